Context: an optimization exercise on an open-source flow, tuned for small area. The choices shown serve that exercise and are no tape-out recipe.
Where RTL was checked, it was by simulation tests only, not by an equivalence proof against the original.
The runs stand in the order in which they began. Some may have run side by side, so a run need not build on the results above it, and the first need not be the original design.
Not every run is shown, and edits may drop behaviour that the tests do not exercise.
Function not checked in runs 2 to 4: the RTL went through the layout flow alone.
In runs 12 and 13 the design's own scripts or RTL, not TritonCTS, make the clock network.
No driver is modelled on the clock port, so clock power and skew are understated where the tree is cut down; a real chip needs a root buffer or a tree.

**flow/design.v**
```verilog
module debouncer(
  input clk,  
  input PB,   
  output reg PB_state,   
  output PB_state_nx,    
  output PB_fall         
);
  reg PB_sync_0;
  always @(posedge clk) PB_sync_0 <= PB;
  reg PB_sync_1;
  always @(posedge clk) PB_sync_1 <= PB_sync_0;
  reg [15:0] PB_cnt;
  always @(posedge clk)
  if(PB_state==PB_sync_1)
    PB_cnt <= 0;
  else
  begin
    PB_cnt <= PB_cnt + 1'b1; 
    if(PB_cnt == 16'hffff) PB_state <= ~PB_state; 
  end
  wire PB_toggle = (PB_state != PB_sync_1) && (PB_cnt == 16'hffff);
  assign PB_state_nx = PB_state ^ PB_toggle;
  assign PB_fall = PB_state & PB_toggle;
endmodule
module counter4_up(
  input clk,
  input rst,
  input en,
  output reg [3:0] cnt
);
  wire [3:0] q_next;
  always@(posedge clk)
  if(rst)
    cnt <= 0;
  else if(en)
    cnt <= q_next;
  assign q_next = cnt + 1;
endmodule
module hex_to_sseg_case(
  input [3:0] hex,
  output reg [7:0] sseg );
  always @*
  begin
    case(hex)
      4'b0000: sseg = 8'b1100_0000;  
      4'b0001: sseg = 8'b1111_1001;  
      4'b0010: sseg = 8'b1010_0100;  
      4'b0011: sseg = 8'b1011_0000;  
      4'b0100: sseg = 8'b1001_1001;  
      4'b0101: sseg = 8'b1001_0010;  
      4'b0110: sseg = 8'b1000_0010;  
      4'b0111: sseg = 8'b1111_1000;  
      4'b1000: sseg = 8'b1000_0000;  
      4'b1001: sseg = 8'b1001_0000;  
      4'b1010: sseg = 8'b1000_1000;  
      4'b1011: sseg = 8'b1000_0011;  
      4'b1100: sseg = 8'b1100_0110;  
      4'b1101: sseg = 8'b1010_0001;  
      4'b1110: sseg = 8'b1000_0110;  
      4'b1111: sseg = 8'b1000_1110;  
    endcase
  end
endmodule
module mux_sseg_4dig(
  input wire clk, reset,
  input [7:0] dig3, dig2, dig1, dig0,
  output reg [3:0] en_dig,
  output reg [7:0] sseg
  );
  localparam N = 18;
  reg [N-1:0] q_reg;
  wire [N-1:0] q_next;
  always@(posedge clk)
  if(reset)
    q_reg <= 0;
  else
    q_reg <= q_next;
  assign q_next = q_reg + 1'b1;
  always @*
  case(q_reg[N-1:N-2])
    2'b00:
      begin
        en_dig = 4'b1110;
        sseg = dig0;
      end
    2'b01:
      begin
        en_dig = 4'b1101;
        sseg = dig1;
      end
    2'b10:
      begin
        en_dig = 4'b1011;
        sseg = dig2;
      end
    2'b11:    
      begin
        en_dig = 4'b0111;
        sseg = dig3;
      end
  endcase
endmodule
module tes_mux_sseg_counter4_up(
  input clk,
  input [3:0] btn,
  input reset,
  output [3:0] led,
  output [7:0] sseg,
  output [3:0] en_dig  
);
  wire [3:0] cnt0, cnt1, cnt2, cnt3;
  wire [7:0] dig0, dig1, dig2, dig3;
  wire [3:0] dbtn;
  wire [3:0] dbtn_nx;
  wire [3:0] dbtn_fall;
  wire dreset;
  wire dreset_nx;
  wire dreset_fall;
  debouncer DB0( clk, btn[0], dbtn[0], dbtn_nx[0], dbtn_fall[0] );
  debouncer DB1( clk, btn[1], dbtn[1], dbtn_nx[1], dbtn_fall[1] );
  debouncer DB2( clk, btn[2], dbtn[2], dbtn_nx[2], dbtn_fall[2] );
  debouncer DB3( clk, btn[3], dbtn[3], dbtn_nx[3], dbtn_fall[3] );
  debouncer DBr( clk, reset, dreset, dreset_nx, dreset_fall ); 
  wire clr = ~dreset | ~dreset_nx;
  counter4_up CNT0( clk, clr, dbtn_fall[0], cnt0 );
  counter4_up CNT1( clk, clr, dbtn_fall[1], cnt1 );
  counter4_up CNT2( clk, clr, dbtn_fall[2], cnt2 );
  counter4_up CNT3( clk, clr, dbtn_fall[3], cnt3 );  
  assign led = ~cnt0;  
  hex_to_sseg_case BCD4SSEG0( cnt0, dig0);
  hex_to_sseg_case BCD4SSEG1( cnt1, dig1);
  hex_to_sseg_case BCD4SSEG2( cnt2, dig2);
  hex_to_sseg_case BCD4SSEG3( cnt3, dig3);  
  mux_sseg_4dig MUXSSEG( clk, clr, dig3, dig2, dig1, dig0, en_dig, sseg); 
endmodule
```
**flow/run.sh**
```bash
#!/bin/bash
# synth_recipe.tcl (not shown) runs the flow's synth.tcl, then flattens the netlist and writes it again
# the make line also repeats each setting of config.mk as NAME=value (left out here)
make -C /OpenROAD-flow-scripts/flow DESIGN_CONFIG=/design/flow/config.mk WORK_HOME=/design/flow/orfs CLKGATE_MAP_FILE= SYNTH_SCRIPT=/design/flow/synth_recipe.tcl finish
```
**flow/constraint.sdc**
```tcl
create_clock -name core_clock -period 10.0 [get_ports {clk}]
set_input_delay 2.0000 -clock core_clock [delete_from_list [all_inputs] [get_ports {clk}]]
set_output_delay 2.0000 -clock core_clock [all_outputs]
set_load 0.01 [all_outputs]
```
**flow/config.mk**
```make
export PLATFORM = sky130hd
export DESIGN_NAME = tes_mux_sseg_counter4_up
export DESIGN_NICKNAME = tes_mux_sseg_counter4_up
export VERILOG_FILES = /design/flow/design.v
export SDC_FILE = /design/flow/constraint.sdc
export NUM_CORES = 4
export LEC_CHECK = 0
export CAP_MARGIN = 20
export CORE_MARGIN = 2
export CORE_UTILIZATION = 40
export SLEW_MARGIN = 20
```
==> results of run 1 <==
==> path summary, 6_finish.rpt <==
check	startpoint	to	slack [ns]	depth (start not counted)
worst max register to register	DBr.PB_cnt[0]	MUXSSEG.dig3[4]	6.73	13
worst min register to register	DB1.PB_sync_0	DB1.PB_sync_1	0.33	0
worst max-delay path	MUXSSEG.q_reg[16]	sseg[5]	5.75	2
worst min-delay path	DB1.PB_sync_0	DB1.PB_sync_1	0.33	0
==> cells by family after synthesis <==
group	Yosys count
AND/OR/NAND/NOR	297
XOR/XNOR	87
other	1
AO/OA/AOI/OAI	91
buffers and inverters	52
adder cells (fa/ha/maj)	34
flip-flops	157
multiplexers	32
==> per-stage QoR <==
step | std cells | utilization, % | cell area (um2) | hold WS (ns) | setup WS, ns
3_3_place_gp | 982 | 43.6 | 7600 | 0.316 | 6.19
3_5_place_dp | 982 | 43.6 | 7600 | 0.312 | 6.17
6_report | 1014 | 46.9 | 8170 | 0.327 | 5.75
5_1_grt | 1014 | 46.9 | 8170 | 0.338 | 5.62
2_1_floorplan | 751 | - | 7180 | 0.310 | 6.62
4_1_cts | 1014 | 46.9 | 8170 | 0.327 | 5.70
==> worst max-delay path, cell delays in order, from the launching register on <==
cell             delay, ns
dfxtp_1               0.74
mux4_2                0.59
clkdlybuf4s50_1       0.49
==> Yosys cell counts (all sizes together), types with 12 or more instances <==
master,n
mux2i,21
and4,15
xnor2,37
nand3,49
ha,34
dfxtp,152
nor2,96
xor2,50
nand2,32
inv,32
and3,22
nand4,18
o21ai,22
a21oi,28
o22ai,12
==> cell usage in the layout (no fill, tap or decap), types with 3 or more instances in the layout <==
cell type          n
and2_1             9
xor2_1            50
nand4_1           18
clkinv_2           3
nor4_1             3
nand3_1           48
inv_1             31
or4_1              4
or2_2              4
buf_4              6
nor3b_1            4
nand2b_1           6
ha_1              34
nor2b_1           10
xnor2_1           37
o22ai_1           12
nor2_1            96
dfxtp_1          152
clkdlybuf4s50_1   20
nor3_1             8
edfxtp_1           5
mux2_2             4
mux2i_1           21
o2bb2ai_1          6
o21ai_0           21
a221oi_1           3
a21oi_1           26
and4_1            15
mux4_2             7
or3_1              9
and3_1            22
o31ai_1            5
nand2_1           32
clkbuf_16         18
inv_6              6
==> area by class of cell <==
type                       count  share of cell area [%]
multi-input combinational    542                    46.1
sequential                   157                    39.1
clock buffer                  19                    5.68
tap                          225                    3.45
timing repair buffer          26                    3.00
inverter                      32                    1.47
clock inverter                13                    1.26
==> per-layer routing <==
metal	track usage, %	wire length [um]	vias to the layer above
met4	6.41	221	0
li1	-	-	2675
met2	24.9	6340	70
met3	3.29	414	18
met1	18.6	6450	2488
met5	0	0	-
==> results list, run 1 <==
* Register area: 3190 um2
- In the routed layout, each cell is associated on average with a via count of 5.18.
- Among all flip-flop cells after synthesis, the most frequent one is dfxtp_1.
- From left edge to right edge, the die measures 138 um.
- Post-synth EDFFs: 5
* Die span in y: 138 um
* Htree depth: 4
* CTS Hold Bufs: 0
- The floorplan step defined a core boundary enclosing 17400 um2.
- Entering global routing, the biggest net connects 45 pins.
- Die ar.: 19000 um2
* Largest register FFs: 18
* Cells after synthesis: 751
- Fin. max-slew vios: 0
- The worst setup path is captured at an output port.
- Number of antenna repair diodes: 0
* Standard-cell rows: 48
- After detailed routing, the total wire length is 13.4 mm.
- Simple-gate share of the synthesized area: 21.8%
* Fraction of final layout cells sized beyond drive strength 1: 8.11%
- Number of design-rule violations left by the first detailed-router iteration: 284
- Clock tree from TritonCTS: done
- The synthesized netlist occupies a cell area of 7180 um2.
- Setup repair after global routing left no endpoint under its margin.
- The synthesized netlist devotes 5.93% of its cell area to adder and majority cells.
- Wire length of the first global-routing pass: 22.7 mm
- Kind of start point of the critical path: flip-flop
- The number of hold violations in the final report was 0.
- Average wire per cell in the routed design: 13.2 um
- Across the run, the number of max-cap violations was 0.
- Across every metal layer, demand over resource in global routing totals 15.0%.
* Number of top-level pins: 22
- Multiplexer area fraction after synthesis: 5.75%
* Synthesized flop and latch total: 157
- The number of gates resized after CTS was 0.
- The multi-input combinational cells in the finished layout cover a total of 3760 um2.
- After synthesis, the netlist uses 58 different library cells.
- Setup violations remaining at the end of the flow were counted as 0.
- The synthesized netlist devotes 10.6% of its cell area to XOR and XNOR gates.
- After legalization and detailed placement, the total HPWL measured 9.46 mm.
- Data on the critical path is required at its endpoint by 8.00 ns.
- Proportion of register bits with asynchronous set or reset after synthesis: 0%
* Maximum clock path buffer count: 2
- Area added between synthesis and finish: 13.8%
- Routability Congestion: 0.766
* Dominant combinational cell family by area after synthesis: simple AND/OR/NAND/NOR gates
- Initial Util: 41.2%
- The synthesized design devotes to its leading area cell type 42.4% of total area.
- The flow ran to the end and the layout has no timing, DRC or antenna violations.
- The filler cells instantiated in the layout total 1671.
- CP max FO: 13
- The total overflow left after global routing is 0.
- After detailed routing, the number of remaining DRC violations is 0.
* Post-synthesis sequential area ratio: 44.5%
- Arrival time of data at the critical path endpoint: 2.25 ns
- Clock tree synthesis found a total of 157 sinks.
* Yosys Warn Count: 4
- Summing the areas of all compound-gate instances in the mapped netlist gives 8.28% of the synthesized area.
- Clock-pin slew was measured on the worst setup and hold paths at 0.06 ns.
* Number of antenna violations at the first check in global routing: 0
* Net total in the final layout: 816
* TritonCTS Buffers: 17
- The root buffer cell chosen for the clock tree is clkbuf_16.
* Clock period minus final worst setup slack: 4.25 ns
- Synthesized area per cell: 9.56 um2
- Headroom to the max-slew limit: 37.1%
- In this run the worst hold path is classified as flip-flop to flip-flop.
* Clock latency reported for the late side of the worst-skew pair: 0.43 ns
* DRT antenna net count: 0
- Peak clock frequency supported by timing: 236 MHz
- Counting every net in the synthesized netlist gives 791.
- Final period utilization: 42.5%
- Worst slew pin tran: 0.943 ns
* Largest area contributor in the synthesized netlist: dfxtp_1
- Across the routed clock network, the largest skew measured is 0.00847 ns.
* First-pass DRT Iterations: 5
* Postcts setup bufs: 0
- Ranked by total cell area, the synthesized netlist is headed by dfxtp_1 (42%), xor2_1 (6.1%), ha_1 (5.9%).
* Setup CP Type: flip-flop to output port
- Sum of negative setup slack: 0 ns
- The detailed router placed 5251 vias in this run.
- Port-buffer cells: 20
* Number of global-route vias before repair: 4994
Power of run 1 is not shown: the default activity estimate is doubtful for this run.
==> inputs of run 2 (changes only) <==
==> flow/design.v (replaced) <==
module debouncer(
  input clk,
  input PB,              
  output reg PB_state,   
  output PB_state_nx,    
  output PB_fall         
);
  reg PB_sync_0;
  always @(posedge clk) PB_sync_0 <= PB;
  reg PB_sync_1;
  always @(posedge clk) PB_sync_1 <= PB_sync_0;
  wire run = PB_state ^ PB_sync_1;    
  wire term;
  lfsr_cnt16 CNT(clk, run, term);
  assign PB_state_nx = term ? PB_sync_1 : PB_state;
  assign PB_fall = PB_state & ~PB_sync_1 & term;
  always @(posedge clk) PB_state <= PB_state_nx;
endmodule
module lfsr_cnt16(
  input clk,
  input en,
  output term
);
  localparam [15:0] P = 16'haaaa;         
  localparam [15:0] S0 = 16'haaaa;        
  localparam [15:0] T = 16'h5555;         
  reg  [15:0] r;
  wire [15:0] t = r ^ P;
  wire z15 = ~|t[14:0];
  wire fb = t[15] ^ t[14] ^ t[12] ^ t[3] ^ z15;
  wire [15:0] tn = {t[14:0], fb};
  always @(posedge clk) r <= en ? (tn ^ P) : 16'h0000;
  assign term = (t == T);
endmodule
module counter4_up(
  input clk,
  input rst,
  input en,
  output reg [3:0] cnt_n
);
  always @(posedge clk)
  if (rst)
    cnt_n <= 4'hf;
  else if (en)
    cnt_n <= cnt_n - 1'b1;
endmodule
module hex_to_sseg_case(
  input [3:0] hex_n,
  output reg [7:0] sseg );
  always @*
  begin
    case(~hex_n)
      4'b0000: sseg = 8'b1100_0000;  
      4'b0001: sseg = 8'b1111_1001;  
      4'b0010: sseg = 8'b1010_0100;  
      4'b0011: sseg = 8'b1011_0000;  
      4'b0100: sseg = 8'b1001_1001;  
      4'b0101: sseg = 8'b1001_0010;  
      4'b0110: sseg = 8'b1000_0010;  
      4'b0111: sseg = 8'b1111_1000;  
      4'b1000: sseg = 8'b1000_0000;  
      4'b1001: sseg = 8'b1001_0000;  
      4'b1010: sseg = 8'b1000_1000;  
      4'b1011: sseg = 8'b1000_0011;  
      4'b1100: sseg = 8'b1100_0110;  
      4'b1101: sseg = 8'b1010_0001;  
      4'b1110: sseg = 8'b1000_0110;  
      default: sseg = 8'b1000_1110;  
    endcase
  end
endmodule
module mux_sseg_4dig(
  input wire clk, reset,
  input [3:0] dig3, dig2, dig1, dig0,    
  output reg [3:0] en_dig,
  output [7:0] sseg
  );
  wire wrap;
  lfsr_cnt16 LOW(clk, ~reset, wrap);
  reg [1:0] k;
  always @(posedge clk)
  if (reset)
    k <= 2'd0;
  else if (wrap)
    k <= k + 1'b1;
  reg [3:0] dsel;
  always @*
  case (k)
    2'b00: begin en_dig = 4'b1110; dsel = dig0; end
    2'b01: begin en_dig = 4'b1101; dsel = dig1; end
    2'b10: begin en_dig = 4'b1011; dsel = dig2; end
    default: begin en_dig = 4'b0111; dsel = dig3; end
  endcase
  hex_to_sseg_case DEC(dsel, sseg);
endmodule
module tes_mux_sseg_counter4_up(
  input clk,
  input [3:0] btn,
  input reset,
  output [3:0] led,
  output [7:0] sseg,
  output [3:0] en_dig
);
  wire [3:0] cnt0_n, cnt1_n, cnt2_n, cnt3_n;
  wire [3:0] dbtn;
  wire [3:0] dbtn_nx;
  wire [3:0] dbtn_fall;
  wire dreset;
  wire dreset_nx;
  wire dreset_fall;
  debouncer DB0( clk, btn[0], dbtn[0], dbtn_nx[0], dbtn_fall[0] );
  debouncer DB1( clk, btn[1], dbtn[1], dbtn_nx[1], dbtn_fall[1] );
  debouncer DB2( clk, btn[2], dbtn[2], dbtn_nx[2], dbtn_fall[2] );
  debouncer DB3( clk, btn[3], dbtn[3], dbtn_nx[3], dbtn_fall[3] );
  debouncer DBr( clk, reset, dreset, dreset_nx, dreset_fall );
  wire clr = ~dreset | ~dreset_nx;
  counter4_up CNT0( clk, clr, dbtn_fall[0], cnt0_n );
  counter4_up CNT1( clk, clr, dbtn_fall[1], cnt1_n );
  counter4_up CNT2( clk, clr, dbtn_fall[2], cnt2_n );
  counter4_up CNT3( clk, clr, dbtn_fall[3], cnt3_n );
  assign led = cnt0_n;  
  mux_sseg_4dig MUXSSEG( clk, clr, cnt3_n, cnt2_n, cnt1_n, cnt0_n, en_dig, sseg);
endmodule
--- a/flow/config.mk
+++ b/flow/config.mk
@@ -10,2 +10,5 @@
 export CORE_UTILIZATION = 40
+export CTS_BUF_LIST = sky130_fd_sc_hd__clkbuf_4
+export CTS_CLUSTER_DIAMETER = 100
+export CTS_CLUSTER_SIZE = 40
 export SLEW_MARGIN = 20
==> run 2 against run 1 <==
Still clean on timing, DRC and antenna. Core utilization shrank 0.84 points. Sequential share of layout area rose by 11 points. Global-route usage fell by 0.83 points. First-iteration DRC count fell by 17%. Register-to-register slack better by 1.4 ns. Non-clock buffer count down 6. Setup slack lost 1.1 ns. Die area fell by 35%. Synthesized cell count shrank 41%. Critical path depth is 8 higher. Highest routed layer unchanged.
==> results list, run 2 <==
- The number of nets in the final layout is 497 (-39%).
* GRT Resource Usage Total: 14.1% (-0.83 points)
- The share of layout cells above drive strength 1 was 9.58% (+1.5 points).
* Vias: 3104 (-41%)
- The worst setup path is launched from a flip-flop.
* Synthesized area per cell: 10.4 um2 (+9.2%)
* Area added between synthesis and finish: 13.0%
- Fin. max-slew vios: 0 (unchanged)
* Number of max-capacitance violations reported: 0 (unchanged)
* Initial Util: 40.8% (-0.46 points)
* Number of clock sinks seen by CTS: 129 (-18%)
- TritonCTS built the clock tree.
- Final period utilization: 53.9% (+11 points)
* CP max FO: 7 (-6)
- The count of cells resized by post-cts repair came to 0 (unchanged).
- The post-synthesis cell type count was 37 (-36%).
- For this run, the leading register cell type out of synthesis is dfxtp_1.
- Vias per cell: 4.97 (-3.9%)
* Die ar.: 12400 um2 (-35%)
* Worst slew pin tran: 0.969 ns (+0.0260 ns)
- Routability Congestion: 0.769 (+0.42%)
* Placed inst area: 4920 um2 (-35%)
- Arrival time of data at the critical path endpoint: 3.39 ns (+1.14 ns)
- The maximum number of pins on one net before global-route repair is 19 (-58%).
* Port-buffer cells: 20 (unchanged)
* First-pass DRT Iterations: 4 (-1)
* Clock latency reported for the late side of the worst-skew pair: 0.53 ns (+0.10 ns)
- Reg-to-reg slack, setup: 8.18 ns (+1.45 ns)
- Cells after synthesis: 442 (-41%)
- Die X: 111 um (-19%)
- Cell types with the largest area share after synthesis: dfxtp_1 (54%), nor2_1 (8.1%), ha_1 (6.5%)
- Setup violation total in the final timing report: 0 (unchanged)
* Core ar.: 11300 um2 (-35%)
- The post-CTS setup buffer count is 0 (unchanged).
- CTS Hold Bufs: 0 (unchanged)
- The sequential element share of the synthesized area came to 56.8% (+12 points).
- DRT antenna net count: 0 (unchanged)
- The data required time of the worst path was 8.00 ns (about the same).
* Post-route DRC violation count: 0 (unchanged)
- Setup repair after global routing left no endpoint under its margin.
- Yosys Warn Count: 5 (+1)
- The async set-or-reset flop fraction in the synthesized netlist is 0% (unchanged).
- The total congestion overflow is 0 (unchanged).
- Synth top cells by count: dfxtp_1 (125), nor2_1 (99), ha_1 (24), inv_1 (22), nand4_1 (18)
- Global-route track usage on met1: 16.5% (-2.1 points)
* Clk root buf: clkbuf_4
* Sum of negative setup slack: 0 ns (unchanged)
- Standard-cell rows: 39 (-19%)
- Wire length of the first global-routing pass: 13.9 mm (-39%)
* Register clock-pin slew on the reported worst setup and hold paths: 0.10 ns (+0.04 ns)
- The library cell used most frequently in the layout, excluding fill and tap cells, is dfxtp_1.
- The flow ran to the end and the layout has no timing, DRC or antenna violations.
- The area share of the largest cell type after synthesis came to 54.2% (+12 points).
- Synthesized flop and latch total: 129 (-18%)
- Htree depth: 4 (unchanged)
- Die span in y: 111 um (-19%)
* Most Used Layer, Global Route: met2
- Half-perimeter wire length after detailed placement: 5.62 mm (-41%)
* Nets in the synthesized netlist: 472 (-40%)
- The global-route track usage on met2 is 22.9% (-2.0 points).
- The count of flip-flops with a built-in enable after synthesis came to 4 (-1).
- The worst setup path is of the flip-flop to output port kind.
- The clock skew was 0.0124 ns (+0.00394 ns).
- The number of buffers inserted during clock tree synthesis came to 17 (unchanged).
- Peak clock frequency supported by timing: 185 MHz (-21%)
* Post-route cell area: 5220 um2 (-36%)
- Top library cells by usage in the layout, fill and taps aside: dfxtp_1 (125), nor2_1 (99), ha_1 (24)
- Combined area of all synthesized cells: 4610 um2 (-36%)
- Number of top-level pins: 22 (unchanged)
* Met3 routing resource usage after global routing: 5.39% (+2.1 points)
- The detailed router's first-iteration violation count was 237 (-17%).
* Largest area contributor in the synthesized netlist: dfxtp_1
* Average wire per cell in the routed design: 12.8 um (-3.3%)
- The total length of routed wires was 7.99 mm (-40%).
- Type of the most critical hold path: flip-flop to flip-flop
* Most repeated cell in the gate-level netlist after synthesis: dfxtp_1
- The max-slew headroom at the worst pin came to 35.4% (-1.7 points).
* Critical path endpoint category: output port
- Number of global-route vias before repair: 3085 (-38%)
- The number of antenna violations at the first check in global routing was 1 (+1).
- The number of hold violations in the final report came to 0 (unchanged).
* Clock period minus final worst setup slack: 5.39 ns (+1.15 ns)
- Maximum clock path buffer count: 2 (unchanged)
[run 2: cells by family (layout without fill, tap and decap cells)]
kind of cell	after synthesis	count (layout)	synth area share [%]
xor+xnor	21	21	3.99
compound gates	45	45	6.35
flops	129	129	56.8
simple gates	174	174	20.1
mux	12	12	2.74
other cells	1	2	0.0813
fa+ha+maj	24	24	6.51
buf+inv	36	74	3.39
[run 2: critical path, cell delays in order, from the launching register on]
cell and delay (ns):
dfxtp_1 0.41, inv_1 0.09, ha_1 0.26, a222oi_1 0.39, mux2i_1 0.30, inv_1 0.15, ha_1 0.23, inv_1 0.08
mux2_2 0.27, mux2i_1 0.14, clkdlybuf4s50_1 0.55
[run 2: final cells by class]
type	count	area, um2
well taps	143	179
multi-input cells	277	1840
diodes	1	2.50
inverters	22	82.6
clock inverters	15	158
flip-flops and latches	129	2620
fillers	1100	6110
repair buffers	20	200
clock buffers	17	128
[run 2: through the flow]
step	std cells	setup WS (ns)	hold WS, ns	util [%]
after detailed placement	591	5.18	0.312	43.5
final	624	4.61	0.337	46.1
after global routing	624	4.37	0.334	46.1
after global placement	591	5.37	0.315	43.5
after floorplan	442	5.94	0.310	-
after CTS	623	4.56	0.339	46.0
[run 2: worst paths after layout]
kind	cells after the start	startpoint	endpoint
max	10	MUXSSEG.k[0]	sseg[3]
min	0	DB3.PB_sync_0	DB3.PB_sync_1
max reg2reg	5	DBr.CNT.r[14]	MUXSSEG.k[0]
min reg2reg	0	DB3.PB_sync_0	DB3.PB_sync_1
[run 2: per-layer routing]
layer  share of wire (%)  vias up
li1                    -     1592
met1                  46     1448
met2                  48       49
met3                 4.3       15
met4                 1.8        0
met5                   0        -
Power of run 2 is not shown: the default activity estimate is doubtful for this run.
==> inputs of run 3 (changes only) <==
==> flow/flow/run.sh (new file) <==
#!/bin/bash
# Standard ORFS layout (standard.sh, standard synthesis), with two
# changes: clock tree synthesis without dummy loads, and minimum-size
# buffers on the ports.  Tool output goes to the logs under orfs/logs and
# to standard.log here.
set -euo pipefail
CTS="-sink_clustering_enable -repair_clock_nets -dont_use_dummy_load -buf_list sky130_fd_sc_hd__clkbuf_4"
bash standard.sh "CTS_ARGS=$CTS" "BUFFER_PORTS_ARGS=-buffer_cell sky130_fd_sc_hd__buf_1" finish > standard.log 2>&1
==> flow/standard.sh (new file) <==
#!/bin/bash
# synth_recipe.tcl (not shown) runs the flow's synth.tcl, then flattens the netlist and writes it again
# the make line also repeats each setting of config.mk as NAME=value (left out here)
make -C /OpenROAD-flow-scripts/flow DESIGN_CONFIG=/design/flow/config.mk WORK_HOME=/design/flow/orfs CLKGATE_MAP_FILE= SYNTH_SCRIPT=/design/flow/synth_recipe.tcl "${@:-finish}"
--- a/flow/config.mk
+++ b/flow/config.mk
@@ -10,5 +10,2 @@
 export CORE_UTILIZATION = 40
-export CTS_BUF_LIST = sky130_fd_sc_hd__clkbuf_4
-export CTS_CLUSTER_DIAMETER = 100
-export CTS_CLUSTER_SIZE = 40
 export SLEW_MARGIN = 20
removed: flow/run.sh
==> run 3 against run 2 <==
Hold slack lost 0.021 ns. Non-clock buffer count is the same. Setup slack gained 0.49 ns. Flip-flop and latch count is the same. Clock skew grew 0.031 ns.
==> results list, run 3 <==
* Synthesized area per cell: 10.4 um2 (unchanged)
- The global-route total usage across every layer is 13.4% (-0.69 points).
- The post-route DRC violation count came to 0 (unchanged).
* Peak clock frequency supported by timing: 204 MHz (+9.9%)
- Standard-cell rows: 39 (unchanged)
- Register area: 2620 um2 (unchanged)
- CTS Hold Bufs: 0 (unchanged)
- The critical-path maximum fanout came to 7 (unchanged).
- The sequential element share of the synthesized area came to 56.8% (unchanged).
- Category of cells accounting for the largest share of critical-path delay: multiplexers
* Worst clock skew on the final layout: 0.0432 ns (+0.0308 ns)
* Post-cts sizing count: 0 (unchanged)
* Post-route cell area: 4930 um2 (-5.5%)
* Port-buffer cells: 20 (unchanged)
- By area the synthesized netlist is led by dfxtp_1 (54%), nor2_1 (8.1%), ha_1 (6.5%).
* Pin count of the biggest net entering global routing: 19 (unchanged)
- The count of yosys warnings during synthesis came to 5 (unchanged).
- CP peak stage delay: 0.41 ns (-0.14 ns)
- The total I/O pin count was 22 (unchanged).
- Aggregate routed wire length: 7.83 mm (-1.9%)
- By area, the combinational part of the netlist is dominated by simple AND/OR/NAND/NOR gates.
- The fraction of the mapped netlist area in simple logic gates came to 20.1% (unchanged).
* Postcts setup bufs: 0 (unchanged)
- The ratio of routed vias to standard cells was 5.00 (+0.61%).
- The post-synthesis xor/xnor area fraction is 3.99% (unchanged).
- Synthesized flop and latch total: 129 (unchanged)
- The maximum buffer depth of the clock tree is 2 (unchanged).
* Number of max-capacitance violations reported: 0 (unchanged)
- Largest area contributor in the synthesized netlist: dfxtp_1
* Crit path buf inv count: 4 (unchanged)
* Post-synth EDFFs: 4 (unchanged)
- The number of hold violations in the final report is 0 (unchanged).
* Number of clock sinks seen by CTS: 129 (unchanged)
* Setup CP Type: flip-flop to output port
- The antenna cell count was 0 (-1).
- The number of inserted filler cells in the final layout was 1101 (+0.091%).
* Proportion of register bits with asynchronous set or reset after synthesis: 0% (unchanged)
- Clock latency reported for the late side of the worst-skew pair: 0.53 ns (about the same)
* Most common cell after layout, fill and taps aside: dfxtp_1
- The worst setup path is captured at an output port.
- Die span in y: 111 um (unchanged)
- The detailed router's first-iteration violation count is 202 (-15%).
- Number of antenna violations at the first check in global routing: 0 (-1)
- Synth top cells by count: dfxtp_1 (125), nor2_1 (99), ha_1 (24), inv_1 (22), nand4_1 (18)
- The final estimated routing congestion in global placement was 0.786 (+2.2%).
- The total number of H-tree levels came to 4 (unchanged).
* Die ar.: 12400 um2 (unchanged)
- The top cell types in the final layout, fill and taps aside, are dfxtp_1 (125), nor2_1 (99), ha_1 (24).
- The total nets after synthesis was 472 (unchanged).
- Kind of start point of the critical path: flip-flop
* First-pass DRT Iterations: 4 (unchanged)
- Average wire per cell in the routed design: 12.9 um (+0.67%)
* Cell at the slowest stage of the critical path: dfxtp_1
* Data required time at the worst endpoint: 8.00 ns (about the same)
- The area share of the largest cell type after synthesis was 54.2% (unchanged).
* Setup violation total in the final timing report: 0 (unchanged)
* DRT antenna net count: 0 (unchanged)
- The share of layout cells above drive strength 1 was 6.67% (-2.9 points).
- The clock transition time at the flip-flop clock pins of the worst setup and hold paths came to 0.12 ns (+0.02 ns).
- Vias: 3043 (-2.0%)
- Area added between synthesis and finish: 6.83%
- The synthesized area is 4610 um2 (unchanged).
- The share of the synthesized area in compound gates (AO/OA/AOI/OAI) was 6.34% (unchanged).
- The measured slew at the worst slew-check pin is 0.978 ns (+0.00839 ns).
- Overflow left after global routing: 0 (unchanged)
- Clock period minus final worst setup slack: 4.90 ns (-0.487 ns)
- Placed inst area: 4790 um2 (-2.5%)
* Fin. max-slew vios: 0 (unchanged)
- Cells after synthesis: 442 (unchanged)
- The adder and majority cell fraction of the synthesized area came to 6.51% (unchanged).
- Most repeated cell in the gate-level netlist after synthesis: dfxtp_1
* Net total in the final layout: 497 (unchanged)
- The area inside the core boundary was 11300 um2 (unchanged).
* Initial Util: 40.8% (unchanged)
* Type of the most critical hold path: flip-flop to flip-flop
* Most common cell type on the critical path: inv_1
- The arrival time of the worst setup path came to 2.90 ns (-0.49 ns).
* Leading register cell type out of synthesis: dfxtp_1
* Cells along the critical path: inv_1 -> ha_1 -> a222oi_1 -> mux2i_1 -> inv_1 -> ha_1 -> inv_1 -> mux2_2 -> mux2i_1 -> buf_1
- The setup TNS is 0 ns (unchanged).
* Unique cell type count in the Yosys netlist: 37 (unchanged)
- The number of buffers inserted during clock tree synthesis is 17 (unchanged).
- Final period utilization: 49.0% (-4.9 points)
- The global-route wire length before repair came to 13.4 mm (-4.1%).
* Result of the run: no timing/DRC/antenna violations
- Clock tree from TritonCTS: done
* Number of global-route vias before repair: 2984 (-3.3%)
- Setup repair after global routing missed its margin: no
- The detailed placer's ending HPWL came to 5.58 mm (-0.77%).
- Multiplexer area fraction after synthesis: 2.74% (unchanged)
- The max-slew headroom at the worst pin came to 34.8% (-0.56 points).
- The root buffer cell chosen for the clock tree is clkbuf_4.
* Multi-input combinational cell area: 1840 um2 (unchanged)
- The die width came to 111 um (unchanged).
-- run 3: worst paths after layout --
kind | endpoint | startpoint | depth (start not counted) | slack (ns)
min reg2reg | DB2.PB_sync_1 | DB2.PB_sync_0 | 0 | 0.32
max reg2reg | MUXSSEG.LOW.r[5] | DBr.CNT.r[14] | 5 | 8.20
min | DB2.PB_sync_1 | DB2.PB_sync_0 | 0 | 0.32
max | sseg[3] | MUXSSEG.k[0] | 10 | 5.10
-- run 3: cell families after synthesis --
group / count (synthesis)
mux: 12
fa+ha+maj: 24
flops: 129
simple gates: 174
other cells: 1
buf+inv: 36
compound gates: 45
xor+xnor: 21
-- run 3: final cells by class --
type | count | area share, %
clock buffers | 17 | 2.59
inverters | 22 | 1.68
multi-input cells | 277 | 37.4
flip-flops and latches | 129 | 53.2
well taps | 143 | 3.63
repair buffers | 20 | 1.52
-- run 3: metal layers --
metal | vias to the layer above | part of all wire (%) | track usage, %
met1 | 1403 | 49 | 16.1
met4 | 0 | 1.5 | 5.68
met5 | - | 0 | 0
met3 | 13 | 4.4 | 5.44
li1 | 1583 | - | -
met2 | 44 | 45 | 21.5
-- run 3: metrics by stage --
stage	utilization [%]	cells	hold slack, ns	setup WS [ns]
final	43.5	608	0.316	5.10
after global routing	43.5	608	0.327	4.84
after CTS	43.5	608	0.322	5.07
after detailed placement	42.4	591	0.313	5.67
after global placement	42.4	591	0.310	5.75
after floorplan	-	442	0.310	5.94
Power of run 3 is not shown: the default activity estimate is doubtful for this run.
==> inputs of run 4 (changes only) <==
--- a/flow/config.mk
+++ b/flow/config.mk
@@ -9,3 +9,4 @@
 export CORE_MARGIN = 2
-export CORE_UTILIZATION = 40
+export CORE_UTILIZATION = 70
+export PLACE_DENSITY = 0.8
 export SLEW_MARGIN = 20
==> run 4 against run 3 <==
Critical endpoint unchanged. Sequential share of layout area is 0.91 points higher. Core utilization is 33 points higher. Global-route usage is 9.5 points higher.
==> results list, run 4 <==
- Combined area of all synthesized cells: 4610 um2 (unchanged)
- The antenna cell count was 0 (unchanged).
- The logic depth of the worst register-to-register path was 5 (unchanged).
- Setup repair after global routing missed its margin: no
* Nets in the synthesized netlist: 472 (unchanged)
- Headroom to the max-slew limit: 32.7% (-2.1 points)
- Cell types with the largest area share after synthesis: dfxtp_1 (54%), nor2_1 (8.1%), ha_1 (6.5%)
* Yosys Warn Count: 5 (unchanged)
- The number of nets in the final layout was 497 (unchanged).
* Number of max-capacitance violations reported: 0 (unchanged)
* Aggregate routed wire length: 7.68 mm (-2.0%)
* Post-cts sizing count: 0 (unchanged)
* Clock latency reported for the late side of the worst-skew pair: 0.49 ns (-0.04 ns)
- Htree depth: 4 (unchanged)
* Timing startpoint of the critical path: MUXSSEG.k[0]
- The average wire per cell in the routed design is 14.2 um (+9.9%).
* Port-buffer cells: 20 (unchanged)
* CTS Hold Bufs: 0 (unchanged)
- The tightest min-delay check is of the flip-flop to flip-flop type.
* Kind of start point of the critical path: flip-flop
- From synthesis to final layout, the design area changed by 5.04%.
- Final period utilization: 49.3% (+0.25 points)
- The final estimated routing congestion in global placement was 0.914 (+16%).
* First-pass DRT Iterations: 5 (+1)
- The async set-or-reset flop fraction in the synthesized netlist came to 0% (unchanged).
* Half-perimeter wire length after detailed placement: 5.59 mm (+0.23%)
* Overflow left after global routing: 0 (unchanged)
* Hold violation count in the final report: 0 (unchanged)
- The mean area per synthesized cell came to 10.4 um2 (unchanged).
- Clock tree from TritonCTS: done
- DRT antenna net count: 0 (unchanged)
* Clk root buf: clkbuf_4
* Register clock-pin slew on the reported worst setup and hold paths: 0.08 ns (-0.04 ns)
- Fin. max-slew vios: 0 (unchanged)
* Fillcell total: 463 (-58%)
- The share of layout cells above drive strength 1 was 6.67% (unchanged).
- Core ar.: 6350 um2 (-44%)
- Die X: 85.2 um (-24%)
- Result of the run: no timing/DRC/antenna violations
* Number of top-level pins: 22 (unchanged)
- Post-route DRC violation count: 0 (unchanged)
- The worst register-to-register path ends at MUXSSEG.k[1].
- The starting density of the core came to 72.7% (+32 points).
- The number of antenna violations at the first check in global routing was 0 (unchanged).
- Setup violation total in the final timing report: 0 (unchanged)
- The die outline area was 7260 um2 (-42%).
* CP max FO: 7 (unchanged)
- The count of flip-flops with a built-in enable after synthesis came to 4 (unchanged).
* Vias per cell: 5.65 (+13%)
- The path with the worst hold slack has its endpoint at DB1.PB_sync_1.
- The clock skew came to 0.0317 ns (-0.0115 ns).
- Largest area contributor in the synthesized netlist: dfxtp_1
- Startpoint of the worst register-to-register path: DBr.CNT.r[14]
- The total vias in the final route is 3064 (+0.69%).
- The post-route minimum period is 4.93 ns (+0.0253 ns).
* GRT Resource Usage Total: 22.9% (+9.5 points)
- The maximum buffer depth of the clock tree was 2 (unchanged).
- Number of clock sinks seen by CTS: 129 (unchanged)
* Unique cell type count in the Yosys netlist: 37 (unchanged)
* Number of design-rule violations left by the first detailed-router iteration: 145 (-28%)
- Most repeated cell in the gate-level netlist after synthesis: dfxtp_1
- The global-route wire length before repair was 13.1 mm (-2.2%).
- The gate count after technology mapping was 442 (unchanged).
- Arrival time of data at the critical path endpoint: 2.93 ns (+0.03 ns)
- The height of the die was 85.2 um (-24%).
- Standard-cell rows: 29 (-26%)
- The number of buffers inserted during clock tree synthesis came to 17 (unchanged).
- The sequential element share of the synthesized area was 56.8% (unchanged).
- Most common cell after layout, fill and taps aside: dfxtp_1
- For this run, the leading register cell type out of synthesis is dfxtp_1.
* Synthesized flop and latch total: 129 (unchanged)
- The achievable frequency came to 203 MHz (-0.51%).
* Sum of negative setup slack: 0 ns (unchanged)
- Top library cells by usage in the layout, fill and taps aside: dfxtp_1 (125), nor2_1 (99), ha_1 (24)
* Hold Path Depth: 0 (unchanged)
* Postcts setup bufs: 0 (unchanged)
* Reg-to-reg slack, setup: 8.22 ns (+0.02 ns)
- Fraction of synthesized cell area taken by the top area cell type: 54.2% (unchanged)
* Setup CP Type: flip-flop to output port
- Hold Startpoint: DB1.PB_sync_0
- Critical path endpoint category: output port
- Pin count of the biggest net entering global routing: 19 (unchanged)
* Data required time at the worst endpoint: 8.00 ns (about the same)
* Synth top cells by count: dfxtp_1 (125), nor2_1 (99), ha_1 (24), inv_1 (22), nand4_1 (18)
- Worst slew pin tran: 1.01 ns (+0.0314 ns)
- Util after Layout: 76.3% (+33 points)
- The via count of the first global-routing pass is 2917 (-2.2%).
==> run 4: cell families after synthesis <==
logic type               synth area share [%]
AND/OR/NAND/NOR                          20.1
flip-flops                               56.8
AO/OA/AOI/OAI                            6.35
buffers and inverters                    3.39
adder cells (fa/ha/maj)                  6.51
XOR/XNOR                                 3.99
multiplexers                             2.74
other                                  0.0813
==> run 4: worst max-delay path by stage <==
stage	slack, ns	to	cells after the start
after CTS	5.08	sseg[3]	10
final	5.07	sseg[3]	10
after detailed placement	5.57	sseg[3]	10
after global placement	5.77	sseg[3]	10
after global routing	4.88	sseg[3]	10
after floorplan	5.94	sseg[3]	9
==> run 4: per-layer routing <==
layer | vias up | track usage [%] | part of all wire [%]
met3 | 7 | 7.10 | 4.3
met4 | 0 | 8.23 | 1.1
met5 | - | 0 | 0
li1 | 1586 | - | -
met1 | 1413 | 28.8 | 46
met2 | 58 | 37.4 | 48
==> run 4: per-stage QoR <==
step	area [um2]	hold WS (ns)	instances	worst slack, ns
2_1_floorplan	4610	0.310	442	5.94
5_1_grt	4850	0.314	542	4.88
6_report	4850	0.315	542	5.07
3_3_place_gp	4710	0.312	525	5.77
3_5_place_dp	4710	0.312	525	5.57
4_1_cts	4840	0.313	542	5.08
==> run 4: final cells by class <==
type | count | area, um2 | share of cell area (%)
Inverter | 22 | 82.6 | 1.70
Multi-Input combinational cell | 277 | 1840 | 38.0
Sequential cell | 129 | 2620 | 54.1
Clock buffer | 17 | 128 | 2.63
Timing Repair Buffer | 20 | 75.1 | 1.55
Tap cell | 77 | 96.3 | 1.99
==> run 4: worst max-delay path, cell delays in order, from the launching register on <==
cell and delay [ns]:
dfxtp_1 0.41, inv_1 0.09, ha_1 0.26, a222oi_1 0.40, mux2i_1 0.31, inv_1 0.15
ha_1 0.22, inv_1 0.07, mux2_2 0.26, mux2i_1 0.13, buf_1 0.17
Power of run 4 is not shown: the default activity estimate is doubtful for this run.
==> inputs of run 5 (changes only) <==
--- a/flow/design.v
+++ b/flow/design.v
@@ -15,3 +15,3 @@
   assign PB_state_nx = term ? PB_sync_1 : PB_state;
-  assign PB_fall = PB_state & ~PB_sync_1 & term;
+  assign PB_fall = (term & ~PB_sync_1) & PB_state;
   always @(posedge clk) PB_state <= PB_state_nx;
@@ -23,12 +23,11 @@
 );
-  localparam [15:0] P = 16'haaaa;         
-  localparam [15:0] S0 = 16'haaaa;        
-  localparam [15:0] T = 16'h5555;         
-  reg  [15:0] r;
-  wire [15:0] t = r ^ P;
-  wire z15 = ~|t[14:0];
-  wire fb = t[15] ^ t[14] ^ t[12] ^ t[3] ^ z15;
-  wire [15:0] tn = {t[14:0], fb};
-  always @(posedge clk) r <= en ? (tn ^ P) : 16'h0000;
-  assign term = (t == T);
+  reg [15:0] r;
+  wire ev = ((r[0] & r[2]) & (r[4] & r[6])) & ((r[8] & r[10]) & (r[12] & r[14]));
+  wire z15 = ev & ~(((r[1] | r[3]) | (r[5] | r[7])) | ((r[9] | r[11]) | r[13]));
+  assign term = ev & (((r[1] & r[3]) & (r[5] & r[7])) & ((r[9] & r[11]) & r[13])) & ~r[15];
+  wire fb = ((r[15] ^ r[12]) ^ (r[14] ^ r[3])) ^ z15;
+  always @(posedge clk) begin
+    r[0] <= en & ~fb;
+    r[15:1] <= en ? ~r[14:0] : 15'd0;
+  end
 endmodule
@@ -40,10 +39,11 @@
 );
+  wire c1 = en & ~cnt_n[0];
+  wire c2 = c1 & ~cnt_n[1];
+  wire c3 = c2 & ~cnt_n[2];
   always @(posedge clk)
-  if (rst)
-    cnt_n <= 4'hf;
-  else if (en)
-    cnt_n <= cnt_n - 1'b1;
+    cnt_n <= {rst | (cnt_n[3] ^ c3), rst | (cnt_n[2] ^ c2),
+              rst | (cnt_n[1] ^ c1), rst | (cnt_n[0] ^ en)};
 endmodule
 module hex_to_sseg_case(
-  input [3:0] hex_n,
+  input [3:0] hex,
   output reg [7:0] sseg );
@@ -51,3 +51,3 @@
   begin
-    case(~hex_n)
+    case(hex)
       4'b0000: sseg = 8'b1100_0000;  
@@ -73,4 +73,4 @@
   input wire clk, reset,
-  input [3:0] dig3, dig2, dig1, dig0,    
-  output reg [3:0] en_dig,
+  input [3:0] dig3_n, dig2_n, dig1_n, dig0_n,
+  output [3:0] en_dig,
   output [7:0] sseg
@@ -81,15 +81,6 @@
   always @(posedge clk)
-  if (reset)
-    k <= 2'd0;
-  else if (wrap)
-    k <= k + 1'b1;
-  reg [3:0] dsel;
-  always @*
-  case (k)
-    2'b00: begin en_dig = 4'b1110; dsel = dig0; end
-    2'b01: begin en_dig = 4'b1101; dsel = dig1; end
-    2'b10: begin en_dig = 4'b1011; dsel = dig2; end
-    default: begin en_dig = 4'b0111; dsel = dig3; end
-  endcase
-  hex_to_sseg_case DEC(dsel, sseg);
+    k <= {~reset & (k[1] ^ (wrap & k[0])), ~reset & (k[0] ^ wrap)};
+  assign en_dig = {~(k[1] & k[0]), ~(k[1] & ~k[0]), ~(~k[1] & k[0]), ~(~k[1] & ~k[0])};
+  wire [3:0] dsel_n = k[1] ? (k[0] ? dig3_n : dig2_n) : (k[0] ? dig1_n : dig0_n);
+  hex_to_sseg_case DEC(~dsel_n, sseg);
 endmodule
==> run 5 against run 4 <==
Still clean on timing, DRC and antenna. Clock skew rose by 0.012 ns. Synthesized area fell by 4.4%. Final cell count fell by 6.1%. Routed wire length fell by 11%. Flip-flop and latch count did not move. Sequential share of layout area rose by 2.1 points. Maximum frequency rose by 2.2%. Count of clock-buffer cells in the layout did not move.
==> results list, run 5 <==
- Hold violation count in the final report: 0 (unchanged)
- Multi-input combinational cell area: 1680 um2 (-8.9%)
* Largest area contributor in the synthesized netlist: dfxtp_1
- Synth top cells by count: dfxtp_1 (125), nor2_1 (97), xnor2_1 (22), nand2_1 (20), ha_1 (19)
* Setup repair after global routing missed its margin: no
- The count of cells resized by post-cts repair is 0 (unchanged).
- Cell types with the largest area share after synthesis: dfxtp_1 (57%), nor2_1 (8.3%), ha_1 (5.4%)
- DRT antenna net count: 0 (unchanged)
- Worst clock skew on the final layout: 0.0436 ns (+0.0119 ns)
* Cells after synthesis: 409 (-7.5%)
- The measured slew at the worst slew-check pin came to 0.705 ns (-0.304 ns).
* Top library cells by usage in the layout, fill and taps aside: dfxtp_1 (125), nor2_1 (97), nand2_1 (20), buf_1 (20), ha_1 (19)
- Fraction of synthesized cell area taken by the top area cell type: 56.8% (+2.5 points)
- Final period utilization: 48.2% (-1.1 points)
- The number of antenna violations at the first check in global routing is 0 (unchanged).
* Number of antenna repair diodes: 0 (unchanged)
- The post-synthesis sequential element count came to 129 (unchanged).
* Combined area of all synthesized cells: 4410 um2 (-4.4%)
- Type of the most critical hold path: flip-flop to flip-flop
- Standard-cell rows: 28 (-3.4%)
- The area inside the core boundary came to 5990 um2 (-5.7%).
- The worst setup slack for register-to-register paths came to 7.99 ns (-0.23 ns).
* Overflow left after global routing: 0 (unchanged)
* Aggregate routed wire length: 6.83 mm (-11%)
- The post-CTS setup buffer count is 0 (unchanged).
- The post-route DRC violation count is 0 (unchanged).
* Number of design-rule violations left by the first detailed-router iteration: 107 (-26%)
- The share of layout cells above drive strength 1 is 7.14% (+0.48 points).
- The worst-skew pair later-pin latency was 0.50 ns (about the same).
- The area of all sequential standard cells is 2620 um2 (unchanged).
- GRT Resource Usage Total: 21.7% (-1.2 points)
- The area growth from synthesis to layout is 5.73%.
- Arrival time of data at the critical path endpoint: 2.82 ns (-0.11 ns)
* Critical path endpoint category: output port
* Die span in y: 83.4 um (-2.1%)
- STA classifies the critical path startpoint as a flip-flop.
- dfxtp_1 is the most common cell in the netlist.
- The reported max-cap violation count was 0 (unchanged).
- Wire length of the first global-routing pass: 12.0 mm (-8.4%)
- Net total in the final layout: 461 (-7.2%)
* Synthesized area per cell: 10.8 um2 (+3.3%)
- The total vias in the final route came to 2783 (-9.2%).
- The number of clock sinks seen by CTS was 129 (unchanged).
- The post-synthesis cell type count is 40 (+8.1%).
- The count of yosys warnings during synthesis was 5 (unchanged).
* Post-synthesis sequential area ratio: 59.5% (+2.6 points)
* TritonCTS Buffers: 17 (unchanged)
* Die X: 83.4 um (-2.1%)
- Number of top-level pins: 22 (unchanged)
- The maximum number of pins on one net before global-route repair was 18 (-1).
* Die ar.: 6950 um2 (-4.2%)
- The flow ran to the end and the layout has no timing, DRC or antenna violations.
- Leading register cell type out of synthesis: dfxtp_1
- The count of flip-flops with a built-in enable after synthesis came to 4 (unchanged).
- Maximum clock path buffer count: 2 (unchanged)
* Setup violation total in the final timing report: 0 (unchanged)
* Half-perimeter wire length after detailed placement: 4.97 mm (-11%)
- The ratio of routed vias to standard cells is 5.47 (-3.3%).
- The tree is rooted in a clkbuf_4.
* Register clock-pin slew on the reported worst setup and hold paths: 0.08 ns (about the same)
* Sum of negative setup slack: 0 ns (unchanged)
* Met1 wire length: 3.17 mm (-11%)
* Routed wire length on met3: 238 um (-27%)
* Htree depth: 4 (unchanged)
- The final estimated routing congestion in global placement came to 0.829 (-9.3%).
- Top Layer Used: met4
* Total length of routed met2 wires: 3.33 mm (-11%)
- The post-route minimum period came to 4.82 ns (-0.108 ns).
- Port-buffer cells: 20 (unchanged)
* Setup CP Type: flip-flop to output port
- Nets in the synthesized netlist: 434 (-8.1%)
* Clock tree from TritonCTS: done
* Fillcell total: 405 (-13%)
- First-pass DRT Iterations: 4 (-1)
- The critical-path maximum fanout is 10 (+3).
* Data required time at the worst endpoint: 8.00 ns (about the same)
- The total of hold buffers inserted after clock tree synthesis was 0 (unchanged).
- The average wire per cell in the routed design is 13.4 um (-5.2%).
- Headroom to the max-slew limit: 52.8% (+20 points)
* Fin. max-slew vios: 0 (unchanged)
* Peak clock frequency supported by timing: 207 MHz (+2.2%)
- Most common cell after layout, fill and taps aside: dfxtp_1
* Number of global-route vias before repair: 2792 (-4.3%)
* Proportion of register bits with asynchronous set or reset after synthesis: 0% (unchanged)
- Initial Util: 73.6% (+0.93 points)
==> run 5: changes by cell type in the layout (fill, tap and decap cells not counted), moves of 8 or more <==
cell / delta
a21oi_1: -8
and4_1: -8
and3_1: -8
o21ai_0: -16
a31oi_1: -8
nand2_1: +19
xnor2_1: +9
==> run 5: final timing paths <==
check	endpoint	depth (start not counted)	start
setup / recovery	sseg[3]	5	MUXSSEG.k[0]
hold / removal	DB2.PB_sync_1	0	DB2.PB_sync_0
setup reg to reg	CNT0.cnt_n[3]	8	DB0.CNT.r[14]
hold reg to reg	DB2.PB_sync_1	0	DB2.PB_sync_0
==> run 5: cell type report <==
type / count / share of cell area, %
clock buffer: 17 / 2.74
tap: 75 / 2.01
timing repair buffer: 20 / 1.61
multi-input combinational: 251 / 36.0
inverter: 17 / 1.37
sequential: 129 / 56.3
==> run 5: kinds of logic (layout without fill, tap and decap cells) <==
| kind of cell | count (synthesis) | in the layout | share of synthesized area [%] |
|---|---|---|---|
| mux | 8 | 8 | 3.26 |
| simple gates | 177 | 177 | 19.3 |
| buf+inv | 29 | 54 | 3.29 |
| flops | 129 | 129 | 59.5 |
| xor+xnor | 34 | 34 | 6.75 |
| other cells | 1 | 1 | 0.0850 |
| fa+ha+maj | 19 | 19 | 5.39 |
| compound gates | 12 | 12 | 2.44 |
==> run 5: layer usage <==
metal	GRT usage [%]	up-vias
met3	6.86	9
li1	-	1423
met4	8.94	0
met5	0	-
met1	26.1	1305
met2	35.9	46
==> run 5: per-stage QoR <==
stage	instance area, um2	util (%)	hold WS [ns]	worst slack, ns	std cells
after global placement	4500	75.1	0.310	5.75	492
after CTS	4620	77.2	0.334	5.11	509
after global routing	4660	77.8	0.344	4.98	509
after floorplan	4410	-	0.310	5.97	409
final	4660	77.8	0.335	5.18	509
after detailed placement	4500	75.1	0.314	5.65	492
==> run 5: critical path, stage by stage (launching register included) <==
cell,delay (ns)
dfxtp_1,0.54
mux4_1,0.76
inv_1,0.17
ha_1,0.26
mux4_1,0.50
buf_1,0.14
Power of run 5 is not shown: the default activity estimate is doubtful for this run.
==> inputs of run 6 (changes only) <==
--- a/flow/design.v
+++ b/flow/design.v
@@ -24,5 +24,4 @@
   reg [15:0] r;
-  wire ev = ((r[0] & r[2]) & (r[4] & r[6])) & ((r[8] & r[10]) & (r[12] & r[14]));
-  wire z15 = ev & ~(((r[1] | r[3]) | (r[5] | r[7])) | ((r[9] | r[11]) | r[13]));
-  assign term = ev & (((r[1] & r[3]) & (r[5] & r[7])) & ((r[9] & r[11]) & r[13])) & ~r[15];
+  wire z15 = (r[14:0] == 15'h5555);
+  assign term = z15 & ~r[15];
   wire fb = ((r[15] ^ r[12]) ^ (r[14] ^ r[3])) ^ z15;
@@ -30,3 +29,3 @@
     r[0] <= en & ~fb;
-    r[15:1] <= en ? ~r[14:0] : 15'd0;
+    r[15:1] <= en ? ~r[14:0] : 15'h2aaa;
   end
==> flow/flow/run.sh (replaced) <==
#!/bin/bash
# Layout flow: the standard flow (standard.sh, standard synthesis) with
#  - the synthesized netlist's combinational logic re-mapped by ABC with a
#    stronger area script (flow/resynth.tcl); registers, their names and
#    cell types are kept exactly as the standard synthesis made them,
#  - clock tree synthesis without dummy loads,
#  - minimum-size buffers on the ports.
# Each tool's output goes to a log file in this folder (and ORFS's own logs
# under orfs/logs).
set -euo pipefail
W=$(pwd)
R=$W/orfs/results/$FLOW_PLATFORM/tes_mux_sseg_counter4_up/base
CTS="-sink_clustering_enable -repair_clock_nets -dont_use_dummy_load -buf_list sky130_fd_sc_hd__clkbuf_4"
MK=("CTS_ARGS=$CTS" "BUFFER_PORTS_ARGS=-buffer_cell sky130_fd_sc_hd__buf_1")

bash standard.sh "${MK[@]}" synth > standard_synth.log 2>&1
cp $R/1_2_yosys.v $W/standard_1_2_yosys.v

export RS_LIB=$FLOW_HOME/platforms/$FLOW_PLATFORM/lib/sky130_fd_sc_hd__tt_025C_1v80.lib
export RS_TOP=$FLOW_TOP
export RS_DONT_USE="$(cat $W/flow/dont_use.txt)"
export RS_SCRIPT=$W/flow/abc_area.script
export RS_IN=$W/standard_1_2_yosys.v
export RS_OUT=$W/resynth_1_2_yosys.v
export RS_STAT=$W/resynth_stat.txt
yosys -c $W/flow/resynth.tcl > $W/resynth.log 2>&1

cp $RS_OUT $R/1_2_yosys.v
rm -f $R/1_synth.odb $R/1_synth.sdc
bash standard.sh "${MK[@]}" finish > standard.log 2>&1
==> flow/flow/abc_area.script (new file) <==
&get -n
&deepsyn -T 30
&dch -f
&nf -R 1000 -p
&put
topo
==> flow/flow/dont_use.txt (new file) <==
sky130_fd_sc_hd__probe_p_8
sky130_fd_sc_hd__probec_p_8
sky130_fd_sc_hd__lpflow_bleeder_1
sky130_fd_sc_hd__lpflow_clkbufkapwr_1
sky130_fd_sc_hd__lpflow_clkbufkapwr_16
sky130_fd_sc_hd__lpflow_clkbufkapwr_2
sky130_fd_sc_hd__lpflow_clkbufkapwr_4
sky130_fd_sc_hd__lpflow_clkbufkapwr_8
sky130_fd_sc_hd__lpflow_clkinvkapwr_1
sky130_fd_sc_hd__lpflow_clkinvkapwr_16
sky130_fd_sc_hd__lpflow_clkinvkapwr_2
sky130_fd_sc_hd__lpflow_clkinvkapwr_4
sky130_fd_sc_hd__lpflow_clkinvkapwr_8
sky130_fd_sc_hd__lpflow_decapkapwr_12
sky130_fd_sc_hd__lpflow_decapkapwr_3
sky130_fd_sc_hd__lpflow_decapkapwr_4
sky130_fd_sc_hd__lpflow_decapkapwr_6
sky130_fd_sc_hd__lpflow_decapkapwr_8
sky130_fd_sc_hd__lpflow_inputiso0n_1
sky130_fd_sc_hd__lpflow_inputiso0p_1
sky130_fd_sc_hd__lpflow_inputiso1n_1
sky130_fd_sc_hd__lpflow_inputiso1p_1
sky130_fd_sc_hd__lpflow_inputisolatch_1
sky130_fd_sc_hd__lpflow_isobufsrc_1
sky130_fd_sc_hd__lpflow_isobufsrc_16
sky130_fd_sc_hd__lpflow_isobufsrc_2
sky130_fd_sc_hd__lpflow_isobufsrc_4
sky130_fd_sc_hd__lpflow_isobufsrc_8
sky130_fd_sc_hd__lpflow_isobufsrckapwr_16
sky130_fd_sc_hd__lpflow_lsbuf_lh_hl_isowell_tap_1
sky130_fd_sc_hd__lpflow_lsbuf_lh_hl_isowell_tap_2
sky130_fd_sc_hd__lpflow_lsbuf_lh_hl_isowell_tap_4
sky130_fd_sc_hd__lpflow_lsbuf_lh_isowell_4
sky130_fd_sc_hd__lpflow_lsbuf_lh_isowell_tap_1
sky130_fd_sc_hd__lpflow_lsbuf_lh_isowell_tap_2
sky130_fd_sc_hd__lpflow_lsbuf_lh_isowell_tap_4
==> flow/flow/resynth.tcl (new file) <==
# Re-map the combinational logic of the standard synthesis netlist with a
# stronger ABC area script.  Registers (and tie cells) are kept as they are:
# same instances, names and cell types.
yosys -import
set lib $::env(RS_LIB)
read_liberty -ignore_miss_func $lib
read_verilog -sv $::env(RS_IN)
hierarchy -top $::env(RS_TOP)
blackbox sky130_fd_sc_hd__df* sky130_fd_sc_hd__edf* sky130_fd_sc_hd__sdf* sky130_fd_sc_hd__sedf* sky130_fd_sc_hd__dl* sky130_fd_sc_hd__conb_1
flatten
opt_clean -purge
opt -full
set du {}
foreach c $::env(RS_DONT_USE) { lappend du -dont_use $c }
abc -liberty $lib {*}$du -script $::env(RS_SCRIPT)
opt_clean -purge
hilomap -singleton -hicell sky130_fd_sc_hd__conb_1 HI -locell sky130_fd_sc_hd__conb_1 LO
insbuf -buf sky130_fd_sc_hd__buf_4 A X
splitnets
opt_clean -purge
tee -o $::env(RS_STAT) stat -liberty $lib
write_verilog -noattr -nohex -nodec $::env(RS_OUT)
==> run 6 against run 5 <==
Count of clock-buffer cells in the layout unchanged. Maximum frequency increased by 7.7%. Setup slack improved by 0.35 ns. Global-route usage increased by 2.3 points. Synthesized area decreased by 7.3%. Sequential share of layout area increased by 4.1 points. Routed wire length decreased by 0.22%. Critical path depth increased by 5. Core utilization increased by 0.093 points. Via count increased by 1.1%. Synthesized cell count increased by 0.24%.
==> results list, run 6 <==
* Result of the run: no timing/DRC/antenna violations
- The die width came to 80.4 um (-3.6%).
* Most common cell type on the critical path: a21oi_1
- Endpoint with the worst hold slack: DBr.PB_sync_1
- Type of the most critical hold path: flip-flop to flip-flop
- Number of top-level pins: 22 (unchanged)
* Peak clock frequency supported by timing: 223 MHz (+7.7%)
* Setup violation total in the final timing report: 0 (unchanged)
* Cell at the slowest stage of the critical path: dfxtp_1
* Pin count of the biggest net entering global routing: 20 (+2)
- The total of hold buffers inserted after clock tree synthesis was 0 (unchanged).
- The total congestion overflow came to 0 (unchanged).
- Number of design-rule violations left by the first detailed-router iteration: 146 (+36%)
* Postcts setup bufs: 0 (unchanged)
- TritonCTS built the clock tree.
- Number of antenna repair diodes: 0 (unchanged)
- The tree is rooted in a clkbuf_4.
* Register clock-pin slew on the reported worst setup and hold paths: 0.10 ns (+0.02 ns)
- Arrival time of data at the critical path endpoint: 2.48 ns (-0.34 ns)
- Combined area of all synthesized cells: 4090 um2 (-7.3%)
* Worst slew pin tran: 0.726 ns (+0.0211 ns)
* Yosys Warn Count: 5 (unchanged)
- Util after Layout: 77.9% (+0.093 points)
- The clock skew was 0.0421 ns (-0.00154 ns).
- First-pass DRT Iterations: 5 (+1)
* Clock latency reported for the late side of the worst-skew pair: 0.50 ns (about the same)
- The starting density of the core was 73.3% (-0.31 points).
- The footprint of the multi-input gates is 1410 um2 (-16%).
- Leaving out fill and tap cells, the most frequent cell in the layout is dfxtp_1.
- The number of hold violations in the final report came to 0 (unchanged).
- Capturing point of the worst reg2reg path: CNT1.cnt_n[3]
- The logic depth of the worst register-to-register path came to 9 (+1).
- The data required time of the worst path is 8.00 ns (about the same).
- The area inside the core boundary is 5570 um2 (-7.0%).
- Headroom to the max-slew limit: 51.3% (-1.5 points)
- The number of nets in the final layout came to 450 (-2.4%).
- Kind of start point of the critical path: flip-flop
- The cell depth of the worst hold path is 0 (unchanged).
* Number of max-capacitance violations reported: 0 (unchanged)
- The share of layout cells above drive strength 1 came to 4.07% (-3.1 points).
* Setup CP Type: flip-flop to output port
- The post-route DRC violation count came to 0 (unchanged).
- Nets in the synthesized netlist: 416 (-4.1%)
- The mean area per synthesized cell is 9.96 um2 (-7.6%).
* Vias per cell: 5.47 (about the same)
- Area added between synthesis and finish: 6.31%
- GRT Resource Usage Total: 23.9% (+2.3 points)
- Top library cells by usage in the layout, fill and taps aside: dfxtp_1 (125), nor2_1 (76), nand2_1 (73)
- Half-perimeter wire length after detailed placement: 4.79 mm (-3.5%)
- Post-cts sizing count: 0 (unchanged)
- Cells after synthesis: 410 (+0.24%)
- Critical path endpoint category: output port
- Aggregate routed wire length: 6.82 mm (-0.22%)
- Setup repair after global routing left no endpoint under its margin.
* CP max FO: 7 (-3)
- TritonCTS Buffers: 17 (unchanged)
- In this run the most critical hold path is launched from DBr.PB_sync_0.
- The number of inserted filler cells in the final layout is 402 (-0.74%).
* CP peak stage delay: 0.37 ns (-0.39 ns)
- The signal on the critical path passes through nor2_1 -> clkinv_1 -> o22ai_1 -> or2_0 -> a21oi_1 -> a21oi_1 -> nand3_1 -> o21ai_0 -> o21ba_1 -> buf_1.
- Number of clock sinks seen by CTS: 129 (unchanged)
- Startpoint of the worst register-to-register path: DB1.CNT.r[5]
- Final period utilization: 44.8% (-3.5 points)
- DRT antenna net count: 0 (unchanged)
- The maximum buffer depth of the clock tree came to 2 (unchanged).
- Clock period minus final worst setup slack: 4.48 ns (-0.345 ns)
- Sum of negative setup slack: 0 ns (unchanged)
- The area of all sequential standard cells is 2620 um2 (unchanged).
- Fin. max-slew vios: 0 (unchanged)
- Number of global-route vias before repair: 2792 (unchanged)
- Die ar.: 6460 um2 (-7.0%)
- Die span in y: 80.4 um (-3.6%)
- The number of antenna violations at the first check in global routing is 0 (unchanged).
* Wire length of the first global-routing pass: 11.7 mm (-2.6%)
* Port-buffer cells: 20 (unchanged)
- Standard-cell rows: 27 (-3.6%)
- Vias: 2813 (+1.1%)
- The average wire per cell in the routed design is 13.3 um (-1.2%).
* Htree depth: 4 (unchanged)
- Routability Congestion: 0.863 (+4.1%)
- Reg-to-reg slack, setup: 7.71 ns (-0.28 ns)
## run 6: worst max path at each step
| stage | from | to | cells past startpoint |
|---|---|---|---|
| after CTS | MUXSSEG.k[0] | sseg[5] | 9 |
| after global placement | MUXSSEG.k[1] | sseg[5] | 9 |
| after global routing | MUXSSEG.k[0] | sseg[5] | 9 |
| final | MUXSSEG.k[0] | sseg[5] | 10 |
| after floorplan | MUXSSEG.k[0] | sseg[5] | 7 |
| after detailed placement | MUXSSEG.k[0] | sseg[5] | 9 |
## run 6: layer usage
layer | vias to the layer above | part of all wire (%) | global-route usage, %
met1 | 1312 | 46 | 28.2
li1 | 1424 | - | -
met2 | 65 | 46 | 39.3
met4 | 0 | 1.8 | 9.66
met5 | - | 0 | 0
met3 | 12 | 5.5 | 8.99
## run 6: per-stage QoR
| step | area [um2] | cells | hold slack (ns) | setup WS [ns] |
|---|---|---|---|---|
| after floorplan | 4090 | 410 | 0.310 | 6.11 |
| after global placement | 4210 | 497 | 0.310 | 6.16 |
| after detailed placement | 4210 | 497 | 0.312 | 6.05 |
| after CTS | 4340 | 514 | 0.325 | 5.53 |
| after global routing | 4340 | 514 | 0.338 | 5.23 |
| final | 4340 | 514 | 0.323 | 5.52 |
## run 6: area by class of cell
class,count,area share (%)
clock buffers,17,2.94
well taps,72,2.07
multi-input cells,272,32.5
inverters,4,0.346
repair buffers,20,1.73
flip-flops and latches,129,60.4
## run 6: worst max-delay path, delay by kind of cell (launching register included)
kind            cells  cell delay [ns]
simple gates        3             0.61
flops               1             0.37
compound gates      5             0.73
buf+inv             2             0.30
Power of run 6 is not shown: the default activity estimate is doubtful for this run.
==> inputs of run 7 (changes only) <==
--- a/flow/design.v
+++ b/flow/design.v
@@ -23,8 +23,10 @@
 );
-  reg [15:0] r;
-  wire z15 = (r[14:0] == 15'h5555);
-  assign term = z15 & ~r[15];
-  wire fb = ((r[15] ^ r[12]) ^ (r[14] ^ r[3])) ^ z15;
+  localparam [15:0] P = 16'h5555;        
+  reg  [15:0] r;
+  wire [15:0] t = r ^ P;
+  wire s = (t[14:0] == 15'h0000);
+  assign term = s & ~t[15];
+  wire fb = t[15] ^ ((~t[1] & t[3] & t[4]) | t[14]) ^ s;
   always @(posedge clk) begin
-    r[0] <= en & ~fb;
+    r[0] <= en ? (fb ^ P[0]) : 1'b0;
     r[15:1] <= en ? ~r[14:0] : 15'h2aaa;
==> run 7 against run 6 <==
Still clean. Setup slack worse by 0.25 ns. Clock skew is 0.0088 ns higher. Routed wire length is 0.22% lower. Sequential share of layout area is 0.79 points higher. Flip-flop and latch count stayed put. Critical path type unchanged. Largest cell class unchanged.
==> results list, run 7 <==
- Result of the run: no timing/DRC/antenna violations
- Fillcell total: 391 (-2.7%)
- Nets in the synthesized netlist: 416 (unchanged)
- Overflow left after global routing: 0 (unchanged)
- Post-layout instance count excluding filler cells: 514 (unchanged)
* Yosys Warn Count: 5 (unchanged)
* Number of global-route vias before repair: 2623 (-6.1%)
* Clk root buf: clkbuf_4
- The top cell types in the final layout, fill and taps aside, are dfxtp_1 (125), nand2_1 (78), nor2_1 (62).
- The maximum buffer depth of the clock tree came to 2 (unchanged).
* Critical path endpoint category: output port
- The ratio of final minimum period to clock period came to 47.3% (+2.5 points).
* Hold Path Depth: 0 (unchanged)
* Die X: 79.9 um (-0.63%)
* Die ar.: 6380 um2 (-1.3%)
- Synthesized area per cell: 9.83 um2 (-1.3%)
- The max-slew violation count was 0 (unchanged).
* Worst clock skew on the final layout: 0.0509 ns (+0.00885 ns)
- Half-perimeter wire length after detailed placement: 4.80 mm (+0.13%)
- Worst slew pin tran: 0.785 ns (+0.0592 ns)
- The total instance count after detailed placement came to 497 (unchanged).
* Hold violation count in the final report: 0 (unchanged)
- Peak clock frequency supported by timing: 212 MHz (-5.3%)
- Standard-cell rows: 27 (unchanged)
* Setup repair after global routing missed its margin: no
- Area added between synthesis and finish: 6.33% (about the same)
- The area inside the core boundary came to 5540 um2 (-0.61%).
- The number of nets still failing antenna checks after routing was 0 (unchanged).
- The arrival time of the worst setup path came to 2.73 ns (+0.25 ns).
- The area of all sequential standard cells is 2620 um2 (unchanged).
- Aggregate routed wire length: 6.80 mm (-0.22%)
- Multi-input combinational cell area: 1350 um2 (-4.3%)
* Vias: 2831 (+0.64%)
- The total I/O pin count was 22 (unchanged).
- The final estimated routing congestion in global placement is 0.790 (-8.5%).
- Net total in the final layout: 450 (unchanged)
- Cells after synthesis: 410 (unchanged)
- The global-route total usage across every layer was 23.6% (-0.28 points).
- Wire length of the first global-routing pass: 11.3 mm (-3.3%)
- Headroom to the max-slew limit: 47.7% (-3.6 points)
- The critical path is of the flip-flop to output port type.
* Number of design-rule violations left by the first detailed-router iteration: 123 (-16%)
- The worst setup path is launched from a flip-flop.
- The post-route DRC violation count came to 0 (unchanged).
* Number of antenna repair diodes: 0 (unchanged)
* Setup violation total in the final timing report: 0 (unchanged)
* Pin count of the biggest net entering global routing: 23 (+15%)
- The total of buffers placed on input and output ports came to 20 (unchanged).
- First-pass DRT Iterations: 5 (unchanged)
- Most common cell after layout, fill and taps aside: dfxtp_1
* Die span in y: 79.9 um (-0.63%)
- Htree depth: 4 (unchanged)
* Clock tree from TritonCTS: done
- The data required time of the worst path came to 8.00 ns (about the same).
- Number of max-capacitance violations reported: 0 (unchanged)
- Clock period minus final worst setup slack: 4.73 ns (+0.250 ns)
- Postcts setup bufs: 0 (unchanged)
- The count of cells resized by post-cts repair is 0 (unchanged).
- The total of hold buffers inserted after clock tree synthesis is 0 (unchanged).
- Initial Util: 72.8% (-0.52 points)
* Combined area of all synthesized cells: 4030 um2 (-1.3%)
- The clock transition time at the flip-flop clock pins of the worst setup and hold paths came to 0.09 ns (about the same).
- The number of antenna violations at the first check in global routing came to 0 (unchanged).
* CP max FO: 10 (+3)
* Hold slack: 0.338 ns (+0.0146 ns)
* Vias per cell: 5.51 (+0.64%)
- The average wire per cell in the routed design came to 13.2 um (-0.22%).
- Sum of negative setup slack: 0 ns (unchanged)
* Worst Reg2Reg Path Length in Cells: 6 (-3)
- Number of clock sinks seen by CTS: 129 (unchanged)
- Type of the most critical hold path: flip-flop to flip-flop
- The number of buffers inserted during clock tree synthesis was 17 (unchanged).
* Fraction of final layout cells sized beyond drive strength 1: 3.85% (-0.23 points)
- The worst-skew pair later-pin latency came to 0.51 ns (about the same).
run 7: path summary, 6_finish.rpt:
path	startpoint	to	slack, ns
min	DB3.PB_sync_0	DB3.PB_sync_1	0.34
max reg2reg	DBr.CNT.r[1]	MUXSSEG.LOW.r[0]	7.72
max	MUXSSEG.k[0]	sseg[0]	5.27
min reg2reg	DB3.PB_sync_0	DB3.PB_sync_1	0.34
run 7: layer usage:
| metal | track usage (%) | share of wire, % | vias to the layer above |
|---|---|---|---|
| li1 | - | - | 1444 |
| met1 | 28.3 | 47 | 1326 |
| met2 | 38.2 | 47 | 52 |
| met3 | 9.62 | 4.8 | 9 |
| met4 | 8.81 | 1.1 | 0 |
| met5 | 0 | 0 | - |
run 7: final cells by class:
class | instances | area share [%]
multi-input cells | 271 | 31.6
clock buffers | 17 | 2.98
inverters | 5 | 0.438
repair buffers | 20 | 1.75
well taps | 72 | 2.10
flip-flops and latches | 129 | 61.2
run 7: metrics by stage:
step | instance area [um2] | setup WS, ns | util (%)
after floorplan | 4030 | 5.93 | -
after global placement | 4160 | 5.99 | 75.1
after detailed placement | 4160 | 5.81 | 75.1
after CTS | 4290 | 5.27 | 77.4
after global routing | 4290 | 4.98 | 77.4
final | 4290 | 5.27 | 77.4
run 7: critical path, cell delays in order, from the launching register on:
cell and delay [ns]:
dfxtp_1 0.47, nor2b_1 0.36, a22oi_1 0.14, nand3_1 0.20, nand2b_1 0.18, a31oi_1 0.07, o21ai_0 0.19, nand2_1 0.12
o21ai_0 0.25, o22ai_1 0.13, buf_1 0.14
Power of run 7 is not shown: the default activity estimate is doubtful for this run.
==> inputs of run 8 (changes only) <==
--- a/flow/design.v
+++ b/flow/design.v
@@ -28,3 +28,3 @@
   assign term = s & ~t[15];
-  wire fb = t[15] ^ ((~t[1] & t[3] & t[4]) | t[14]) ^ s;
+  wire fb = t[15] ^ ((~t[1] & t[3] & t[4]) | t[14] | s);
   always @(posedge clk) begin
--- a/flow/flow/run.sh
+++ b/flow/flow/run.sh
@@ -3,4 +3,6 @@
 #  - the synthesized netlist's combinational logic re-mapped by ABC with a
-#    stronger area script (flow/resynth.tcl); registers, their names and
-#    cell types are kept exactly as the standard synthesis made them,
+#    stronger area script (flow/resynth.tcl, flow/abc_area.script.in), run
+#    from four random seeds, keeping the smallest result; registers, their
+#    names and cell types are kept exactly as the standard synthesis made
+#    them,
 #  - clock tree synthesis without dummy loads,
@@ -21,10 +23,23 @@
 export RS_DONT_USE="$(cat $W/flow/dont_use.txt)"
-export RS_SCRIPT=$W/flow/abc_area.script
 export RS_IN=$W/standard_1_2_yosys.v
-export RS_OUT=$W/resynth_1_2_yosys.v
-export RS_STAT=$W/resynth_stat.txt
-yosys -c $W/flow/resynth.tcl > $W/resynth.log 2>&1
+for s in 1 2 3 4; do
+  sed "s/SEED/$s/" $W/flow/abc_area.script.in > $W/abc_area_$s.script
+  RS_SCRIPT=$W/abc_area_$s.script RS_OUT=$W/resynth_$s.v RS_STAT=$W/resynth_stat_$s.txt \
+    yosys -c $W/flow/resynth.tcl > $W/resynth_$s.log 2>&1 &
+done
+wait
+best=""; best_area=""
+for s in 1 2 3 4; do
+  a=$(awk '/Chip area for module/ {print $NF}' $W/resynth_stat_$s.txt 2>/dev/null || true)
+  echo "seed $s: ${a:-failed}" >> $W/resynth_summary.txt
+  if [[ -n "$a" ]] && { [[ -z "$best_area" ]] || awk -v x="$a" -v y="$best_area" 'BEGIN{exit !(x<y)}'; }; then
+    best=$s; best_area=$a
+  fi
+done
+echo "best: seed $best, $best_area" >> $W/resynth_summary.txt
 
-cp $RS_OUT $R/1_2_yosys.v
-rm -f $R/1_synth.odb $R/1_synth.sdc
+if [[ -n "$best" ]]; then
+  cp $W/resynth_$best.v $R/1_2_yosys.v
+  rm -f $R/1_synth.odb $R/1_synth.sdc
+fi
 bash standard.sh "${MK[@]}" finish > standard.log 2>&1
==> flow/flow/abc_area.script.in (new file) <==
&get -n
&deepsyn -J 1000 -T 900 -S SEED
&dch -f
&nf -R 1000 -p
&put
topo
removed: flow/flow/abc_area.script
==> run 8 against run 7 <==
Clock skew shrank 0.0012 ns. Core utilization is essentially flat. First-iteration DRC count grew 30%. Synthesized cell count shrank 1.2%. Final cell count shrank 0.78%. Count of clock-buffer cells in the layout is the same. Non-clock buffer count grew 1. Hold slack lost 0.0028 ns. Synthesized area shrank 0.16%. Global-route usage shrank 0.43 points. Setup slack lost 0.10 ns. Critical path depth shrank 1. Critical endpoint is now sseg[4]. Largest cell class unchanged. Highest routed layer unchanged.
==> results list, run 8 <==
- Setup repair after global routing missed its margin: no
- The clock transition time at the flip-flop clock pins of the worst setup and hold paths is 0.09 ns (about the same).
- Die ar.: 6370 um2 (-0.15%)
- Top library cells by usage in the layout, fill and taps aside: dfxtp_1 (125), nor2_1 (70), nand2_1 (69)
- The cell sitting at the root of the clock tree is a clkbuf_4.
- The logic depth of the worst register-to-register path was 9 (+3).
* GRT Resource Usage Total: 23.2% (-0.43 points)
- Peak clock frequency supported by timing: 207 MHz (-2.2%)
- Sum of negative setup slack: 0 ns (unchanged)
- Post-cts sizing count: 0 (unchanged)
* Hold violation count in the final report: 0 (unchanged)
- Number of global-route vias before repair: 2570 (-2.0%)
- Die X: 79.8 um (about the same)
- Number of max-capacitance violations reported: 0 (unchanged)
- First-pass DRT Iterations: 6 (+1)
* Arrival time of data at the critical path endpoint: 2.83 ns (+0.10 ns)
* Nets in the synthesized netlist: 411 (-1.2%)
- Critical path endpoint category: output port
- Number of antenna repair diodes: 0 (unchanged)
- Initial Util: 72.7% (-0.11 points)
- Fillcell total: 393 (+0.51%)
- The max-slew headroom at the worst pin is 49.3% (+1.6 points).
- The worst hold path belongs to the class flip-flop to flip-flop.
- Data required time at the worst endpoint: 8.00 ns (about the same)
* Half-perimeter wire length after detailed placement: 4.67 mm (-2.8%)
* Final period utilization: 48.3% (+1.0 points)
- The total of buffers placed on input and output ports was 20 (unchanged).
* Worst clock skew on the final layout: 0.0497 ns (-0.00120 ns)
* Cells after synthesis: 405 (-1.2%)
* Hold Path Depth: 0 (unchanged)
- The maximum number of pins on one net before global-route repair came to 21 (-8.7%).
* Overflow left after global routing: 0 (unchanged)
- Most common cell after layout, fill and taps aside: dfxtp_1
* Post-route DRC violation count: 0 (unchanged)
- Number of antenna violations at the first check in global routing: 0 (unchanged)
- Register area: 2620 um2 (unchanged)
* Fraction of final layout cells sized beyond drive strength 1: 4.11% (+0.26 points)
* Wire length of the first global-routing pass: 11.2 mm (-0.67%)
- The measured slew at the worst slew-check pin came to 0.755 ns (-0.0300 ns).
- Number of top-level pins: 22 (unchanged)
- The total length of routed wires is 6.56 mm (-3.5%).
- The final estimated routing congestion in global placement came to 0.791 (+0.15%).
* Result of the run: no timing/DRC/antenna violations
- The final-report setup violation count came to 0 (unchanged).
* Standard-cell rows: 27 (unchanged)
- The average wire per cell in the routed design was 12.9 um (-2.8%).
* Core ar.: 5540 um2 (unchanged)
- The worst setup slack for register-to-register paths was 7.79 ns (+0.07 ns).
* Fin. max-slew vios: 0 (unchanged)
- The footprint of the multi-input gates was 1320 um2 (-2.1%).
* CTS Hold Bufs: 0 (unchanged)
- Postcts setup bufs: 0 (unchanged)
- The worst-skew pair later-pin latency was 0.47 ns (-0.04 ns).
* Util after Layout: 77.4% (about the same)
- TritonCTS Buffers: 17 (unchanged)
- Vias per cell: 5.40 (-2.0%)
* Vias: 2754 (-2.7%)
- Net total in the final layout: 446 (-0.89%)
* CP max FO: 6 (-4)
- Kind of start point of the critical path: flip-flop
* Yosys Warn Count: 5 (unchanged)
- Clock period minus final worst setup slack: 4.83 ns (+0.104 ns)
- The synthesized area was 4030 um2 (-0.16%).
- TritonCTS built the clock tree.
- The height of the die was 79.8 um (about the same).
- The critical path in this run is classified as flip-flop to output port.
* Hold slack: 0.335 ns (-0.00276 ns)
- Htree depth: 4 (unchanged)
* Number of clock sinks seen by CTS: 129 (unchanged)
* Synthesized area per cell: 9.94 um2 (+1.1%)
- Relative to the synthesized area, the layout overhead comes to 6.53%.
- The maximum buffer depth of the clock tree is 2 (unchanged).
* DRT antenna net count: 0 (unchanged)
- Number of design-rule violations left by the first detailed-router iteration: 160 (+30%)
[run 8: worst paths after layout]
kind / to / from
min: DBr.PB_sync_1 / DBr.PB_sync_0
max: sseg[4] / MUXSSEG.k[1]
min reg2reg: DBr.PB_sync_1 / DBr.PB_sync_0
max reg2reg: CNT0.cnt_n[3] / DB0.CNT.r[5]
[run 8: worst max-delay path: stages, from the launching register on]
cell      delay (ns)
dfxtp_1         0.35
or2_0           0.32
o21ai_0         0.61
xnor2_1         0.22
clkinv_1        0.13
nand3_1         0.10
nand2_1         0.07
o31ai_1         0.32
o21ai_0         0.12
buf_1           0.14
[run 8: cell type report]
class                   count  share of cell area, %
flip-flops and latches    129                   61.2
multi-input cells         260                   30.9
clock buffers              17                   2.98
well taps                  72                   2.10
repair buffers             21                   1.93
inverters                  11                  0.963
[run 8: through the flow]
step	area, um2	cells	setup WS [ns]
2_1_floorplan	4030	405	5.72
3_3_place_gp	4160	493	5.89
3_5_place_dp	4160	493	5.67
4_1_cts	4290	510	5.17
5_1_grt	4290	510	4.85
6_report	4290	510	5.17
[run 8: routing by layer]
metal  GRT usage [%]  wire (um)  vias to the layer above
li1                -          -                     1407
met1            30.2       3140                     1258
met2            35.5       3030                       83
met3            7.35        345                        6
met4            10.7         44                        0
met5               0          0                        -
Power of run 8 is not shown: the default activity estimate is doubtful for this run.
==> inputs of run 9 (changes only) <==
--- a/flow/flow/run.sh
+++ b/flow/flow/run.sh
@@ -4,3 +4,3 @@
 #    stronger area script (flow/resynth.tcl, flow/abc_area.script.in), run
-#    from four random seeds, keeping the smallest result; registers, their
+#    from eight random seeds, keeping the smallest result; registers, their
 #    names and cell types are kept exactly as the standard synthesis made
@@ -24,10 +24,12 @@
 export RS_IN=$W/standard_1_2_yosys.v
-for s in 1 2 3 4; do
-  sed "s/SEED/$s/" $W/flow/abc_area.script.in > $W/abc_area_$s.script
-  RS_SCRIPT=$W/abc_area_$s.script RS_OUT=$W/resynth_$s.v RS_STAT=$W/resynth_stat_$s.txt \
-    yosys -c $W/flow/resynth.tcl > $W/resynth_$s.log 2>&1 &
+for batch in "1 2 3 4" "5 6 7 8"; do
+  for s in $batch; do
+    sed "s/SEED/$s/" $W/flow/abc_area.script.in > $W/abc_area_$s.script
+    RS_SCRIPT=$W/abc_area_$s.script RS_OUT=$W/resynth_$s.v RS_STAT=$W/resynth_stat_$s.txt \
+      yosys -c $W/flow/resynth.tcl > $W/resynth_$s.log 2>&1 &
+  done
+  wait
 done
-wait
 best=""; best_area=""
-for s in 1 2 3 4; do
+for s in 1 2 3 4 5 6 7 8; do
   a=$(awk '/Chip area for module/ {print $NF}' $W/resynth_stat_$s.txt 2>/dev/null || true)
==> flow/flow/abc_area.script.in (replaced) <==
&get -n
&deepsyn -J 2000 -T 1200 -S SEED
&dch -f
&nf -R 1000 -p
&put
topo
--- a/flow/config.mk
+++ b/flow/config.mk
@@ -10,2 +10,3 @@
 export CORE_UTILIZATION = 70
+export GPL_TIMING_DRIVEN = 0
 export PLACE_DENSITY = 0.8
==> run 9 against run 8 <==
Flip-flop and latch count unchanged. Sequential share of layout area down 0.23 points. Critical path depth down 1. Still clean on timing, DRC and antenna. Clock skew down 0.018 ns. Critical endpoint unchanged. Highest routed layer unchanged.
==> results list, run 9 <==
- Clock tree from TritonCTS: done
- Maximum clock path buffer count: 2 (unchanged)
- The total I/O pin count was 22 (unchanged).
- The average wire per cell in the routed design came to 13.9 um (+8.0%).
* Routed wire length on met3: 324 um (-6.1%)
* Setup violation total in the final timing report: 0 (unchanged)
- The area inside the core boundary is 5510 um2 (-0.61%).
* Worst Reg2Reg Path Length in Cells: 7 (-2)
- The share of layout cells above drive strength 1 came to 5.03% (+0.92 points).
- The final estimated routing congestion in global placement is 0.804 (+1.7%).
* GRT Resource Usage Total: 24.7% (+1.5 points)
- The number of clock sinks seen by CTS was 129 (unchanged).
- DRT antenna net count: 0 (unchanged)
- Number of max-capacitance violations reported: 0 (unchanged)
* Fin. max-slew vios: 0 (unchanged)
- The ratio of final minimum period to clock period was 47.6% (-0.71 points).
- Hold Path Depth: 0 (unchanged)
* Kind of start point of the critical path: flip-flop
* CTS Hold Bufs: 0 (unchanged)
* Net total in the final layout: 445 (-0.22%)
- The achievable frequency came to 210 MHz (+1.5%).
* Synthesized area per cell: 10.0 um2 (+0.90%)
- The total congestion overflow came to 0 (unchanged).
- The die width was 79.7 um (-0.16%).
- Die ar.: 6350 um2 (-0.33%)
* Initial Util: 72.8% (+0.20 points)
- Standard-cell rows: 27 (unchanged)
- The gate count after technology mapping was 400 (-1.2%).
* Aggregate routed wire length: 7.07 mm (+7.7%)
* Arrival time of data at the critical path endpoint: 2.76 ns (-0.07 ns)
- Register clock-pin slew on the reported worst setup and hold paths: 0.11 ns (+0.02 ns)
- The number of inserted filler cells in the final layout came to 375 (-4.6%).
- The total vias in the final route is 2818 (+2.3%).
- Total length of routed met2 wires: 3.48 mm (+15%)
- The post-route minimum period came to 4.76 ns (-0.0708 ns).
* Die span in y: 79.7 um (-0.16%)
* Top Layer Used: met4
- The max-slew headroom at the worst pin was 42.3% (-7.0 points).
- The via count of the first global-routing pass is 2743 (+6.7%).
- The total number of H-tree levels came to 4 (unchanged).
* First-pass DRT Iterations: 4 (-2)
- Half-perimeter wire length after detailed placement: 4.90 mm (+4.9%)
- The clock skew is 0.0321 ns (-0.0176 ns).
- Clk root buf: clkbuf_4
- The total nets after synthesis is 406 (-1.2%).
* Worst slew pin tran: 0.865 ns (+0.110 ns)
* Hold violation count in the final report: 0 (unchanged)
- Vias per cell: 5.54 (+2.5%)
* TritonCTS Buffers: 17 (unchanged)
* Yosys Warn Count: 5 (unchanged)
- Postcts setup bufs: 0 (unchanged)
* Sum of negative setup slack: 0 ns (unchanged)
* Number of design-rule violations left by the first detailed-router iteration: 179 (+12%)
* Post-route DRC violation count: 0 (unchanged)
- Clock latency reported for the late side of the worst-skew pair: 0.51 ns (+0.04 ns)
- Setup repair after global routing missed its margin: no
- Critical path endpoint category: output port
- Post-cts sizing count: 0 (unchanged)
- The global-route wire length before repair was 11.8 mm (+5.5%).
- Number of antenna repair diodes: 0 (unchanged)
* Area added between synthesis and finish: 7.30%
- The tightest min-delay check is of the flip-flop to flip-flop type.
* Port-buffer cells: 20 (unchanged)
- Data required time at the worst endpoint: 8.00 ns (about the same)
- The maximum number of pins on one net before global-route repair is 19 (-9.5%).
* Top library cells by usage in the layout, fill and taps aside: dfxtp_1 (125), nor2_1 (67), nand2_1 (62)
- CP max FO: 6 (unchanged)
- Result of the run: no timing/DRC/antenna violations
- Combined area of all synthesized cells: 4010 um2 (-0.34%)
- Leaving out fill and tap cells, the most frequent cell in the layout is dfxtp_1.
- The critical path in this run is classified as flip-flop to output port.
* Met1 wire length: 3.23 mm (+2.9%)
- The number of antenna violations at the first check in global routing is 0 (unchanged).
-- run 9: final timing paths --
check                 from       endpoint  slack (ns)
min reg2reg  DB1.PB_sync_0  DB1.PB_sync_1        0.32
max reg2reg   DBr.CNT.r[1]  CNT1.cnt_n[0]        7.55
min          DB1.PB_sync_0  DB1.PB_sync_1        0.32
max           MUXSSEG.k[1]        sseg[4]        5.24
-- run 9: metal layers --
metal  vias up  global-route usage [%]
met3         5                    9.62
li1       1415                       -
met2        52                    41.1
met5         -                       0
met4         0                    9.31
met1      1346                    28.8
-- run 9: worst max-delay path, cell delays in order (launching register included) --
cell and delay (ns):
dfxtp_1 0.40, or2_0 0.34, o22ai_1 0.13, nor2_1 0.37, and3b_1 0.25, o31ai_1 0.28
o22ai_1 0.18, o21ai_0 0.17, buf_1 0.17
-- run 9: through the flow --
step | instances | hold WS [ns] | setup WS, ns | area [um2] | utilization (%)
final | 509 | 0.316 | 5.24 | 4300 | 78.2
after global routing | 509 | 0.320 | 4.95 | 4300 | 78.2
after CTS | 509 | 0.310 | 5.25 | 4300 | 78.2
after detailed placement | 492 | 0.313 | 5.79 | 4180 | 75.8
after global placement | 492 | 0.313 | 5.85 | 4180 | 75.8
after floorplan | 400 | 0.310 | 5.74 | 4010 | -
-- run 9: final cells by class --
class	instances	area (um2)	area share [%]
clock buffer	17	128	2.97
timing repair buffer	20	75.1	1.74
buffer	5	37.5	0.872
sequential	129	2620	60.9
multi-input combinational	257	1320	30.6
inverter	9	33.8	0.785
tap	72	90.1	2.09
Power of run 9 is not shown: the default activity estimate is doubtful for this run.
==> inputs of run 10 (changes only) <==
--- a/flow/flow/run.sh
+++ b/flow/flow/run.sh
@@ -35,2 +35,6 @@
   a=$(awk '/Chip area for module/ {print $NF}' $W/resynth_stat_$s.txt 2>/dev/null || true)
+  # keep only netlists with the standard synthesis's registers and no assigns
+  nreg_std=$(grep -cE '^ *sky130_fd_sc_hd__e?df' $W/standard_1_2_yosys.v || true)
+  nreg=$(grep -cE '^ *sky130_fd_sc_hd__e?df' $W/resynth_$s.v 2>/dev/null || true)
+  if [[ "$nreg" != "$nreg_std" ]] || grep -q '^ *assign' $W/resynth_$s.v 2>/dev/null; then a=""; fi
   echo "seed $s: ${a:-failed}" >> $W/resynth_summary.txt
==> flow/flow/abc_area.script.in (replaced) <==
&get -n
&deepsyn -J 2000 -T 1200 -S SEED
&dch -f
&nf -R 1000 -p
&put
&get -n
&dch -f
&nf -R 1000 -p
&put
topo
==> flow/flow/resynth.tcl (replaced) <==
# Re-map the combinational logic of the standard synthesis netlist with a
# stronger ABC area script.  Registers are kept as they are (same instances,
# names and cell types): their cell models are black boxes here, every other
# cell is flattened into its logic function and mapped again.
yosys -import
set lib $::env(RS_LIB)
read_liberty -ignore_miss_func $lib
read_verilog -sv $::env(RS_IN)
hierarchy -top $::env(RS_TOP)
blackbox sky130_fd_sc_hd__df* sky130_fd_sc_hd__edf* sky130_fd_sc_hd__sdf* sky130_fd_sc_hd__sedf* sky130_fd_sc_hd__dl*
flatten
# names made by flattening the cell models (e.g. _123_.A) are internal
yosys rename -hide w:_*_.*
opt_clean -purge
opt -full
set du {}
foreach c $::env(RS_DONT_USE) { lappend du -dont_use $c }
abc -liberty $lib {*}$du -script $::env(RS_SCRIPT)
opt_clean -purge
hilomap -singleton -hicell sky130_fd_sc_hd__conb_1 HI -locell sky130_fd_sc_hd__conb_1 LO
splitnets
opt_clean -purge
tee -o $::env(RS_STAT) stat -liberty $lib
write_verilog -noattr -nohex -nodec $::env(RS_OUT)
==> run 10 against run 9 <==
Sequential share of layout area increased by 0.84 points. Critical path depth rose by 2. Routed wire length is 4.2% higher.
==> results list, run 10 <==
* Number of max-capacitance violations reported: 0 (unchanged)
- In the layout the commonest cells are dfxtp_1 (125), nor2_1 (72), nand2_1 (67).
* Peak clock frequency supported by timing: 211 MHz (+0.56%)
- CP peak stage delay: 0.42 ns (+0.02 ns)
* Pin count of the biggest net entering global routing: 19 (unchanged)
* Headroom to the max-slew limit: 37.3% (-5.0 points)
- Clock tree from TritonCTS: done
- The post-CTS setup buffer count is 0 (unchanged).
- The global-route wire length before repair came to 12.2 mm (+3.4%).
* Vias per cell: 5.67 (+2.4%)
* Number of design-rule violations left by the first detailed-router iteration: 131 (-27%)
* Half-perimeter wire length after detailed placement: 5.05 mm (+3.0%)
- The final-report setup violation count is 0 (unchanged).
- STA classifies the critical path endpoint as an output port.
- Data required time at the worst endpoint: 8.00 ns (about the same)
- CP max FO: 7 (+1)
- The height of the die came to 79.1 um (-0.70%).
- Area added between synthesis and finish: 7.41%
- Net total in the final layout: 441 (-0.90%)
- The count of cells resized by post-cts repair came to 0 (unchanged).
- Worst slew pin tran: 0.940 ns (+0.0753 ns)
- On the critical path, the stage with the largest delay is an instance of dfxtp_1.
- The path with the worst hold slack has its endpoint at DB3.PB_sync_1.
- Result of the run: no timing/DRC/antenna violations
* Aggregate routed wire length: 7.37 mm (+4.2%)
- The startpoint identified for the worst hold timing path is DB3.PB_sync_0.
- Final period utilization: 47.3% (-0.27 points)
* Cells along the critical path: or2_0 -> o22ai_1 -> nor2_1 -> o22ai_1 -> a22oi_1 -> a21oi_1 -> nor2_1 -> a31oi_1 -> o21ai_0 -> buf_1
* Die ar.: 6260 um2 (-1.4%)
* Startpoint of the worst register-to-register path: DBr.CNT.r[1]
- The number of buffers inserted during clock tree synthesis came to 17 (unchanged).
* Average wire per cell in the routed design: 14.6 um (+5.0%)
- The post-route DRC violation count was 0 (unchanged).
- The clock skew came to 0.0453 ns (+0.0131 ns).
* Combined area of all synthesized cells: 3950 um2 (-1.5%)
- The standard cell area after detailed placement was 4120 um2 (-1.4%).
* Capturing point of the worst reg2reg path: CNT2.cnt_n[0]
* Synthesized area per cell: 9.98 um2 (-0.47%)
* Worst Reg2Reg Path Length in Cells: 7 (unchanged)
- Clk root buf: clkbuf_4
- Most common cell after layout, fill and taps aside: dfxtp_1
- Fin. max-slew vios: 0 (unchanged)
- Number of top-level pins: 22 (unchanged)
- The number of buffer and inverter stages on the critical path is 1 (unchanged).
- Cells after synthesis: 396 (-1.0%)
* Standard-cell rows: 27 (unchanged)
- Die X: 79.1 um (-0.70%)
* CTS Hold Bufs: 0 (unchanged)
- Category of cells accounting for the largest share of critical-path delay: compound AO/OA/AOI/OAI gates
- The worst setup slack for register-to-register paths is 7.76 ns (+0.21 ns).
- Hold violation count in the final report: 0 (unchanged)
* Register area: 2620 um2 (unchanged)
- The via count of the first global-routing pass is 2842 (+3.6%).
- Kind of start point of the critical path: flip-flop
- The final estimated routing congestion in global placement was 0.801 (-0.42%).
- Core ar.: 5470 um2 (-0.61%)
- Nets in the synthesized netlist: 402 (-0.99%)
- Setup CP Type: flip-flop to output port
- Clock latency reported for the late side of the worst-skew pair: 0.51 ns (about the same)
* Setup repair after global routing missed its margin: no
- The total congestion overflow was 0 (unchanged).
* Type of the most critical hold path: flip-flop to flip-flop
* Maximum clock path buffer count: 2 (unchanged)
- The number of nets still failing antenna checks after routing is 0 (unchanged).
* Htree depth: 4 (unchanged)
- Number of antenna violations at the first check in global routing: 0 (unchanged)
- Hold Path Depth: 0 (unchanged)
- Register clock-pin slew on the reported worst setup and hold paths: 0.09 ns (-0.02 ns)
* Sum of negative setup slack: 0 ns (unchanged)
- Vias: 2864 (+1.6%)
- The global-route total usage across every layer is 25.9% (+1.2 points).
- The count of yosys warnings during synthesis was 5 (unchanged).
* Fraction of final layout cells sized beyond drive strength 1: 3.93% (-1.1 points)
- Port-buffer cells: 20 (unchanged)
- Post-route cell area: 4250 um2 (-1.4%)
- Number of antenna repair diodes: 0 (unchanged)
- First-pass DRT Iterations: 5 (+1)
- Arrival time of data at the critical path endpoint: 2.73 ns (-0.03 ns)
* Fillcell total: 384 (+2.4%)
* Multi-input combinational cell area: 1330 um2 (+0.66%)
- Clock period minus final worst setup slack: 4.73 ns (-0.0267 ns)
- Initial Util: 72.2% (-0.62 points)
- The number of clock sinks seen by CTS is 129 (unchanged).
-- run 10: cell types whose count changed in the layout (fill, tap and decap cells not counted), moves of 3 or more --
cell	change
buf_4	-5
o21ai_0	-4
nor4b_1	-4
nand2_1	+5
or2_0	-3
nor2_1	+5
clkinv_1	-8
nand4_1	+5
nor3_1	+6
-- run 10: layout make-up --
type | count | share of cell area (%)
inverters | 1 | 0.0884
clock buffers | 17 | 3.01
well taps | 72 | 2.12
repair buffers | 20 | 1.77
flip-flops and latches | 129 | 61.8
multi-input cells | 266 | 31.2
-- run 10: worst max path at each step --
| stage | from | depth (start not counted) | end |
|---|---|---|---|
| finish | MUXSSEG.k[0] | 10 | sseg[1] |
| global placement | MUXSSEG.k[1] | 10 | sseg[1] |
| detailed placement | MUXSSEG.k[0] | 10 | sseg[1] |
| global route | MUXSSEG.k[1] | 10 | sseg[1] |
| floorplan | MUXSSEG.k[1] | 8 | sseg[1] |
| CTS | MUXSSEG.k[0] | 10 | sseg[1] |
-- run 10: through the flow --
stage                     std cells  util [%]  hold WS (ns)  worst slack (ns)
after global placement          488      75.2         0.311              5.91
after global routing            505      77.6         0.348              4.99
final                           505      77.6         0.331              5.27
after CTS                       505      77.6         0.336              5.30
after detailed placement        488      75.2         0.314              5.84
after floorplan                 396         -         0.310              5.92
-- run 10: per-layer routing --
layer	GRT usage, %	wire length, um	vias up
li1	-	-	1418
met1	27.9	3160	1376
met2	45.7	3780	51
met3	8.86	261	19
met4	11.7	163	0
met5	0	0	-
Power of run 10 is not shown: the default activity estimate is doubtful for this run.
==> inputs of run 11 (changes only) <==
--- a/flow/flow/run.sh
+++ b/flow/flow/run.sh
@@ -7,3 +7,4 @@
 #    them,
-#  - clock tree synthesis without dummy loads,
+#  - clock tree synthesis without dummy loads, its buffers then rebuilt as
+#    inverters sized to the flip-flops each one drives (flow/post_cts.tcl),
 #  - minimum-size buffers on the ports.
@@ -15,3 +16,3 @@
 CTS="-sink_clustering_enable -repair_clock_nets -dont_use_dummy_load -buf_list sky130_fd_sc_hd__clkbuf_4"
-MK=("CTS_ARGS=$CTS" "BUFFER_PORTS_ARGS=-buffer_cell sky130_fd_sc_hd__buf_1")
+MK=("CTS_ARGS=$CTS" "BUFFER_PORTS_ARGS=-buffer_cell sky130_fd_sc_hd__buf_1" "POST_CTS_TCL=$W/flow/post_cts.tcl")
 
==> flow/flow/post_cts.tcl (new file) <==
# POST_CTS hook: rebuild the two-level clock tree that clock_tree_synthesis
# made (clk -> root buffer -> leaf buffers -> flip-flops) with inverters
# (two inversions on every path, so every flip-flop still sees clk), then
# size each leaf inverter to the smallest one that keeps the slew at its
# flip-flop clock pins under a target, and legalize the placement.
set cts_target_slew 0.100
set cts_leaf_sizes {sky130_fd_sc_hd__inv_2 sky130_fd_sc_hd__inv_4 sky130_fd_sc_hd__inv_6 sky130_fd_sc_hd__inv_8}
set cts_root_cell sky130_fd_sc_hd__inv_6

proc cts_buf_to_inv { inst mname } {
  set block [ord::get_db_block]
  set m [[ord::get_db] findMaster $mname]
  set name [$inst getName]
  set in [[$inst findITerm A] getNet]
  set out [[$inst findITerm X] getNet]
  set loc [$inst getLocation]
  odb::dbInst_destroy $inst
  set ni [odb::dbInst_create $block $m $name]
  $ni setLocation [lindex $loc 0] [lindex $loc 1]
  $ni setPlacementStatus PLACED
  [$ni findITerm A] connect $in
  [$ni findITerm Y] connect $out
  return $ni
}

proc cts_is_clkbuf { inst } {
  return [string match "sky130_fd_sc_hd__clkbuf_*" [[$inst getMaster] getName]]
}

proc cts_invert_tree { } {
  global cts_target_slew cts_leaf_sizes cts_root_cell
  set block [ord::get_db_block]
  set clknet [$block findNet clk]
  # the clock port must drive exactly one clock buffer (the root)
  set roots {}
  foreach it [$clknet getITerms] { lappend roots [$it getInst] }
  if { [llength $roots] != 1 || ![cts_is_clkbuf [lindex $roots 0]] } {
    puts "post_cts: clock tree is not root/leaf shaped, left as it is"
    return
  }
  set root [lindex $roots 0]
  set rootnet [[$root findITerm X] getNet]
  set leaves {}
  foreach it [$rootnet getITerms] {
    set inst [$it getInst]
    if { $inst eq $root } { continue }
    if { ![cts_is_clkbuf $inst] } {
      puts "post_cts: root drives [$inst getName] directly, left as it is"
      return
    }
    # every load of a leaf must be a flip-flop clock pin
    foreach lt [[[$inst findITerm X] getNet] getITerms] {
      set li [$lt getInst]
      if { $li eq $inst } { continue }
      if { [[$lt getMTerm] getName] ne "CLK" } {
        puts "post_cts: leaf [$inst getName] drives [$li getName], left as it is"
        return
      }
    }
    lappend leaves $inst
  }
  puts "post_cts: root [$root getName], [llength $leaves] leaves"
  cts_buf_to_inv $root $cts_root_cell
  set leafnames {}
  foreach l $leaves {
    lappend leafnames [$l getName]
    cts_buf_to_inv $l [lindex $cts_leaf_sizes 0]
  }
  set_propagated_clock [all_clocks]
  for { set iter 0 } { $iter < [llength $cts_leaf_sizes] } { incr iter } {
    estimate_parasitics -placement
    set changed 0
    foreach n $leafnames {
      set inst [$block findInst $n]
      set worst 0.0
      foreach lt [[[$inst findITerm Y] getNet] getITerms] {
        if { [$lt getInst] eq $inst } { continue }
        set pin [get_pins "[[$lt getInst] getName]/CLK"]
        set s [get_property $pin slew_max]
        if { $s > $worst } { set worst $s }
      }
      set cur [lsearch $cts_leaf_sizes [[$inst getMaster] getName]]
      if { $worst > $cts_target_slew && $cur < [llength $cts_leaf_sizes] - 1 } {
        $inst swapMaster [[ord::get_db] findMaster [lindex $cts_leaf_sizes [expr {$cur + 1}]]]
        set changed 1
      }
    }
    if { !$changed } { break }
  }
  foreach n $leafnames {
    set inst [$block findInst $n]
    puts "post_cts: $n [[$inst getMaster] getName]"
  }
  detailed_placement
  check_placement -verbose
  estimate_parasitics -placement
}

cts_invert_tree
==> run 11 against run 10 <==
The flow now stops in clock tree synthesis. Synthesized area unchanged. Synthesized cell count unchanged.
==> results list, run 11 <==
* Nets in the synthesized netlist: 402 (unchanged)
* Stop Error: Error: cts.tcl, 90 can't read "cts_root_cell": no such variable
* Number of top-level pins: 22 (unchanged)
* Standard-cell rows: 27 (unchanged)
* Half-perimeter wire length after detailed placement: 5.05 mm (unchanged)
- Result of the run: did not finish
* Die span in y: 79.1 um (unchanged)
- Yosys Warn Count: 5 (unchanged)
- Initial Util: 72.2% (unchanged)
* Cells after synthesis: 396 (unchanged)
* Die X: 79.1 um (unchanged)
- The total of buffers placed on input and output ports was 20 (unchanged).
- Routability Congestion: 0.801 (unchanged)
* Last stage reached: clock tree synthesis
- The synthesized area came to 3950 um2 (unchanged).
- Synthesized area per cell: 9.98 um2 (unchanged)
-- run 11: how the worst max path moves through the flow --
| stage | end | cells past startpoint | from |
|---|---|---|---|
| after detailed placement | sseg[1] | 10 | MUXSSEG.k[0] |
| after global placement | sseg[1] | 10 | MUXSSEG.k[1] |
| after floorplan | sseg[1] | 8 | MUXSSEG.k[1] |
-- run 11: through the flow --
| step | setup WS, ns | instance area (um2) | util, % | instances | hold WS (ns) |
|---|---|---|---|---|---|
| floorplan | 5.92 | 3950 | - | 396 | 0.310 |
| global placement | 5.91 | 4120 | 75.2 | 488 | 0.311 |
| detailed placement | 5.84 | 4120 | 75.2 | 488 | 0.314 |
==> inputs of run 12 (changes only) <==
--- a/flow/flow/post_cts.tcl
+++ b/flow/flow/post_cts.tcl
@@ -5,5 +5,5 @@
 # flip-flop clock pins under a target, and legalize the placement.
-set cts_target_slew 0.100
-set cts_leaf_sizes {sky130_fd_sc_hd__inv_2 sky130_fd_sc_hd__inv_4 sky130_fd_sc_hd__inv_6 sky130_fd_sc_hd__inv_8}
-set cts_root_cell sky130_fd_sc_hd__inv_6
+set ::cts_target_slew 0.110
+set ::cts_leaf_sizes {sky130_fd_sc_hd__inv_2 sky130_fd_sc_hd__inv_4 sky130_fd_sc_hd__inv_6 sky130_fd_sc_hd__inv_8}
+set ::cts_root_cell sky130_fd_sc_hd__inv_6
 
@@ -30,3 +30,5 @@
 proc cts_invert_tree { } {
-  global cts_target_slew cts_leaf_sizes cts_root_cell
+  set cts_target_slew $::cts_target_slew
+  set cts_leaf_sizes $::cts_leaf_sizes
+  set cts_root_cell $::cts_root_cell
   set block [ord::get_db_block]
==> run 12 against run 11 <==
Now clean on timing, DRC and antenna. Synthesized cell count is the same. Synthesized area is the same.
==> results list, run 12 <==
- The flow ran to the end and the layout has no timing, DRC or antenna violations.
* Type of the most critical hold path: flip-flop to flip-flop
- For the worst-skew pair, the clock arrives at the later sink with an insertion delay of 0.24 ns.
- Sum of negative setup slack: 0 ns
- The height of the die came to 79.1 um (unchanged).
- Cells after synthesis: 396 (unchanged)
- Number of global-route vias before repair: 2834
- For this run, the total global-route usage over all layers was measured as 25.9%.
- DRT antenna net count: 0
- The worst path needs 4.45 ns of the cycle, external delays included.
- Peak clock frequency supported by timing: 225 MHz
- Area added between synthesis and finish: 6.62%
- First-pass DRT Iterations: 5
- The die width was 79.1 um (unchanged).
- The clock arrives with 0.0240 ns of skew.
* Port-buffer cells: 20 (unchanged)
- The final estimated routing congestion in global placement was 0.801 (unchanged).
- STA classifies the critical path endpoint as an output port.
- Top library cells by usage in the layout, fill and taps aside: dfxtp_1 (125), nor2_1 (72), nand2_1 (67)
* Hold violation count in the final report: 0
- CP max FO: 7
- For this run, the post-layout net count is 441.
* Vias: 2906
- The synthesized area was 3950 um2 (unchanged).
* Number of design-rule violations left by the first detailed-router iteration: 140
- Core ar.: 5470 um2
- Headroom to the max-slew limit came out at 36.9%.
- Register clock-pin slew on the reported worst setup and hold paths: 0.10 ns
- The first global-routing pass estimated 12.3 mm of wire.
* Data required time at the worst endpoint: 8.00 ns
- Cells with a size suffix above 1 make up 3.93% of the layout.
* Initial Util: 72.2% (unchanged)
- The floorplan step defined a die boundary enclosing 6260 um2.
* Final period utilization: 44.5%
* Half-perimeter wire length after detailed placement: 5.05 mm (unchanged)
- Number of antenna violations at the first check in global routing: 0
- The total nets after synthesis came to 402 (unchanged).
* Most common cell after layout, fill and taps aside: dfxtp_1
- Overflow left after global routing: 0
- The floorplan row count is 27 (unchanged).
- STA classifies the critical path startpoint as a flip-flop.
- Arrival time of data at the critical path endpoint: 2.45 ns
- The count of yosys warnings during synthesis came to 5 (unchanged).
- Setup CP Type: flip-flop to output port
* Average wire per cell in the routed design: 14.5 um
- After detailed routing, the number of remaining DRC violations is 0.
- Vias per cell: 5.75
- Number of top-level pins: 22 (unchanged)
* Number of clock sinks seen by CTS: 129
- Synthesized area per cell: 9.98 um2 (unchanged)
- Pin count of the biggest net entering global routing: 19
- Number of antenna repair diodes: 0
* Fillcell total: 394
- Fin. max-slew vios: 0
* Setup violation total in the final timing report: 0
* Worst slew pin tran: 0.945 ns
- Aggregate routed wire length: 7.34 mm
- The tool flagged a number of max-cap violations equal to 0.
- Setup repair after global routing missed its margin: no
run 12: worst paths after layout:
check                 from             to  slack [ns]  cells past startpoint
max           MUXSSEG.k[0]        sseg[1]        5.55                     10
max reg2reg   DBr.CNT.r[1]  CNT2.cnt_n[0]        7.79                      7
min          DBr.PB_sync_0  DBr.PB_sync_1        0.31                      0
min reg2reg  DBr.PB_sync_0  DBr.PB_sync_1        0.31                      0
run 12: cell type report:
cell class | instances | area, um2 | area share (%)
inverters | 18 | 100 | 2.38
multi-input cells | 266 | 1330 | 31.5
flip-flops and latches | 129 | 2620 | 62.2
well taps | 72 | 90.1 | 2.14
repair buffers | 20 | 75.1 | 1.78
run 12: worst max-delay path: stages (launching register included):
cell and delay (ns):
dfxtp_1 0.42, or2_0 0.28, o22ai_1 0.15, nor2_1 0.38
o22ai_1 0.19, a22oi_1 0.23, a21oi_1 0.10, nor2_1 0.12
a31oi_1 0.06, o21ai_0 0.15, buf_1 0.16
run 12: layer usage:
metal  part of all wire [%]  vias to the layer above  global-route usage, %
met3                    4.0                       16                   9.20
li1                       -                     1420                      -
met2                     52                       65                   45.8
met1                     42                     1405                   28.0
met4                    2.0                        0                   10.7
met5                      0                        -                      0
run 12: through the flow:
| step | utilization [%] | hold WS (ns) | cell area, um2 | worst slack [ns] | std cells |
|---|---|---|---|---|---|
| finish | 77.0 | 0.309 | 4210 | 5.55 | 505 |
| floorplan | - | 0.310 | 3950 | 5.92 | 396 |
| global route | 77.0 | 0.320 | 4210 | 5.28 | 505 |
| global placement | 75.2 | 0.311 | 4120 | 5.91 | 488 |
| detailed placement | 75.2 | 0.314 | 4120 | 5.84 | 488 |
Power of run 12 is not shown: the default activity estimate is doubtful for this run.
==> inputs of run 13 (changes only) <==
==> flow/flow/run.sh (replaced) <==
#!/bin/bash
# Layout flow: the standard flow (standard.sh, standard synthesis) with
#  - the synthesized netlist's combinational logic re-mapped by ABC with a
#    stronger area script (flow/resynth.tcl, flow/abc_area.script.in):
#    a first pass from eight random seeds, then two more passes, each from
#    four seeds, starting from the smallest netlist so far; the smallest
#    result is kept.  Registers, their names and cell types are kept exactly
#    as the standard synthesis made them,
#  - clock tree synthesis without dummy loads, its buffers then rebuilt as
#    inverters sized to the flip-flops each one drives (flow/post_cts.tcl),
#  - minimum-size buffers on the ports.
# Each tool's output goes to a log file in this folder (and ORFS's own logs
# under orfs/logs).
set -euo pipefail
W=$(pwd)
R=$W/orfs/results/$FLOW_PLATFORM/tes_mux_sseg_counter4_up/base
CTS="-sink_clustering_enable -repair_clock_nets -dont_use_dummy_load -buf_list sky130_fd_sc_hd__clkbuf_4"
MK=("CTS_ARGS=$CTS" "BUFFER_PORTS_ARGS=-buffer_cell sky130_fd_sc_hd__buf_1" "POST_CTS_TCL=$W/flow/post_cts.tcl")

bash standard.sh "${MK[@]}" synth > standard_synth.log 2>&1
cp $R/1_2_yosys.v $W/standard_1_2_yosys.v

export RS_LIB=$FLOW_HOME/platforms/$FLOW_PLATFORM/lib/sky130_fd_sc_hd__tt_025C_1v80.lib
export RS_TOP=$FLOW_TOP
export RS_DONT_USE="$(cat $W/flow/dont_use.txt)"
nreg_std=$(grep -cE '^ *sky130_fd_sc_hd__e?df' $W/standard_1_2_yosys.v || true)

best_v=""; best_area=""
# run_pass TAG INPUT "SEEDS..."
run_pass() {
  local tag=$1 input=$2 seeds=$3 s a nreg
  for s in $seeds; do
    sed "s/SEED/$s/" $W/flow/abc_area.script.in > $W/abc_area_${tag}_$s.script
    RS_IN=$input RS_SCRIPT=$W/abc_area_${tag}_$s.script RS_OUT=$W/resynth_${tag}_$s.v \
      RS_STAT=$W/resynth_stat_${tag}_$s.txt \
      yosys -c $W/flow/resynth.tcl > $W/resynth_${tag}_$s.log 2>&1 &
  done
  wait
  for s in $seeds; do
    a=$(awk '/Chip area for module/ {print $NF}' $W/resynth_stat_${tag}_$s.txt 2>/dev/null || true)
    # keep only netlists with the standard synthesis's registers and no assigns
    nreg=$(grep -cE '^ *sky130_fd_sc_hd__e?df' $W/resynth_${tag}_$s.v 2>/dev/null || true)
    if [[ "$nreg" != "$nreg_std" ]] || grep -q '^ *assign' $W/resynth_${tag}_$s.v 2>/dev/null; then a=""; fi
    echo "pass $tag seed $s: ${a:-failed}" >> $W/resynth_summary.txt
    if [[ -n "$a" ]] && { [[ -z "$best_area" ]] || awk -v x="$a" -v y="$best_area" 'BEGIN{exit !(x<y)}'; }; then
      best_v=$W/resynth_${tag}_$s.v; best_area=$a
    fi
  done
}
run_pass p1a $W/standard_1_2_yosys.v "1 2 3 4"
run_pass p1b $W/standard_1_2_yosys.v "5 6 7 8"
for p in p2 p3; do
  if [[ -n "$best_v" ]]; then run_pass $p $best_v "1 2 3 4"; fi
done
echo "best: $best_v, $best_area" >> $W/resynth_summary.txt

if [[ -n "$best_v" ]]; then
  cp $best_v $R/1_2_yosys.v
  rm -f $R/1_synth.odb $R/1_synth.sdc
fi
bash standard.sh "${MK[@]}" finish > standard.log 2>&1
==> run 13 against run 12 <==
Maximum frequency shrank 1.4%. Hold slack better by 0.022 ns. Design area shrank 0.56%.
==> results list, run 13 <==
* Fraction of final layout cells sized beyond drive strength 1: 4.12% (+0.19 points)
- The measured slew at the worst slew-check pin was 0.813 ns (-0.132 ns).
- The library cells used most frequently in the layout, excluding fill and tap cells, are dfxtp_1 (125), nor2_1 (72), nand2_1 (67).
* Capturing point of the worst reg2reg path: CNT3.cnt_n[3]
- Final period utilization: 45.1% (+0.63 points)
* GRT Resource Usage Total: 23.8% (-2.1 points)
* Yosys Warn Count: 5 (unchanged)
- Vias: 2796 (-3.8%)
- The most critical setup path has its endpoint at sseg[1].
* Cells along the critical path: or2_0 -> o22ai_1 -> nor2_1 -> o21ai_0 -> o21ai_0 -> a22oi_1 -> a21oi_1 -> o21ai_0 -> nand2_1 -> o21ai_0 -> buf_1
- Number of antenna violations at the first check in global routing: 0 (unchanged)
- The total length of routed wires came to 6.66 mm (-9.2%).
* Logic depth of the worst setup path including buffers: 11 (+1)
- The number of inserted filler cells in the final layout was 414 (+5.1%).
* Nets in the synthesized netlist: 406 (+1.0%)
- The most numerous cell type found on the critical path is o21ai_0.
- The average wire per cell in the routed design came to 13.1 um (-9.9%).
- Pin count of the biggest net entering global routing: 19 (unchanged)
* Overflow left after global routing: 0 (unchanged)
- Most common cell after layout, fill and taps aside: dfxtp_1
- Sum of negative setup slack: 0 ns (unchanged)
- The gate count after technology mapping came to 400 (+1.0%).
- The achievable frequency is 222 MHz (-1.4%).
* Combined area of all synthesized cells: 3940 um2 (-0.44%)
* Util after Layout: 76.6% (-0.43 points)
- Clock latency reported for the late side of the worst-skew pair: 0.22 ns (-0.02 ns)
- Arrival time of data at the critical path endpoint: 2.51 ns (+0.06 ns)
- The area of all sequential standard cells came to 2620 um2 (unchanged).
* Setup repair after global routing missed its margin: no
- CP max FO: 6 (-1)
- Hold violation count in the final report: 0 (unchanged)
* Synthesized area per cell: 9.84 um2 (-1.4%)
- The area inside the core boundary was 5470 um2 (unchanged).
- The reported max-cap violation count came to 0 (unchanged).
- Number of top-level pins: 22 (unchanged)
- Headroom to the max-slew limit: 45.8% (+8.8 points)
- Area added between synthesis and finish: 6.49%
- The total of buffers placed on input and output ports was 20 (unchanged).
- Timing startpoint of the critical path: MUXSSEG.k[1]
- The clock transition time at the flip-flop clock pins of the worst setup and hold paths was 0.08 ns (-0.02 ns).
- Data required time at the worst endpoint: 8.00 ns (about the same)
- Fin. max-slew vios: 0 (unchanged)
- The antenna cell count was 0 (unchanged).
* Category of cells accounting for the largest share of critical-path delay: compound AO/OA/AOI/OAI gates
- Post-route DRC violation count: 0 (unchanged)
- Number of design-rule violations left by the first detailed-router iteration: 109 (-22%)
* Setup CP Type: flip-flop to output port
- The die outline area was 6240 um2 (-0.43%).
* Result of the run: no timing/DRC/antenna violations
- Die span in y: 79.0 um (-0.21%)
- Worst Reg2Reg Path Length in Cells: 8 (+1)
* Hold Path Depth: 0 (unchanged)
* Setup violation total in the final timing report: 0 (unchanged)
- Reg-to-reg slack, setup: 7.91 ns (+0.12 ns)
- For this design, the slowest cell found on the critical path is dfxtp_1.
- In this run the worst hold path is classified as flip-flop to flip-flop.
* DRT antenna net count: 0 (unchanged)
- The worst setup path is launched from a flip-flop.
- Number of global-route vias before repair: 2690 (-5.1%)
* Startpoint of the worst register-to-register path: DB3.CNT.r[12]
- The clock skew was 0.0236 ns (-0.000418 ns).
- The post-route minimum period came to 4.51 ns (+0.0627 ns).
- The number of nets in the final layout is 445 (+0.91%).
- The number of clock sinks seen by CTS came to 129 (unchanged).
- The detailed placer's ending HPWL came to 4.75 mm (-6.0%).
* Vias per cell: 5.49 (-4.5%)
- Wire length of the first global-routing pass: 11.4 mm (-7.0%)
- First-pass DRT Iterations: 4 (-1)
* Initial Util: 71.9% (-0.32 points)
* Die X: 79.0 um (-0.21%)
- STA classifies the critical path endpoint as an output port.
- The delay of the slowest cell on the worst path is 0.35 ns (-0.07 ns).
- Multi-input combinational cell area: 1310 um2 (-1.3%)
* Standard-cell rows: 27 (unchanged)
* Crit path buf inv count: 1 (unchanged)
- The final estimated routing congestion in global placement is 0.757 (-5.5%).
run 13: layout make-up:
type                    instances  area share [%]
inverters                      19            2.24
multi-input cells             269            31.2
flip-flops and latches        129            62.6
well taps                      72            2.15
repair buffers                 20            1.79
run 13: worst min path at each step:
stage                  startpoint            end
floorplan           DB0.PB_sync_0  DB0.PB_sync_1
global placement    DB0.PB_sync_0  DB0.PB_sync_1
detailed placement  DB0.PB_sync_0  DB0.PB_sync_1
global route        DBr.PB_sync_0  DBr.PB_sync_1
finish              DBr.PB_sync_0  DBr.PB_sync_1
run 13: through the flow:
stage,hold WS [ns],cell area [um2],worst slack [ns],cells
floorplan,0.310,3940,5.89,400
global placement,0.311,4100,5.86,492
detailed placement,0.312,4100,5.80,492
global route,0.341,4190,5.17,509
finish,0.330,4190,5.49,509
run 13: worst reg2reg max path, delay by kind of cell (launching register included):
family        cells  cell delay [ns]
simple gates      8             1.66
flops             1             0.35
run 13: routing by layer:
metal / routed length (um) / up-vias / global-route usage, %
met5: 0 / - / 0
met4: 68 / 0 / 8.28
met3: 271 / 9 / 8.52
met2: 3290 / 65 / 39.8
met1: 3030 / 1303 / 28.3
li1: - / 1419 / -
Power of run 13 is not shown: the default activity estimate is doubtful for this run.

==> separate check: timing with driven ports <==
How much do the figures lean on ideal ports? The routed layouts below were timed once more, with nothing changed but the port constraints. Step 1 assumes that a clkbuf_16 drives the clock port and a buf_2 every other input. Step 2 also shifts input and output timing later by t, the mid clock arrival at the registers, as if the neighbouring blocks saw the same clock. Slacks: no drivers / after step 1 / after step 2; pairs: no drivers / after step 1.
| run | shift t [ns] | setup WS [ns] | hold slack, ns | worst setup path at the end | pins driven straight from the clock port |
|---|---|---|---|---|---|
| run 1 | 0.469 | 5.754 / 5.708 / 6.177 | 0.327 / 0.327 / 0.327 | register to output | 1 |
| run 2 | 0.560 | 4.608 / 4.573 / 5.133 | 0.337 / 0.337 / 0.337 | register to output | 1 |
| run 3 | 0.534 | 5.095 / 5.065 / 5.599 | 0.316 / 0.316 / 0.316 | register to output | 1 |
| run 4 | 0.497 | 5.070 / 5.041 / 5.538 | 0.315 / 0.315 / 0.315 | register to output | 1 |
| run 5 | 0.504 | 5.177 / 5.149 / 5.653 | 0.335 / 0.335 / 0.335 | register to output | 1 |
| run 6 | 0.514 | 5.523 / 5.492 / 6.006 | 0.323 / 0.323 / 0.323 | register to output | 1 |
| run 7 | 0.510 | 5.273 / 5.244 / 5.753 | 0.338 / 0.338 / 0.338 | register to output | 1 |
| run 8 | 0.480 | 5.169 / 5.140 / 5.619 | 0.335 / 0.335 / 0.335 | register to output | 1 |
| run 9 | 0.519 | 5.240 / 5.214 / 5.733 | 0.316 / 0.316 / 0.316 | register to output | 1 |
| run 10 | 0.516 | 5.266 / 5.239 / 5.754 | 0.331 / 0.331 / 0.331 | register to output | 1 |
| run 12 | 0.269 | 5.553 / 5.510 / 5.779 | 0.309 / 0.309 / 0.309 | register to output | 1 |
| run 13 | 0.249 | 5.490 / 5.450 / 5.700 | 0.330 / 0.330 / 0.330 | register to output | 1 |
After both steps every run listed still meets setup and hold.
